What follows belongs to an exercise in optimizing a design on an open flow for small area; a production flow would make more cautious choices.
In this exercise RTL edits were held to simulation tests only and were not proved equivalent to the original.
Order is by start time. A run may have started before the one above it ended, and the first run may already hold edits.
Some runs may be left out. An edit can pass the tests and still lose a function that they never use.
No activity file was given, so power comes from the tool's default toggle rates. The clock port is modelled as an ideal driver; clocking choices that lean on that would not hold on a real chip.

$ cat flow/design.v
`timescale 1ns / 1ps
module ALU(
input [31:0] A, B,
input Sel,
output [31:0] Data_out
    );
    wire [31:0] suma, iand;
    assign suma = A + B;
    assign iand = A & B;
    assign Data_out = Sel ? iand : suma;
endmodule
`timescale 1ns / 1ps
module Banco_de_Registros(
input write_enable, clk, rst,
input [4:0] Addrs1, Addrs2, Addrs3,
input [31:0] Data,
output [31:0] R1_out, R2_out
    );
    reg [31:0] R0, R1, R2, R3, R4, R5, R6, R7, R8, R9, R10, R11, R12,
    R13, R14, R15, R16, R17, R18, R19, R20, R21, R22, R23, R24, R25,
    R26, R27, R28, R29, R30, R31;
    always @ (posedge clk)
    begin
        if (rst)
            R0 <= 0;  
        else if ((Addrs3 == 5'd0) & write_enable)
            R0 <= Data;   
        else
            R0 <= R0;   
    end
    always @ (posedge clk)
    begin
        if (rst)
            R1 <= 0;
        else if ((Addrs3 == 5'd1) & write_enable)
            R1 <= Data;
        else
            R1 <= R1;
    end
    always @ (posedge clk)
    begin
        if (rst)
            R2 <= 0;
        else if ((Addrs3 == 5'd2) & write_enable)
            R2 <= Data;
        else
            R2 <= R2;
    end
    always @ (posedge clk)
    begin
        if (rst)
            R3 <= 0;
        else if ((Addrs3 == 5'd3) & write_enable)
            R3 <= Data;
        else
            R3 <= R3;
    end
    always @ (posedge clk)
    begin
        if (rst)
            R4 <= 0;
        else if ((Addrs3 == 5'd4) & write_enable)
            R4 <= Data;
        else
            R4 <= R4;
    end
    always @ (posedge clk)
    begin
        if (rst)
            R5 <= 0;
        else if ((Addrs3 == 5'd5) & write_enable)
            R5 <= Data;
        else
            R5 <= R5;
    end
    always @ (posedge clk)
    begin
        if (rst)
            R6 <= 0;
        else if ((Addrs3 == 5'd6) & write_enable)
            R6 <= Data;
        else
            R6 <= R6;
    end
    always @ (posedge clk)
    begin
        if (rst)
            R7 <= 0;
        else if ((Addrs3 == 5'd7) & write_enable)
            R7 <= Data;
        else
            R7 <= R7;
    end
    always @ (posedge clk)
    begin
        if (rst)
            R8 <= 0;
        else if ((Addrs3 == 5'd8) & write_enable)
            R8 <= Data;
        else
            R8 <= R8;
    end
    always @ (posedge clk)
    begin
        if (rst)
            R9 <= 0;
        else if ((Addrs3 == 5'd9) & write_enable)
            R9 <= Data;
        else
            R9 <= R9;
    end
    always @ (posedge clk)
    begin
        if (rst)
            R10 <= 0;
        else if ((Addrs3 == 5'd10) & write_enable)
            R10 <= Data;
        else
            R10 <= R10;
    end
    always @ (posedge clk)
    begin
        if (rst)
            R11 <= 0;
        else if ((Addrs3 == 5'd11) & write_enable)
            R11 <= Data;
        else
            R11 <= R11;
    end
    always @ (posedge clk)
    begin
        if (rst)
            R12 <= 0;
        else if ((Addrs3 == 5'd12) & write_enable)
            R12 <= Data;
        else
            R12 <= R12;
    end
    always @ (posedge clk)
    begin
        if (rst)
            R13 <= 0;
        else if ((Addrs3 == 5'd13) & write_enable)
            R13 <= Data;
        else
            R13 <= R13;
    end
    always @ (posedge clk)
    begin
        if (rst)
            R14 <= 14;
        else if ((Addrs3 == 5'd14) & write_enable)
            R14 <= Data;
        else
            R14 <= R14;
    end
    always @ (posedge clk)
    begin
        if (rst)
            R15 <= 0;
        else if ((Addrs3 == 5'd15) & write_enable)
            R15 <= Data;
        else
            R15 <= R15;
    end
    always @ (posedge clk)
    begin
        if (rst)
            R16 <= 0;
        else if ((Addrs3 == 5'd16) & write_enable)
            R16 <= Data;
        else
            R16 <= R16;
    end
    always @ (posedge clk)
    begin
        if (rst)
            R17 <= 0;
        else if ((Addrs3 == 5'd17) & write_enable)
            R17 <= Data;
        else
            R17 <= R17;
    end
    always @ (posedge clk)
    begin
        if (rst)
            R18 <= 0;
        else if ((Addrs3 == 5'd18) & write_enable)
            R18 <= Data;
        else
            R18 <= R18;
    end
    always @ (posedge clk)
    begin
        if (rst)
            R19 <= 0;
        else if ((Addrs3 == 5'd19) & write_enable)
            R19 <= Data;
        else
            R19 <= R19;
    end
    always @ (posedge clk)
    begin
        if (rst)
            R20 <= 0;
        else if ((Addrs3 == 5'd20) & write_enable)
            R20 <= Data;
        else
            R20 <= R20;
    end
    always @ (posedge clk)
    begin
        if (rst)
            R21 <= 0;
        else if ((Addrs3 == 5'd21) & write_enable)
            R21 <= Data;
        else
            R21 <= R21;
    end
    always @ (posedge clk)
    begin
        if (rst)
            R22 <= 0;
        else if ((Addrs3 == 5'd22) & write_enable)
            R22 <= Data;
        else
            R22 <= R22;
    end
    always @ (posedge clk)
    begin
        if (rst)
            R23 <= 0;
        else if ((Addrs3 == 5'd23) & write_enable)
            R23 <= Data;
        else
            R23 <= R23;
    end
    always @ (posedge clk)
    begin
        if (rst)
            R24 <= 0;
        else if ((Addrs3 == 5'd24) & write_enable)
            R24 <= Data;
        else
            R24 <= R24;
    end
    always @ (posedge clk)
    begin
        if (rst)
            R25 <= 0;
        else if ((Addrs3 == 5'd25) & write_enable)
            R25 <= Data;
        else
            R25 <= R25;
    end
    always @ (posedge clk)
    begin
        if (rst)
            R26 <= 0;
        else if ((Addrs3 == 5'd26) & write_enable)
            R26 <= Data;
        else
            R26 <= R26;
    end
    always @ (posedge clk)
    begin
        if (rst)
            R27 <= 0;
        else if ((Addrs3 == 5'd27) & write_enable)
            R27 <= Data;
        else
            R27 <= R27;
    end
    always @ (posedge clk)
    begin
        if (rst)
            R28 <= 0;
        else if ((Addrs3 == 5'd28) & write_enable)
            R28 <= Data;
        else
            R28 <= R28;
    end
    always @ (posedge clk)
    begin
        if (rst)
            R29 <= 0;
        else if ((Addrs3 == 5'd29) & write_enable)
            R29 <= Data;
        else
            R29 <= R29;
    end
    always @ (posedge clk)
    begin
        if (rst)
            R30 <= 0;
        else if ((Addrs3 == 5'd30) & write_enable)
            R30 <= Data;
        else
            R30 <= R30;
    end
    always @ (posedge clk)
    begin
        if (rst)
            R31 <= 0;
        else if ((Addrs3 == 5'd31) & write_enable)
            R31 <= Data;
        else
            R31 <= R31;
    end
    reg [31:0] mux1;
    always @* begin
        case(Addrs1)
            5'd0: mux1 = R0;
            5'd1: mux1 = R1;
            5'd2: mux1 = R2;
            5'd3: mux1 = R3;
            5'd4: mux1 = R4;
            5'd5: mux1 = R5;
            5'd6: mux1 = R6;
            5'd7: mux1 = R7;
            5'd8: mux1 = R8;
            5'd9: mux1 = R9;
            5'd10: mux1 = R10;
            5'd11: mux1 = R11;
            5'd12: mux1 = R12;
            5'd13: mux1 = R13;
            5'd14: mux1 = R14;
            5'd15: mux1 = R15;
            5'd16: mux1 = R16;
            5'd17: mux1 = R17;
            5'd18: mux1 = R18;
            5'd19: mux1 = R19;
            5'd20: mux1 = R20;
            5'd21: mux1 = R21;
            5'd22: mux1 = R22;
            5'd23: mux1 = R23;
            5'd24: mux1 = R24;
            5'd25: mux1 = R25;
            5'd26: mux1 = R26;
            5'd27: mux1 = R27;
            5'd28: mux1 = R28;
            5'd29: mux1 = R29;
            5'd30: mux1 = R30;
            5'd31: mux1 = R31;    
        endcase
    end
    reg [31:0] mux2;
    always @* begin
        case(Addrs2)
            5'd0: mux2 = R0;
            5'd1: mux2 = R1;
            5'd2: mux2 = R2;
            5'd3: mux2 = R3;
            5'd4: mux2 = R4;
            5'd5: mux2 = R5;
            5'd6: mux2 = R6;
            5'd7: mux2 = R7;
            5'd8: mux2 = R8;
            5'd9: mux2 = R9;
            5'd10: mux2 = R10;
            5'd11: mux2 = R11;
            5'd12: mux2 = R12;
            5'd13: mux2 = R13;
            5'd14: mux2 = R14;
            5'd15: mux2 = R15;
            5'd16: mux2 = R16;
            5'd17: mux2 = R17;
            5'd18: mux2 = R18;
            5'd19: mux2 = R19;
            5'd20: mux2 = R20;
            5'd21: mux2 = R21;
            5'd22: mux2 = R22;
            5'd23: mux2 = R23;
            5'd24: mux2 = R24;
            5'd25: mux2 = R25;
            5'd26: mux2 = R26;
            5'd27: mux2 = R27;
            5'd28: mux2 = R28;
            5'd29: mux2 = R29;
            5'd30: mux2 = R30;
            5'd31: mux2 = R31;    
        endcase
    end
    assign R1_out = mux1;
    assign R2_out = mux2;
endmodule
`timescale 1ns / 1ps
module Extensor_de_Signo(
input ImnSrc,
input [19:0] inmediato,
output [31:0] out
    );
    wire [31:0] twelve_bits, vingt_bits;
    assign twelve_bits = inmediato[19] ? {inmediato[19], 20'b11111111111111111111, inmediato[18:8]} : {inmediato[19], 20'b0, inmediato[18:8]};
    assign vingt_bits = {inmediato[19:0], 12'b0};
    assign out = ImnSrc ? vingt_bits : twelve_bits;
endmodule
`timescale 1ns / 1ps
module Memoria_Datos(
input clk, rst, write_enable, stype,
input [4:0] Addrs,
input [31:0] Data_in,
output [31:0] Data_out
    );
    reg [7:0] Mem [31:0];
    wire [31:0] Data;
    wire [4:0] AddrsP1, AddrsP2, AddrsP3;
    assign AddrsP1 = Addrs + 5'd1;
    assign AddrsP2 = Addrs + 5'd2;
    assign AddrsP3 = Addrs + 5'd3;
    assign Data = stype ? {Data_in[7:0], Mem[AddrsP1], Mem[AddrsP2], Mem[AddrsP3]} : Data_in; 
    integer i;
    always @(posedge clk)
    begin
    if (rst)
        for (i = 0; i < 32; i = i + 1)
            Mem[i] <= 0;
    else if (write_enable)
    begin
        Mem[Addrs] <= Data[31:24];
        Mem[AddrsP1] <= Data[23:16];
        Mem[AddrsP2] <= Data[15:8];
        Mem[AddrsP3] <= Data[7:0];
    end
    end
    assign Data_out = {Mem[Addrs], Mem[AddrsP1], Mem[AddrsP2], Mem[AddrsP3]};
endmodule
`timescale 1ns / 1ps
module UC_ES(
input [3:0] Q,
input [1:0] x,
output [3:0] State
    );
    assign State[0] = ~Q[3]&~Q[2]&~Q[1]&~Q[0] | ~Q[3]&~Q[2]&~Q[1]&(x[1] | x[0]) | Q[2]&Q[1]&Q[0]&~x[0];
    assign State[1] = ~Q[3]&~Q[2]&Q[0] | ~Q[2]&Q[1]&~Q[0];
    assign State[2] = ~Q[2]&Q[1] | ~Q[3]&Q[0]&(Q[1] | ~Q[2]&x[1]);
    assign State[3] = ~Q[3]&Q[2]&~Q[1]&Q[0];
endmodule
`timescale 1ns / 1ps
module Unidad_Control(
input clk, rst,
input [31:0] inst, 
output AluControl, InstW, MemW, RegW, PCW, AluSrcB, stype, ltype, ImnSrc, ImmType,
output [1:0] AluSrcA, ResultSrc
    );
    parameter Fetch = 4'd0;
    parameter Decode = 4'd1;
    parameter Immediate = 4'd2;
    parameter Utype = 4'd3;
    parameter Store = 4'd4;
    parameter Load = 4'd5;
    parameter AluWB = 4'd6;
    parameter MemAddrs = 4'd7;
    parameter MemWB = 4'd8;
    reg [3:0] State;
    wire [3:0] Next;
    reg [1:0] x;   
    wire [6:0] Opcode;
    assign Opcode = inst[6:0];
    always @*
        case(State)
        Decode: x <= {~Opcode[4], Opcode[2]};
        MemAddrs: x <= {1'b0, Opcode[5]}; 
        default: x <= 2'b0;
        endcase
    always @(posedge clk)
    begin
        if (rst)
            State <= 0;
        else
            State <= Next;
    end
    UC_ES LCES(State, x, Next);
    assign AluControl = (State == Immediate) & (&inst[14:12]);  
    assign PCW = State == Fetch;   
    assign InstW = State == Fetch;   
    assign RegW = (State == AluWB) | State[3];   
    assign MemW = State == Store;   
    assign AluSrcB = ~State[3]&~State[2]&~State[1];   
    assign AluSrcA[1] = State == Utype;   
    assign AluSrcA[0] = ~State[3]&~State[2]&~State[1];
    assign ResultSrc[0] = State == MemWB;   
    assign ResultSrc[1] = ~State[3]&~State[2]&~State[1];
    assign ltype = inst[14] & (State == Load);  
    assign stype = ~inst[13] & (State == Store);  
    assign  ImnSrc = State == Utype;
    assign ImmType = Opcode[5]&~Opcode[4];  
endmodule
`timescale 1ns / 1ps
module CPU_top(
input clk, rst,
input [31:0] imem_data,
output [31:0] imem_addr,
output [31:0] out
    );
    wire [31:0] WriteData, ReadData;
    reg [31:0] Result, inst_reg;
    wire AluControl, InstW, MemW, RegW, PCW, AluSrcB, stype, ltype, ImmSrc, ImmType;
    wire [1:0] AluSrcA, ResultSrc;
    Unidad_Control UC (clk, rst, inst_reg, AluControl, InstW, MemW, RegW, PCW, 
    AluSrcB, stype, ltype, ImmSrc, ImmType, AluSrcA, ResultSrc);
    reg [31:0] PC;
    always @(posedge clk)
    begin
    if (rst)
        PC <= 0;
    else if (PCW)
        PC <= Result;
    end
    wire [31:0] inst;
    assign imem_addr = PC;
    assign inst = imem_data;
    always @(posedge clk)
    begin
    if (rst)
        inst_reg <= 0;
    else if (InstW)
        inst_reg <= inst;
    end
    reg [31:0] Data_reg;
    wire [31:0] Data;
    assign Data = ltype ? {24'd0, ReadData[31:24]} : ReadData;
    always @(posedge clk)
    begin
    if (rst)
        Data_reg <= 0;
    else
        Data_reg <= Data;
    end
    Memoria_Datos Datos(clk, rst, MemW, stype, Result[4:0], WriteData, ReadData);
    wire [31:0] R1_out, R2_out;
    reg [31:0] R1_reg, R2_reg;
    assign WriteData = R2_reg;
    Banco_de_Registros Registers(RegW, clk, rst, inst_reg[19:15], inst_reg[24:20], inst_reg[11:7],
    Result, R1_out, R2_out);
    always @(posedge clk)
    begin
    if (rst)
        R1_reg <= 0;
    else
        R1_reg <= R1_out;
    end
    always @(posedge clk)
    begin
    if (rst)
        R2_reg <= 0;
    else
        R2_reg <= R2_out;
    end
    wire [19:0] Imm;
    wire [31:0] ExtImm;
    assign Imm = ImmType ? {inst_reg[31:25], inst_reg[11:7], 8'd0} : inst_reg[31:12];
    Extensor_de_Signo ExtSign(ImmSrc, Imm, ExtImm);
    reg [31:0] SrcA, AluOut;
    wire [31:0] SrcB, AluResult;
    assign SrcB = AluSrcB ? 31'd4 : ExtImm;
    always @*
    case(AluSrcA)
        2'b00: SrcA = R1_reg;
        2'b01: SrcA = PC;
        2'b10: SrcA = 2'b0;
        2'b11: SrcA = 2'b0;
    endcase
    ALU CPU_ALU(SrcA, SrcB, AluControl, AluResult);
    always @(posedge clk)
    begin
    if (rst)
        AluOut <= 0;
    else
        AluOut <= AluResult;
    end
    always @*
    case(ResultSrc)
        2'd0: Result = AluOut;
        2'd1: Result = Data_reg;
        2'd2: Result = AluResult;
        2'd3: Result = 0;
    endcase
    assign out = Result;
endmodule
$ cat flow/run.sh
#!/bin/bash
# synth_recipe.tcl (not shown) runs the flow's synth.tcl, then flattens the netlist and writes it again
# the make line also repeats each setting of config.mk as NAME=value (left out here)
make -C /OpenROAD-flow-scripts/flow DESIGN_CONFIG=/design/flow/config.mk WORK_HOME=/design/flow/orfs CLKGATE_MAP_FILE= SYNTH_SCRIPT=/design/flow/synth_recipe.tcl finish
$ cat flow/config.mk
export PLATFORM = sky130hd
export DESIGN_NAME = CPU_top
export DESIGN_NICKNAME = CPU_top
export VERILOG_FILES = /design/flow/design.v
export SDC_FILE = /design/flow/constraint.sdc
export NUM_CORES = 8
export LEC_CHECK = 0
export CAP_MARGIN = 20
export CORE_MARGIN = 2
export CORE_UTILIZATION = 30
export PLACE_DENSITY = 0.5
export SLEW_MARGIN = 20
$ cat flow/constraint.sdc
create_clock -name core_clock -period 10.5 [get_ports {clk}]
set_input_delay 2.1000 -clock core_clock [delete_from_list [all_inputs] [get_ports {clk}]]
set_output_delay 2.1000 -clock core_clock [all_outputs]
set_load 0.01 [all_outputs]
==> results.yml, run 1 <==
status:
  status: "complete, no violations"
clock_tree:
  htree_levels: 4
  tritoncts: "built"
  hold_buf_cts: 0
  clk_path_buf_depth: 3
  tritoncts_num_sinks: 1472
  clk_pin_slew_ps: 60
  cts_post_setup_buffers_inserted: 0
  cts_inserted_buffers: 171
  cts.repair.resized: 0
  clockRootBuffer: "sky130_fd_sc_hd__clkbuf_16"
  worstSkewPairLatency_ps: 910
detailed_routing:
  finalWirelength_microns: 504300
  vias: 87832
  post-route-drc-count: 0
  count_of_routing_violations_after_the_opening_detailed_route_iteration: 16963
  drt_first_pass_iters: 28
  final_antenna_net_count: 0
  avgViaCountPerCell: 7.014
  wl_per_cell_microns: 40.27
setup_path:
  cp.arrival_ps: 6590
  crit_type: "flip-flop to output port"
  critPathRequiredTime_ps: 8400
  worst-path-max-fanout: 6
  cp-end-kind: "output port"
  worstSetupStartpointType: "flip-flop"
timing:
  clock_skew_ps: 86.88
  final_number_of_setup_violating_endpoints: 0
  fmax_ghz: 0.1151
  fin_crit_ps: 8691
  max_slew.worst_pin.slew_ps: 1274
  report.final.hold_viol_count: 0
  layout_worst_path_cycle_share: 0.8277
  totalNegativeSetupSlack_ps: 0
  grt_setup_unrepaired: "no"
  final-max-slew-violation-count: 0
  max_slew_margin: 0.1483
logic_synthesis:
  netlist_instances: 9195
  share_of_flip_flops_with_an_asynchronous_set_or_reset_after_synthesis: 0
  synth_seq_cells: 1472
  synth_top_flop_cell: "sky130_fd_sc_hd__dfxtp_1"
  post_synth_num_cell_types: 107
  synth-edff-count: 256
  syn_avg_cell_area_sq_um: 8.688
  ys_warn_count: 4
  post_synthesis_sequential_area_ratio: 0.4010
  synthesis.area_sq_um: 79890
global_route:
  grt_max_degree: 200
  globalRoute.totalOverflow: 0
  globalRouteTotalUtil: 0.3551
  grt_pass1_vias: 77980
  initial_antenna_violation_count: 35
  wire_length_of_the_first_global_routing_pass_microns: 674400
floorplan:
  die_area_sq_um: 270400
  initial_core_util: 0.3014
  dieHeight_microns: 520.0
  die_width_microns: 520.0
  floorplan.io_pins: 98
  floorplan.rows: 189
  core_sq_um: 265100
power_and_ir_drop:
  totalPowerFinal_w: 0.02814
  vdd_drop_max_mv: 0.4822
  leakagePower_nw: 29.44
  power_per_cell_area_nw_per_um2: 308.4
finish:
  num-fill-cells: 27142
  finish.utilization: 0.3442
  layout.nets: 8888
  final_instance_count_excl_fillers: 12522
  largest-register: "Datos.Mem"
  area_growth_pct: 14.23
  layout_cell_share_with_drive_strength_beyond_1: 0.1123
  number_of_flip_flops_in_the_largest_register: 256
flow_run:
  max-cap-violations: 0
placement:
  place.detailed.instances: 12168
  globalplace.congestion: 1.051
  place.detailed.hpwl_microns: 310800
  input_output_buffers: 93
worst_hold_path:
  worst_hold_path_type: "flip-flop to flip-flop"
==> synthesized netlist by cell type, types with 16 or more instances <==
master	number	area, sq um
sky130_fd_sc_hd__nor2_1	1447	5431
sky130_fd_sc_hd__dfxtp_1	1216	24340
sky130_fd_sc_hd__a211oi_1	1003	7530
sky130_fd_sc_hd__clkbuf_1	823	3089
sky130_fd_sc_hd__nand2_1	631	2369
sky130_fd_sc_hd__a221oi_1	587	5141
sky130_fd_sc_hd__a22oi_1	389	2920
sky130_fd_sc_hd__a22o_1	343	3004
sky130_fd_sc_hd__a21oi_1	299	1496
sky130_fd_sc_hd__mux2i_1	293	2933
sky130_fd_sc_hd__nand3_1	280	1401
sky130_fd_sc_hd__nor3_1	263	1316
sky130_fd_sc_hd__edfxtp_1	256	7687
sky130_fd_sc_hd__o21ai_0	151	755.7
sky130_fd_sc_hd__nand4_1	134	838.3
sky130_fd_sc_hd__mux4_2	86	1937
sky130_fd_sc_hd__buf_2	80	400.4
sky130_fd_sc_hd__buf_1	62	232.7
sky130_fd_sc_hd__mux2_2	47	529.3
sky130_fd_sc_hd__o211ai_1	47	352.8
sky130_fd_sc_hd__inv_1	46	172.7
sky130_fd_sc_hd__nor4_1	43	269.0
sky130_fd_sc_hd__ha_1	41	513.0
sky130_fd_sc_hd__o22ai_1	31	193.9
sky130_fd_sc_hd__a21o_1	30	225.2
sky130_fd_sc_hd__or4_1	30	225.2
sky130_fd_sc_hd__o31ai_1	29	217.7
sky130_fd_sc_hd__and2_1	23	143.9
sky130_fd_sc_hd__xnor2_1	23	201.4
sky130_fd_sc_hd__and3_1	22	137.6
sky130_fd_sc_hd__nand2b_1	22	137.6
sky130_fd_sc_hd__buf_4	21	157.7
sky130_fd_sc_hd__o21ai_1	20	100.1
sky130_fd_sc_hd__a311oi_1	19	166.4
sky130_fd_sc_hd__a221oi_2	18	270.3
sky130_fd_sc_hd__a31oi_1	18	112.6
sky130_fd_sc_hd__or3_1	17	106.4
sky130_fd_sc_hd__nor2b_1	16	100.1
==> layout by cell type (no fill, tap or decap), types with 280 or more instances in the layout <==
cell type,instances
sky130_fd_sc_hd__a211oi_1,1002
sky130_fd_sc_hd__a21oi_1,292
sky130_fd_sc_hd__a221oi_1,575
sky130_fd_sc_hd__a22o_1,343
sky130_fd_sc_hd__a22oi_1,381
sky130_fd_sc_hd__buf_4,337
sky130_fd_sc_hd__dfxtp_1,1215
sky130_fd_sc_hd__mux2i_1,289
sky130_fd_sc_hd__nand2_1,627
sky130_fd_sc_hd__nand3_1,280
sky130_fd_sc_hd__nor2_1,1344
==> path summary, 6_finish.rpt <==
kind	startpoint	to	slack, ps	cells after the start
setup reg to reg	inst_reg[4]	Datos.Mem[5][0]	1920	19
hold reg to reg	Registers.R1[1]	Registers.R1[1]	480	2
setup / recovery	inst_reg[4]	out[28]	1810	17
hold / removal	Registers.R1[1]	Registers.R1[1]	480	2
==> report_power, final <==
part / total [W] / switching (W) / internal (W)
registers: 0.00658 / 0.000487 / 0.00609
logic: 0.0152 / 0.0114 / 0.00378
clock network: 0.00634 / 0.00279 / 0.00355
==> area by class of cell <==
type	instances	area [sq um]	share of cell area
Timing Repair Buffer	442	3721	0.04078
Antenna cell	38	95.09	0.001042
Sequential cell	1472	32030	0.3510
Multi-Input combinational cell	6674	44950	0.4925
Clock buffer	229	4768	0.05225
Tap cell	3533	4420	0.04844
Inverter	51	203.9	0.002235
Clock inverter	83	1066	0.01168
==> worst max-delay path: stages, from the launching register on <==
cell	delay, ps
sky130_fd_sc_hd__dfxtp_1	400
sky130_fd_sc_hd__nand2b_1	430
sky130_fd_sc_hd__mux2i_1	430
sky130_fd_sc_hd__nor2_1	100
sky130_fd_sc_hd__ha_1	280
sky130_fd_sc_hd__fa_1	480
sky130_fd_sc_hd__nand3_1	160
sky130_fd_sc_hd__a21boi_0	120
sky130_fd_sc_hd__buf_4	180
sky130_fd_sc_hd__o32ai_1	410
sky130_fd_sc_hd__o21ai_0	380
sky130_fd_sc_hd__a41oi_1	670
sky130_fd_sc_hd__o21ai_0	240
sky130_fd_sc_hd__a31o_2	290
sky130_fd_sc_hd__a21oi_1	170
sky130_fd_sc_hd__xor2_1	120
sky130_fd_sc_hd__o21ai_0	280
sky130_fd_sc_hd__clkdlybuf4s50_1	610
==> through the flow <==
stage | worst slack (ps) | instance area, sq um | hold slack (ps)
3_5_place_dp | 2351 | 85200 | 463.5
6_report | 1809 | 91250 | 475.0
4_1_cts | 1896 | 91040 | 477.1
5_1_grt | 1616 | 91160 | 497.4
2_1_floorplan | 2352 | 79890 | 436.7
3_3_place_gp | 2412 | 85150 | 463.0
==> kinds of logic (layout without fill, tap and decap cells) <==
kind of cell,after synthesis,in the layout,synth area share
buf+inv,1049,805,0.05269
fa+ha+maj,42,42,0.006672
simple gates,2996,2996,0.1635
other cells,0,38,0
xor+xnor,33,33,0.003618
mux,435,435,0.07017
compound gates,3168,3168,0.3024
flops,1472,1472,0.4010
==> layer usage <==
| layer | GRT usage | wire (microns) |
|---|---|---|
| met1 | 0.4744 | 196000 |
| met3 | 0.1526 | 80600 |
| met5 | 0 | 205 |
| met2 | 0.4682 | 191200 |
| met4 | 0.2059 | 36280 |
==> run 2: changes to the inputs <==
==> flow/design.v (replaced) <==
module ALU(
input [31:0] a, imm,
input [31:12] u,
input lui, andi,
output [31:0] y
    );
    assign y = lui ? {u, 12'd0} : andi ? (a & imm) : (a + imm);
endmodule
module Banco_de_Registros(
input clk, rst, clr, ph, we,
input [3:0] waddr, raddr,
input [31:0] wdata,
output [31:0] rdata
    );
    wire [31:0] a_w [0:15];
    genvar g;
    generate for (g = 0; g < 16; g = g + 1) begin : ring
        reg [31:0] ra, rb;
        wire sel = clr | (we & (waddr == g));
        wire [31:0] d;
        if (g == 7)   
            assign d = clr ? {28'd0, {3{~rst}}, 1'b0} : wdata;
        else
            assign d = clr ? 32'd0 : wdata;
        always @(posedge clk) begin
            ra <= rb;
            rb <= sel ? d : ra;
        end
        assign a_w[g] = ra;
    end endgenerate
    assign rdata = a_w[raddr];
endmodule
module Extensor_de_Signo(
input [31:7] ir,
input store,
output [31:0] imm
    );
    assign imm = {{20{ir[31]}}, ir[31:25], store ? ir[11:7] : ir[24:20]};
endmodule
module Memoria_Datos(
input clk, rst, we, sb, lbu,
input [4:0] addr,
input [31:0] wdata,
output [31:0] rdata
    );
    wire [2:0] w = addr[4:2];
    wire [1:0] off = addr[1:0];
    wire [7:0] db [0:3];
    assign db[0] = sb ? wdata[7:0] : wdata[31:24];
    assign db[1] = wdata[23:16];
    assign db[2] = wdata[15:8];
    assign db[3] = wdata[7:0];
    wire [7:0] bv [0:3];
    genvar k, j;
    generate for (k = 0; k < 4; k = k + 1) begin : bank
        wire [2:0] idx = w + (k < off);
        wire [1:0] q = k - off;
        wire [7:0] wb = rst ? 8'd0 : db[q];
        wire bwe = we & (~sb | (q == 2'd0));
        wire [7:0] cells [0:7];
        for (j = 0; j < 8; j = j + 1) begin : cb
            reg [7:0] m;
            always @(posedge clk)
                if (rst | (bwe & (idx == j))) m <= wb;
            assign cells[j] = m;
        end
        assign bv[k] = cells[idx];
    end endgenerate
    wire [7:0] b0 = bv[off];
    wire [7:0] b1 = bv[off + 2'd1];
    wire [7:0] b2 = bv[off + 2'd2];
    wire [7:0] b3 = bv[off + 2'd3];
    assign rdata = lbu ? {24'd0, b0} : {b0, b1, b2, b3};
endmodule
module UC_ES(
input [2:0] st,
input load,
output reg [2:0] nxt
    );
    always @*
        case (st)
            3'd0: nxt = 3'd1;
            3'd1: nxt = 3'd2;
            3'd2: nxt = 3'd3;
            3'd3: nxt = load ? 3'd4 : 3'd0;
            default: nxt = 3'd0;
        endcase
endmodule
module Unidad_Control(
input clk, rst,
input [1:0] cls,
output st_f, st_d, st_x, st_w, st_m,
output reg pf,       
output reg ph,       
output clr,          
output is_lui, is_opi, is_load, is_store
    );
    reg [2:0] st;
    reg rst_d;
    wire [2:0] nxt;
    UC_ES LCES (.st(st), .load(is_load), .nxt(nxt));
    always @(posedge clk) begin
        st    <= rst ? 3'd0 : nxt;
        pf    <= ~rst & (st_m | (st_w & ~is_load));
        ph    <= ~rst & ~ph;
        rst_d <= rst;
    end
    assign clr = rst | rst_d;
    assign st_f = st == 3'd0;
    assign st_d = st == 3'd1;
    assign st_x = st == 3'd2;
    assign st_w = st == 3'd3;
    assign st_m = st == 3'd4;
    assign is_lui   = cls == 2'b11;
    assign is_opi   = cls == 2'b01;
    assign is_load  = cls == 2'b00;
    assign is_store = cls == 2'b10;
endmodule
module CPU_top(
input clk, rst,
input [31:0] imem_data,
output [31:0] imem_addr,
output [31:0] out
    );
    wire st_f, st_d, st_x, st_w, st_m, pf, ph, clr;
    wire is_lui, is_opi, is_load, is_store;
    reg  [31:7] ir;
    reg  [1:0]  cls;    
    Unidad_Control UC (.clk(clk), .rst(rst), .cls(cls),
        .st_f(st_f), .st_d(st_d), .st_x(st_x), .st_w(st_w), .st_m(st_m),
        .pf(pf), .ph(ph), .clr(clr),
        .is_lui(is_lui), .is_opi(is_opi), .is_load(is_load), .is_store(is_store));
    reg  [31:2] pc;
    wire [31:2] pc_inc = pc + 30'd1;
    always @(posedge clk)
        if (rst) pc <= 30'd0;
        else if (st_f) pc <= pc_inc;
    assign imem_addr = {pc, 2'b00};
    always @(posedge clk)
        if (st_f) begin
            ir  <= imem_data[31:7];
            cls <= {imem_data[5], imem_data[4]};
        end
    wire andi = ir[14];           
    wire lbu  = ir[14];           
    wire sb   = ~ir[13];          
    wire [4:0]  raddr = (st_d | st_x) ? ir[19:15] : ir[24:20];
    wire [31:0] rv;
    reg  [31:0] T;
    wire wr_now = ((st_w & ~is_load & ~is_store) | st_m | (st_f & pf & ~is_store)) & (ir[7] == ph);
    Banco_de_Registros Registers (.clk(clk), .rst(rst), .clr(clr), .ph(ph),
        .we(wr_now), .waddr(ir[11:8]), .wdata(T), .raddr(raddr[4:1]), .rdata(rv));
    wire [31:0] imm;
    Extensor_de_Signo ExtSign (.ir(ir), .store(is_store), .imm(imm));
    wire [31:0] alu;
    ALU CPU_ALU (.a(rv), .imm(imm), .u(ir[31:12]), .lui(is_lui), .andi(is_opi & andi), .y(alu));
    wire [31:0] mval;
    wire mwe = ((st_w & is_store) | (st_f & pf & is_store)) & (ir[20] == ph);
    Memoria_Datos Datos (.clk(clk), .rst(rst), .we(mwe), .sb(sb), .addr(T[4:0]),
        .wdata(rv), .lbu(lbu), .rdata(mval));
    wire t_alu = (st_d | st_x) & (is_lui | (ir[15] == ph));
    wire t_ld  = st_w & is_load;
    always @(posedge clk)
        if (t_alu | t_ld) T <= t_ld ? mval : alu;
    assign out = (st_w | st_m) ? T : {pc_inc, 2'b00};
endmodule
==> run 2 against run 1 <==
Against the previous run: cell count shrank 41%; still clean on timing, DRC and antenna; non-clock buffer count shrank 233; largest cell class is now registers; combinational power shrank 89%; critical path type is now flip-flop to flip-flop.
==> results.yml, run 2 <==
status:
  status: "complete, no violations"
setup_path:
  worstSetupStartpointType: "flip-flop"
  critical_path.cell_chain: "xnor2_2 -> buf_4 -> or2_1 -> buf_4 -> mux2_2 -> buf_4 -> buf_4 -> a22oi_1 -> o311a_1 -> o2111ai_1 -> ha_1 -> fa_1 -> a211oi_1 -> o311ai_0 -> a221o_1 -> o21ai_0 -> and2_1 -> o211ai_1 -> o221ai_1 -> a21oi_1 -> mux2i_1 -> a221oi_1"
  cp.arrival_ps: 8120
  critical_path.endpoint: "T[28]"
  r2r_end: "T[28]"
  r2r.worst_path.cells: 22
  critPathMaxStageDelay_ps: 550
  critPathRequiredTime_ps: 11060
  standard_cell_with_the_maximum_stage_delay_on_the_critical_path: "sky130_fd_sc_hd__or2_1"
  worst-path-max-fanout: 30
  timing.critical_path.buf_inv: 4
  critPathMostFrequentCell: "sky130_fd_sc_hd__buf_4"
  critical-path-top-delay-family: "compound AO/OA/AOI/OAI gates"
  timing.reg2reg.setup_slack_ps: 2940
  crit_type: "flip-flop to flip-flop"
  cp-end-kind: "flip-flop"
  regToRegStartpoint: "UC.st[0]"
  startpoint: "UC.st[0]"
  cp.depth: 22
power_and_ir_drop:
  power.share.combinational: 0.130
  vdd_drop_max_mv: 0.1708
  switching_share: 0.2819
  switching_power_total_w: 0.003522
  p_int_w: 0.008971
  leakagePower_nw: 20.07
  share_seq_of_total_power: 0.458
  power_per_cell_area_nw_per_um2: 213.8
  totalPowerFinal_w: 0.01249
  clkPwrFrac: 0.411
clock_tree:
  cts_post_setup_buffers_inserted: 0
  clk_path_buf_depth: 3
  clockRootBuffer: "sky130_fd_sc_hd__clkbuf_16"
  cts.repair.resized: 0
  clk_pin_slew_ps: 60
  cts_inserted_buffers: 145
  worstSkewPairLatency_ps: 810
  tritoncts: "built"
  tritoncts_num_sinks: 1375
  hold_buf_cts: 0
  htree_levels: 4
logic_synthesis:
  synth_seq_cells: 1375
  largest_family_of_logic_cells_by_synthesized_area: "compound AO/OA/AOI/OAI gates"
  ys_warn_count: 5
  netlist_instances: 5064
  synth_top_flop_cell: "sky130_fd_sc_hd__dfxtp_1"
  mux_contribution_to_synthesized_area: 0.03980
  synth_adder_area_share: 0.01111
  synth_largest_type_area_fraction: 0.4224
  synth_simple_gate_area_frac: 0.1378
  cell_types_with_the_largest_area_share_after_synthesis: "sky130_fd_sc_hd__dfxtp_1 (42%), sky130_fd_sc_hd__edfxtp_1 (19%), sky130_fd_sc_hd__nand2_1 (9.1%), sky130_fd_sc_hd__a21oi_1 (6.7%), sky130_fd_sc_hd__clkbuf_1 (2.8%)"
  post_synthesis_sequential_area_ratio: 0.6107
  share_of_flip_flops_with_an_asynchronous_set_or_reset_after_synthesis: 0
  yosys-top-cells-count: "sky130_fd_sc_hd__nand2_1 (1221), sky130_fd_sc_hd__dfxtp_1 (1060), sky130_fd_sc_hd__a21oi_1 (671)"
  synth_compound_area_frac: 0.1517
  netlist.top_cell.by_area: "sky130_fd_sc_hd__dfxtp_1"
  synth_most_common_cell: "sky130_fd_sc_hd__nand2_1"
  syn_avg_cell_area_sq_um: 9.920
  xor_xnor_portion_of_the_synthesized_cell_area: 0.01517
  synthesis.area_sq_um: 50240
  post_synth_num_cell_types: 75
  synth-edff-count: 315
global_route:
  initial_antenna_violation_count: 6
  wire_length_of_the_first_global_routing_pass_microns: 268000
  grt_pass1_vias: 36828
  grt_max_degree: 207
  globalRouteTotalUtil: 0.2165
  globalRoute.totalOverflow: 0
floorplan:
  die_width_microns: 413.2
  initial_core_util: 0.3014
  dieHeight_microns: 413.2
  die_area_sq_um: 170700
  floorplan.rows: 150
  core_sq_um: 166700
  floorplan.io_pins: 98
finish:
  layout_top_registers: "Registers.ring.ra (512), Registers.ring.rb (512), Datos.bank.cb.m (256)"
  num-fill-cells: 16606
  layout_cell_share_with_drive_strength_beyond_1: 0.09225
  area_growth_pct: 16.34
  mostFrequentLayoutCell: "sky130_fd_sc_hd__nand2_1"
  layout.nets: 5100
  layout.cells.most_common_list: "sky130_fd_sc_hd__nand2_1 (1220), sky130_fd_sc_hd__dfxtp_1 (1060), sky130_fd_sc_hd__a21oi_1 (671), sky130_fd_sc_hd__edfxtp_1 (315), sky130_fd_sc_hd__nor2_1 (195)"
detailed_routing:
  count_of_routing_violations_after_the_opening_detailed_route_iteration: 4157
  finalWirelength_microns: 188600
  post-route-drc-count: 0
  vias: 38306
  final_antenna_net_count: 0
  met3_wire_length_microns: 13180
  highest-signal-layer: "met5"
  wl_per_cell_microns: 25.69
  wl_met1_microns: 82300
  avgViaCountPerCell: 5.217
  wl_met2_microns: 86700
  drt_first_pass_iters: 6
timing:
  final_number_of_setup_violating_endpoints: 0
  totalNegativeSetupSlack_ps: 0
  report.final.hold_viol_count: 0
  final-max-slew-violation-count: 0
  fmax_ghz: 0.1323
  clock_skew_ps: 65.47
  grt_setup_unrepaired: "no"
  max_slew.worst_pin.slew_ps: 1300
  max_slew_margin: 0.1333
  fin_crit_ps: 7558
  layout_worst_path_cycle_share: 0.7198
  final.hold.worst_slack_ps: 305.2
placement:
  place.detailed.hpwl_microns: 113100
  globalplace.congestion: 0.9463
  input_output_buffers: 90
flow_run:
  max-cap-violations: 0
worst_hold_path:
  min_from: "Registers.ring[15].rb[25]"
  worst_hold_path_type: "flip-flop to flip-flop"
## run 2: cell types whose count changed after synthesis, moves of 204 or more
| cell | delta |
|---|---|
| sky130_fd_sc_hd__a21oi_1 | +372 |
| sky130_fd_sc_hd__a22o_1 | -306 |
| sky130_fd_sc_hd__nor2_1 | -1237 |
| sky130_fd_sc_hd__nand3_1 | -204 |
| sky130_fd_sc_hd__clkbuf_1 | -448 |
| sky130_fd_sc_hd__nand2_1 | +590 |
| sky130_fd_sc_hd__a22oi_1 | -236 |
| sky130_fd_sc_hd__a221oi_1 | -548 |
| sky130_fd_sc_hd__a211oi_1 | -990 |
| sky130_fd_sc_hd__nor3_1 | -233 |
## run 2: how the worst min path moves through the flow
stage	depth (start not counted)	endpoint	slack, ps
after floorplan	0	Registers.ring[0].ra[0]	310
after global placement	0	Registers.ring[1].ra[8]	310
after detailed placement	0	Registers.ring[0].ra[14]	310
after CTS	0	Registers.ring[15].ra[25]	300
after global routing	0	Registers.ring[11].ra[23]	320
final	0	Registers.ring[15].ra[25]	310
## run 2: final cells by class
type,instances,area (sq um),share of cell area
sequential,1375,30680,0.5250
multi-input combinational,3244,18260,0.3125
clock buffer,214,4268,0.07303
tap,2204,2758,0.04719
timing repair buffer,209,1802,0.03083
clock inverter,49,495.5,0.008478
inverter,47,176.4,0.003019
antenna,1,2.502,0.00004282
## run 2: per-layer routing
| metal | up-vias | track usage |
|---|---|---|
| met5 | - | 0 |
| met3 | 320 | 0.03661 |
| met1 | 19025 | 0.2936 |
| li1 | 17540 | - |
| met4 | 8 | 0.07618 |
| met2 | 1413 | 0.3467 |
## run 2: logic make-up after synthesis
group,after synthesis
adder cells (fa/ha/maj),44
buffers and inverters,446
multiplexers,169
XOR/XNOR,87
flip-flops,1375
other,1
AO/OA/AOI/OAI,1248
AND/OR/NAND/NOR,1694
## run 2: per-stage QoR
step	cell area, sq um	instances	setup slack [ps]	utilization
after global routing	58440	7342	2685	0.3507
after CTS	58430	7342	3038	0.3506
after global placement	53670	7079	3010	0.3220
after floorplan	50240	5065	5509	-
after detailed placement	53670	7079	3019	0.3220
final	58440	7343	2942	0.3507
## run 2: power by group through the flow
stage | Sequential, W | Combinational [W] | Clock [W]
after floorplan | 0.00572 | 0.000997 | 0
after global placement | 0.00584 | 0.00161 | 0
after detailed placement | 0.00584 | 0.00161 | 0
after CTS | 0.00573 | 0.00162 | 0.00521
after global routing | 0.00574 | 0.00171 | 0.00542
final | 0.00573 | 0.00163 | 0.00514
==> run 3: changes to the inputs <==
==> flow/flow/run.sh (new file) <==
#!/bin/bash
set -euo pipefail
export CTS_ARGS="-sink_clustering_enable -repair_clock_nets -dont_use_dummy_load -sink_clustering_size 25 -sink_clustering_max_diameter 100"
export BUFFER_PORTS_ARGS="-buffer_cell sky130_fd_sc_hd__buf_1"
bash standard.sh > flow_make.log 2>&1
==> flow/standard.sh (new file) <==
#!/bin/bash
# synth_recipe.tcl (not shown) runs the flow's synth.tcl, then flattens the netlist and writes it again
# the make line also repeats each setting of config.mk as NAME=value (left out here)
make -C /OpenROAD-flow-scripts/flow DESIGN_CONFIG=/design/flow/config.mk WORK_HOME=/design/flow/orfs CLKGATE_MAP_FILE= SYNTH_SCRIPT=/design/flow/synth_recipe.tcl "${@:-finish}"
removed: flow/run.sh
==> run 3 against run 2 <==
Against the previous run: still clean on timing, DRC and antenna; clock power shrank 46%; critical path depth shrank 1; worst hold slack lost 36 ps.
==> results.yml, run 3 <==
power_and_ir_drop:
  vdd_drop_max_mv: 0.1013
  totalPowerFinal_w: 0.01014
  power_per_cell_area_nw_per_um2: 185.2
  leakagePower_nw: 18.31
logic_synthesis:
  synth_most_common_cell: "sky130_fd_sc_hd__nand2_1"
  share_of_flip_flops_with_an_asynchronous_set_or_reset_after_synthesis: 0
  netlist.top_cell.by_area: "sky130_fd_sc_hd__dfxtp_1"
  syn_avg_cell_area_sq_um: 9.920
  ys_warn_count: 5
  synthesis.area_sq_um: 50240
  synth_top_flop_cell: "sky130_fd_sc_hd__dfxtp_1"
  cell_types_with_the_largest_area_share_after_synthesis: "sky130_fd_sc_hd__dfxtp_1 (42%), sky130_fd_sc_hd__edfxtp_1 (19%), sky130_fd_sc_hd__nand2_1 (9.1%), sky130_fd_sc_hd__a21oi_1 (6.7%), sky130_fd_sc_hd__clkbuf_1 (2.8%)"
  synth-edff-count: 315
  yosys-top-cells-count: "sky130_fd_sc_hd__nand2_1 (1221), sky130_fd_sc_hd__dfxtp_1 (1060), sky130_fd_sc_hd__a21oi_1 (671)"
  post_synth_num_cell_types: 75
  post_synthesis_sequential_area_ratio: 0.6107
  synth_largest_type_area_fraction: 0.4224
  netlist_instances: 5064
  synth_seq_cells: 1375
finish:
  layout_cell_share_with_drive_strength_beyond_1: 0.06444
  area_growth_pct: 8.976
  layout.cells.most_common_list: "sky130_fd_sc_hd__nand2_1 (1220), sky130_fd_sc_hd__dfxtp_1 (1060), sky130_fd_sc_hd__a21oi_1 (671), sky130_fd_sc_hd__edfxtp_1 (315), sky130_fd_sc_hd__nor2_1 (195)"
  fin_area_sq_um: 54750
  mostFrequentLayoutCell: "sky130_fd_sc_hd__nand2_1"
  layout.nets: 5015
  layout_top_registers: "Registers.ring.ra (512), Registers.ring.rb (512), Datos.bank.cb.m (256)"
setup_path:
  cp.arrival_ps: 7480
  critical_path.cell_chain: "xnor2_2 -> buf_4 -> or2_1 -> buf_4 -> o31ai_4 -> buf_4 -> a22o_1 -> a221oi_1 -> o2111ai_1 -> ha_1 -> fa_1 -> a211oi_1 -> o311ai_0 -> a221o_1 -> o21ai_0 -> and2_1 -> o211ai_1 -> o221ai_1 -> nor4b_1 -> o21a_1 -> o21ai_0"
  critPathMaxStageDelay_ps: 560
  critical-path-top-delay-family: "compound AO/OA/AOI/OAI gates"
  cp-end-kind: "flip-flop"
  critPathRequiredTime_ps: 10920
  worstSetupStartpointType: "flip-flop"
  crit_type: "flip-flop to flip-flop"
  standard_cell_with_the_maximum_stage_delay_on_the_critical_path: "sky130_fd_sc_hd__o2111ai_1"
  critPathMostFrequentCell: "sky130_fd_sc_hd__buf_4"
  timing.critical_path.buf_inv: 3
  worst-path-max-fanout: 37
timing:
  final.hold.worst_slack_ps: 269.7
  report.final.hold_viol_count: 0
  final-max-slew-violation-count: 0
  max_slew_margin: 0.1918
  grt_setup_unrepaired: "no"
  fmax_ghz: 0.1417
  clock_skew_ps: 130.3
  fin_crit_ps: 7059
  layout_worst_path_cycle_share: 0.6723
  final_number_of_setup_violating_endpoints: 0
  max_slew.worst_pin.slew_ps: 1209
  totalNegativeSetupSlack_ps: 0
clock_tree:
  worstSkewPairLatency_ps: 740
  cts.repair.resized: 0
  clockRootBuffer: "sky130_fd_sc_hd__clkbuf_16"
  clk_path_buf_depth: 3
  htree_levels: 3
  clk_pin_slew_ps: 100
  cts_inserted_buffers: 66
  tritoncts: "built"
  hold_buf_cts: 0
  cts_post_setup_buffers_inserted: 0
  tritoncts_num_sinks: 1375
flow_run:
  max-cap-violations: 0
detailed_routing:
  avgViaCountPerCell: 5.290
  post-route-drc-count: 0
  final_antenna_net_count: 0
  finalWirelength_microns: 188200
  drt_first_pass_iters: 6
  wl_per_cell_microns: 26.36
  vias: 37774
  count_of_routing_violations_after_the_opening_detailed_route_iteration: 4232
status:
  status: "complete, no violations"
global_route:
  initial_antenna_violation_count: 8
  globalRouteTotalUtil: 0.2148
  grt_max_degree: 192
  grt_pass1_vias: 35256
  wire_length_of_the_first_global_routing_pass_microns: 264500
  globalRoute.totalOverflow: 0
placement:
  input_output_buffers: 90
  placedInstanceArea_sq_um: 53070
  globalplace.congestion: 0.9032
  place.detailed.hpwl_microns: 113500
floorplan:
  dieHeight_microns: 413.2
  floorplan.rows: 150
  core_sq_um: 166700
  initial_core_util: 0.3014
  die_width_microns: 413.2
  floorplan.io_pins: 98
  die_area_sq_um: 170700
worst_hold_path:
  worst_hold_path_type: "flip-flop to flip-flop"
[run 3: per-stage QoR]
stage | setup slack [ps] | utilization | cells
6_report | 3441 | 0.3285 | 7140
5_1_grt | 3218 | 0.3285 | 7140
4_1_cts | 3598 | 0.3283 | 7138
3_3_place_gp | 3563 | 0.3184 | 7072
3_5_place_dp | 3554 | 0.3184 | 7072
2_1_floorplan | 5509 | - | 5065
[run 3: area by class of cell]
| type | instances | area, sq um |
|---|---|---|
| Inverter | 47 | 176.4 |
| Sequential cell | 1375 | 30680 |
| Multi-Input combinational cell | 3244 | 18280 |
| Antenna cell | 1 | 2.502 |
| Fill cell | 16889 | 111900 |
| Tap cell | 2204 | 2758 |
| Timing Repair Buffer | 203 | 1200 |
| Clock buffer | 66 | 1652 |
[run 3: cells by family (layout without fill, tap and decap cells)]
family                   count (synthesis)  in the layout  synth area share
AND/OR/NAND/NOR                       1694           1694            0.1378
flip-flops                            1375           1375            0.6107
AO/OA/AOI/OAI                         1248           1248            0.1517
buffers and inverters                  446            316           0.03365
multiplexers                           169            169           0.03980
XOR/XNOR                                87             87           0.01517
adder cells (fa/ha/maj)                 44             44           0.01111
other                                    1              3        0.00007465
[run 3: power breakdown]
part / switching [W] / internal [W]
Sequential: 0.000149 / 0.00557
Combinational: 0.00116 / 0.000458
Clock: 0.00167 / 0.00113
[run 3: routing by layer]
layer | track usage | up-vias | part of all wire
met3 | 0.03052 | 251 | 0.070
li1 | - | 17231 | -
met5 | 0 | - | 0.00022
met2 | 0.3443 | 1430 | 0.46
met4 | 0.06652 | 6 | 0.031
met1 | 0.2983 | 18856 | 0.44
[run 3: worst paths after layout]
kind | startpoint | end | slack [ps] | cells past startpoint
max | UC.st[0] | T[26] | 3440 | 21
min reg2reg | Registers.ring[8].rb[7] | Registers.ring[8].ra[7] | 270 | 0
min | Registers.ring[8].rb[7] | Registers.ring[8].ra[7] | 270 | 0
max reg2reg | UC.st[0] | T[26] | 3440 | 21
==> run 4: changes to the inputs <==
==> flow/flow/run.sh (replaced) <==
#!/bin/bash
# Standard ORFS flow (standard.sh) with three changes:
#  - synthesis: the same script, but ABC maps with an area-oriented script
#    (flow/abc_area.script: &nf -a) instead of ORFS's delay-oriented one.
#    Registers are untouched (ABC only maps the combinational logic).
#  - clock tree: larger sink clusters (25 flip-flops per leaf buffer) and no
#    dummy loads;
#  - port buffers: the smallest buffer (buf_1).
set -euo pipefail
W=$(pwd)
F=$W/flow
# synthesis script: synth_recipe.tcl, sourcing a copy of ORFS synth.tcl whose
# ABC call uses flow/abc_area.script
sed "s#source \$::env(SCRIPTS_DIR)/synth_preamble.tcl#source \$::env(SCRIPTS_DIR)/synth_preamble.tcl\nset abc_args [lreplace \$abc_args 1 1 $F/abc_area.script]#" \
    "$FLOW_HOME/scripts/synth.tcl" > $W/own_synth_core.tcl
sed "s#source \$::env(SCRIPTS_DIR)/synth.tcl#source $W/own_synth_core.tcl#" $W/synth_recipe.tcl > $W/own_synth.tcl
grep -q "own_synth_core.tcl" $W/own_synth.tcl
grep -q "abc_area.script" $W/own_synth_core.tcl
sed "s#SYNTH_SCRIPT=[^ ]*#SYNTH_SCRIPT=$W/own_synth.tcl#" $W/standard.sh > $W/own_standard.sh
grep -q "SYNTH_SCRIPT=$W/own_synth.tcl" $W/own_standard.sh
export CTS_ARGS="-sink_clustering_enable -repair_clock_nets -dont_use_dummy_load -sink_clustering_size 25 -sink_clustering_max_diameter 100"
export BUFFER_PORTS_ARGS="-buffer_cell sky130_fd_sc_hd__buf_1"
bash $W/own_standard.sh > $W/flow_make.log 2>&1
==> flow/flow/abc_area.script (new file) <==
strash
&get -n
&st
&syn2
&dch
&nf -a
&put
topo
stime -c
buffer -c
upsize -c
dnsize -c
==> run 4 against run 3 <==
Against the previous run: global-route usage is 3.3 points lower; sequential power is 9.8% higher; final area is 6.1% lower; largest cell class unchanged; largest power group unchanged.
==> results.yml, run 4 <==
detailed_routing:
  finalWirelength_microns: 150100
  count_of_routing_violations_after_the_opening_detailed_route_iteration: 3009
  final_antenna_net_count: 0
  wl_per_cell_microns: 23.61
  drt_first_pass_iters: 6
  vias: 32453
  post-route-drc-count: 0
  avgViaCountPerCell: 5.104
timing:
  final_number_of_setup_violating_endpoints: 0
  max_slew_margin: 0.1089
  layout_worst_path_cycle_share: 0.6385
  totalNegativeSetupSlack_ps: 0
  report.final.hold_viol_count: 0
  clock_skew_ps: 98.75
  grt_setup_unrepaired: "no"
  final-max-slew-violation-count: 0
  max_slew.worst_pin.slew_ps: 1326
  fin_crit_ps: 6704
  fmax_ghz: 0.1492
setup_path:
  cp-end-kind: "flip-flop"
  worstSetupStartpointType: "flip-flop"
  regToRegStartpoint: "UC.st[0]"
  r2r.worst_path.cells: 20
  timing.reg2reg.setup_slack_ps: 3800
  critical-path-top-delay-family: "compound AO/OA/AOI/OAI gates"
  cp.arrival_ps: 7130
  critical_path.cell_chain: "nor2_2 -> nor3b_4 -> buf_4 -> mux2i_4 -> nor4_4 -> buf_4 -> buf_4 -> a22oi_1 -> nand4_1 -> o31ai_2 -> inv_1 -> ha_1 -> nand2_1 -> or3_1 -> o21ai_0 -> a21oi_1 -> o31ai_1 -> xnor2_1 -> o21ai_0 -> a22o_1"
  critPathMaxStageDelay_ps: 910
  critPathMostFrequentCell: "sky130_fd_sc_hd__buf_4"
  worst-path-max-fanout: 21
  r2r_end: "T[28]"
  crit_type: "flip-flop to flip-flop"
  timing.critical_path.buf_inv: 4
  standard_cell_with_the_maximum_stage_delay_on_the_critical_path: "sky130_fd_sc_hd__o31ai_2"
  critPathRequiredTime_ps: 10930
clock_tree:
  worstSkewPairLatency_ps: 740
  clk_pin_slew_ps: 110
  hold_buf_cts: 0
  cts.repair.resized: 0
  tritoncts_num_sinks: 1375
  htree_levels: 2
  tritoncts: "built"
  cts_inserted_buffers: 61
  clockRootBuffer: "sky130_fd_sc_hd__clkbuf_16"
  clk_path_buf_depth: 3
  cts_post_setup_buffers_inserted: 0
logic_synthesis:
  synth_seq_cells: 1375
  syn_avg_cell_area_sq_um: 10.83
  largest_family_of_logic_cells_by_synthesized_area: "compound AO/OA/AOI/OAI gates"
  synth_most_common_cell: "sky130_fd_sc_hd__dfxtp_1"
  synth_compound_area_frac: 0.1830
  post_synthesis_sequential_area_ratio: 0.6496
  ys_warn_count: 5
  synthesis.area_sq_um: 47230
  synth_top_flop_cell: "sky130_fd_sc_hd__dfxtp_1"
  synth-edff-count: 315
  cell_types_with_the_largest_area_share_after_synthesis: "sky130_fd_sc_hd__dfxtp_1 (45%), sky130_fd_sc_hd__edfxtp_1 (20%), sky130_fd_sc_hd__o21ai_0 (6.5%), sky130_fd_sc_hd__nand2_1 (5.4%), sky130_fd_sc_hd__a22oi_1 (3.9%)"
  synth_adder_area_share: 0.01182
  share_of_flip_flops_with_an_asynchronous_set_or_reset_after_synthesis: 0
  netlist.top_cell.by_area: "sky130_fd_sc_hd__dfxtp_1"
  yosys-top-cells-count: "sky130_fd_sc_hd__dfxtp_1 (1060), sky130_fd_sc_hd__nand2_1 (679), sky130_fd_sc_hd__o21ai_0 (613)"
  post_synth_num_cell_types: 78
  synth_largest_type_area_fraction: 0.4493
  synth_simple_gate_area_frac: 0.1042
  xor_xnor_portion_of_the_synthesized_cell_area: 0.01298
  mux_contribution_to_synthesized_area: 0.009431
  netlist_instances: 4359
finish:
  area_growth_pct: 8.790
  layout.nets: 4379
  mostFrequentLayoutCell: "sky130_fd_sc_hd__dfxtp_1"
  layout_top_registers: "Registers.ring.ra (512), Registers.ring.rb (512), Datos.bank.cb.m (256)"
  layout_cell_share_with_drive_strength_beyond_1: 0.05490
  fin_area_sq_um: 51380
  layout.cells.most_common_list: "sky130_fd_sc_hd__dfxtp_1 (1060), sky130_fd_sc_hd__nand2_1 (679), sky130_fd_sc_hd__o21ai_0 (612), sky130_fd_sc_hd__edfxtp_1 (315), sky130_fd_sc_hd__a22oi_1 (247)"
global_route:
  initial_antenna_violation_count: 7
  wire_length_of_the_first_global_routing_pass_microns: 219900
  grt.met3_usage: 0.01986
  grt_max_degree: 72
  top_usage_layer: "met2"
  globalRouteTotalUtil: 0.1822
  globalRoute.totalOverflow: 0
  grt_pass1_vias: 31102
  gr-usage-met2: 0.2908
  grt_util_met1: 0.2654
worst_hold_path:
  min_path_cells: 0
  min_from: "Registers.ring[10].rb[13]"
  hold_path_end: "Registers.ring[10].ra[13]"
  worst_hold_path_type: "flip-flop to flip-flop"
status:
  status: "complete, no violations"
floorplan:
  die_area_sq_um: 160600
  floorplan.io_pins: 98
  die_width_microns: 400.8
  initial_core_util: 0.3023
  dieHeight_microns: 400.8
  core_sq_um: 156200
  floorplan.rows: 145
flow_run:
  max-cap-violations: 0
placement:
  globalplace.congestion: 0.9037
  place.detailed.hpwl_microns: 96910
  placedInstanceArea_sq_um: 49840
  input_output_buffers: 90
power_and_ir_drop:
  vdd_drop_max_mv: 0.1555
  leakagePower_nw: 18.21
  power_per_cell_area_nw_per_um2: 215.3
==> run 4: area by class of cell <==
class | count | area (sq um)
sequential | 1375 | 30680
fill | 15829 | 104800
antenna | 1 | 2.502
tap | 2058 | 2575
multi-input combinational | 2652 | 15460
inverter | 38 | 142.6
clock buffer | 61 | 1526
timing repair buffer | 173 | 992.2
==> run 4: worst max-delay path by stage <==
stage	start	endpoint	slack, ps	depth (start not counted)
detailed placement	UC.st[0]	T[25]	3970	21
finish	UC.st[0]	T[28]	3800	20
global route	UC.st[0]	T[30]	3470	21
global placement	UC.st[0]	T[25]	3930	21
CTS	UC.st[0]	T[30]	3950	21
floorplan	UC.st[2]	T[30]	5790	21
==> run 4: power breakdown <==
part           switching (W)  internal (W)  total [W]
sequential          0.000261       0.00602    0.00628
combinational        0.00152      0.000621    0.00215
clock                0.00161       0.00104    0.00264
total                0.00339       0.00767     0.0111
==> run 4: logic make-up after synthesis <==
logic type | Yosys count
buffers and inverters | 333
flip-flops | 1375
AND/OR/NAND/NOR | 1101
XOR/XNOR | 70
other | 1
multiplexers | 37
adder cells (fa/ha/maj) | 44
AO/OA/AOI/OAI | 1398
==> run 4: layer usage <==
layer	up-vias	part of all wire
li1	15432	-
met3	150	0.047
met1	16113	0.48
met2	756	0.45
met5	-	0.000087
met4	2	0.020
==> run 4: metrics by stage <==
stage	utilization	setup slack, ps	hold slack, ps	power (W)	instances
2_1_floorplan	-	5787	309.6	0.007591	4360
3_3_place_gp	0.3188	3934	309.7	0.008501	6294
3_5_place_dp	0.3191	3967	312.1	0.008520	6296
4_1_cts	0.3288	3953	292.7	0.01113	6357
5_1_grt	0.3289	3472	314.3	0.01154	6357
6_report	0.3289	3796	304.7	0.01106	6358
==> run 5: changes to the inputs <==
--- a/flow/design.v
+++ b/flow/design.v
@@ -6,3 +6,27 @@
     );
-    assign y = lui ? {u, 12'd0} : andi ? (a & imm) : (a + imm);
+    function [6:0] rca6(input [5:0] x, input [5:0] z, input cin);
+        integer k;
+        reg c;
+        begin
+            c = cin;
+            for (k = 0; k < 6; k = k + 1) begin
+                rca6[k] = x[k] ^ z[k] ^ c;
+                c = (x[k] & z[k]) | (x[k] & c) | (z[k] & c);
+            end
+            rca6[6] = c;
+        end
+    endfunction
+    wire [6:0] l0 = rca6(a[5:0], imm[5:0], 1'b0);
+    wire [6:0] h0 = rca6(a[11:6], imm[11:6], 1'b0);
+    wire [6:0] h1 = rca6(a[11:6], imm[11:6], 1'b1);
+    wire [6:0] h = l0[6] ? h1 : h0;
+    wire s = imm[11];
+    wire [20:0] d;
+    assign d[0] = h[6] ^ s;
+    genvar k;
+    generate for (k = 0; k < 20; k = k + 1) begin : hc
+        assign d[k+1] = (a[12+k] ^ s) & d[k];
+    end endgenerate
+    wire [31:0] sum = {a[31:12] ^ d[19:0], h[5:0], l0[5:0]};
+    assign y = lui ? {u, 12'd0} : andi ? (a & imm) : sum;
 endmodule
@@ -40,4 +64,6 @@
 module Memoria_Datos(
-input clk, rst, we, sb, lbu,
-input [4:0] addr,
+input clk, rst, clr, ph,
+input we1,               
+input sb, lbu,
+input [31:0] t,          
 input [31:0] wdata,
@@ -45,2 +71,13 @@
     );
+    reg [4:0] a5;
+    reg we2, sb2;
+    always @(posedge clk) begin
+        a5  <= t[4:0];
+        we2 <= ~rst & we1;
+        sb2 <= sb;
+    end
+    wire wr = we1 | we2;
+    wire [4:0] addr = we2 ? a5 : t[4:0];
+    wire [31:0] dw = we2 ? t : wdata;
+    wire sbx = we2 ? sb2 : sb;
     wire [2:0] w = addr[4:2];
@@ -48,27 +85,32 @@
     wire [7:0] db [0:3];
-    assign db[0] = sb ? wdata[7:0] : wdata[31:24];
-    assign db[1] = wdata[23:16];
-    assign db[2] = wdata[15:8];
-    assign db[3] = wdata[7:0];
-    wire [7:0] bv [0:3];
-    genvar k, j;
+    assign db[0] = dw[31:24];
+    assign db[1] = dw[23:16];
+    assign db[2] = dw[15:8];
+    assign db[3] = dw[7:0];
+    wire [7:0] bv [0:3];      
+    wire [7:0] ri [0:3];      
+    wire [7:0] ro [0:3];      
+    wire [1:0] amt = wr ? ((sbx ? 2'd3 : 2'd0) - off) : (off + {1'b0, lbu});
+    genvar k, p;
     generate for (k = 0; k < 4; k = k + 1) begin : bank
         wire [2:0] idx = w + (k < off);
-        wire [1:0] q = k - off;
-        wire [7:0] wb = rst ? 8'd0 : db[q];
-        wire bwe = we & (~sb | (q == 2'd0));
-        wire [7:0] cells [0:7];
-        for (j = 0; j < 8; j = j + 1) begin : cb
-            reg [7:0] m;
-            always @(posedge clk)
-                if (rst | (bwe & (idx == j))) m <= wb;
-            assign cells[j] = m;
-        end
-        assign bv[k] = cells[idx];
+        wire bwe = wr & (~sbx | (off == k));
+        wire [7:0] wd = clr ? 8'd0 : ro[k];
+        wire [7:0] ca [0:3];
+        wire [7:0] cb [0:3];
+        for (p = 0; p < 4; p = p + 1) begin : pr
+            reg [7:0] ma, mb;
+            wire sel = clr | (bwe & (idx[2:1] == p) & (idx[0] == ph));
+            always @(posedge clk) begin
+                ma <= mb;
+                mb <= sel ? wd : ma;
+            end
+            assign ca[p] = ma;
+            assign cb[p] = mb;
+        end
+        assign bv[k] = (idx[0] == ph) ? ca[idx[2:1]] : cb[idx[2:1]];
+        assign ri[k] = wr ? db[k] : bv[k];
+        assign ro[k] = ri[(k + amt) & 2'd3];
     end endgenerate
-    wire [7:0] b0 = bv[off];
-    wire [7:0] b1 = bv[off + 2'd1];
-    wire [7:0] b2 = bv[off + 2'd2];
-    wire [7:0] b3 = bv[off + 2'd3];
-    assign rdata = lbu ? {24'd0, b0} : {b0, b1, b2, b3};
+    assign rdata = {ro[0] & {8{~lbu}}, ro[1] & {8{~lbu}}, ro[2] & {8{~lbu}}, ro[3]};
 endmodule
@@ -95,2 +137,3 @@
 output clr,          
+output reg rsel,     
 output is_lui, is_opi, is_load, is_store
@@ -106,2 +149,3 @@
         rst_d <= rst;
+        rsel  <= ~rst & (st_f | st_d);
     end
@@ -124,3 +168,3 @@
     );
-    wire st_f, st_d, st_x, st_w, st_m, pf, ph, clr;
+    wire st_f, st_d, st_x, st_w, st_m, pf, ph, clr, rsel;
     wire is_lui, is_opi, is_load, is_store;
@@ -130,3 +174,3 @@
         .st_f(st_f), .st_d(st_d), .st_x(st_x), .st_w(st_w), .st_m(st_m),
-        .pf(pf), .ph(ph), .clr(clr),
+        .pf(pf), .ph(ph), .clr(clr), .rsel(rsel),
         .is_lui(is_lui), .is_opi(is_opi), .is_load(is_load), .is_store(is_store));
@@ -146,3 +190,3 @@
     wire sb   = ~ir[13];          
-    wire [4:0]  raddr = (st_d | st_x) ? ir[19:15] : ir[24:20];
+    wire [4:0]  raddr = rsel ? ir[19:15] : ir[24:20];
     wire [31:0] rv;
@@ -155,7 +199,8 @@
     wire [31:0] alu;
-    ALU CPU_ALU (.a(rv), .imm(imm), .u(ir[31:12]), .lui(is_lui), .andi(is_opi & andi), .y(alu));
+    wire mwe;
+    ALU CPU_ALU (.a(rv), .imm(imm & {32{~mwe}}), .u(ir[31:12]), .lui(is_lui), .andi(is_opi & andi), .y(alu));
     wire [31:0] mval;
-    wire mwe = ((st_w & is_store) | (st_f & pf & is_store)) & (ir[20] == ph);
-    Memoria_Datos Datos (.clk(clk), .rst(rst), .we(mwe), .sb(sb), .addr(T[4:0]),
-        .wdata(rv), .lbu(lbu), .rdata(mval));
+    assign mwe = ((st_w & is_store) | (st_f & pf & is_store)) & (ir[20] == ph);
+    Memoria_Datos Datos (.clk(clk), .rst(rst), .clr(clr), .ph(ph), .we1(mwe), .sb(sb), .lbu(lbu),
+        .t(T), .wdata(rv), .rdata(mval));
     wire t_alu = (st_d | st_x) & (is_lui | (ir[15] == ph));
@@ -163,3 +208,3 @@
     always @(posedge clk)
-        if (t_alu | t_ld) T <= t_ld ? mval : alu;
+        if (t_alu | t_ld | mwe) T <= t_ld ? mval : alu;
     assign out = (st_w | st_m) ? T : {pc_inc, 2'b00};
--- a/flow/flow/run.sh
+++ b/flow/flow/run.sh
@@ -5,3 +5,3 @@
 #    Registers are untouched (ABC only maps the combinational logic).
-#  - clock tree: larger sink clusters (25 flip-flops per leaf buffer) and no
+#  - clock tree: larger sink clusters (28 flip-flops per leaf buffer) and no
 #    dummy loads;
@@ -20,3 +20,3 @@
 grep -q "SYNTH_SCRIPT=$W/own_synth.tcl" $W/own_standard.sh
-export CTS_ARGS="-sink_clustering_enable -repair_clock_nets -dont_use_dummy_load -sink_clustering_size 25 -sink_clustering_max_diameter 100"
+export CTS_ARGS="-sink_clustering_enable -repair_clock_nets -dont_use_dummy_load -sink_clustering_size 28 -sink_clustering_max_diameter 100"
 export BUFFER_PORTS_ARGS="-buffer_cell sky130_fd_sc_hd__buf_1"
--- a/flow/config.mk
+++ b/flow/config.mk
@@ -9,4 +9,4 @@
 export CORE_MARGIN = 2
-export CORE_UTILIZATION = 30
-export PLACE_DENSITY = 0.5
+export CORE_UTILIZATION = 50
+export PLACE_DENSITY = 0.65
 export SLEW_MARGIN = 20
==> run 5 against run 4 <==
Against the previous run: still clean; cell count is 13% lower; worst hold slack worse by 6.3 ps; global-route usage is 8.1 points higher; critical path depth is 6 higher; via count is 3.1% lower; clock power is 6% lower; wire length is 18% lower; critical path type unchanged; critical endpoint is now T[31].
==> results.yml, run 5 <==
worst_hold_path:
  min_from: "Registers.ring[3].rb[0]"
  worst_hold_path_type: "flip-flop to flip-flop"
  min_path_cells: 0
  hold_path_end: "Registers.ring[3].ra[0]"
detailed_routing:
  drt_first_pass_iters: 5
  met3_wire_length_microns: 8508
  wl_per_cell_microns: 22.31
  count_of_routing_violations_after_the_opening_detailed_route_iteration: 3182
  wl_met1_microns: 56240
  wl_met2_microns: 55090
  final_antenna_net_count: 0
  finalWirelength_microns: 123800
  vias: 31442
  avgViaCountPerCell: 5.666
  post-route-drc-count: 0
  highest-signal-layer: "met4"
clock_tree:
  tritoncts: "built"
  clk_path_buf_depth: 3
  htree_levels: 2
  cts_post_setup_buffers_inserted: 0
  cts_inserted_buffers: 55
  tritoncts_num_sinks: 1383
  clockRootBuffer: "sky130_fd_sc_hd__clkbuf_16"
  worstSkewPairLatency_ps: 680
  cts.repair.resized: 0
  hold_buf_cts: 0
  clk_pin_slew_ps: 120
floorplan:
  die_area_sq_um: 92710
  dieHeight_microns: 304.5
  initial_core_util: 0.5031
  core_sq_um: 89740
  floorplan.io_pins: 98
  die_width_microns: 304.5
  floorplan.rows: 110
finish:
  area_growth_pct: 6.497
  final_instance_count_excl_fillers: 5549
  seq_area_sq_um: 28280
  layout_cell_share_with_drive_strength_beyond_1: 0.06221
  layout_top_registers: "Registers.ring.ra (512), Registers.ring.rb (512)"
  layout.cells.most_common_list: "sky130_fd_sc_hd__dfxtp_1 (1324), sky130_fd_sc_hd__nand2_1 (885), sky130_fd_sc_hd__o21ai_0 (729), sky130_fd_sc_hd__nor2_1 (185), sky130_fd_sc_hd__a21oi_1 (145)"
  num-fill-cells: 8179
  multi_input_comb_area_sq_um: 16000
  layout.nets: 4454
  fin_area_sq_um: 48070
  mostFrequentLayoutCell: "sky130_fd_sc_hd__dfxtp_1"
setup_path:
  worst-path-max-fanout: 29
  regToRegStartpoint: "UC.rsel"
  worstSetupStartpointType: "flip-flop"
  cp.arrival_ps: 9100
  cp-end-kind: "flip-flop"
  r2r_end: "T[31]"
  critPathRequiredTime_ps: 10990
  timing.reg2reg.setup_slack_ps: 1890
  r2r.worst_path.cells: 26
  crit_type: "flip-flop to flip-flop"
global_route:
  grt_max_degree: 80
  grt_pass1_vias: 29984
  initial_antenna_violation_count: 2
  globalRoute.totalOverflow: 0
  wire_length_of_the_first_global_routing_pass_microns: 187300
  globalRouteTotalUtil: 0.2628
power_and_ir_drop:
  vdd_drop_max_mv: 0.1358
  power_per_cell_area_nw_per_um2: 207.3
  leakagePower_nw: 17.79
logic_synthesis:
  post_synthesis_sequential_area_ratio: 0.6264
  synth_most_common_cell: "sky130_fd_sc_hd__dfxtp_1"
  cell_types_with_the_largest_area_share_after_synthesis: "sky130_fd_sc_hd__dfxtp_1 (59%), sky130_fd_sc_hd__o21ai_0 (8.1%), sky130_fd_sc_hd__nand2_1 (7.4%), sky130_fd_sc_hd__edfxtp_1 (3.9%), sky130_fd_sc_hd__mux4_2 (2.4%)"
  synth_seq_cells: 1383
  share_of_flip_flops_with_an_asynchronous_set_or_reset_after_synthesis: 0
  synth-edff-count: 59
  ys_warn_count: 6
  yosys-top-cells-count: "sky130_fd_sc_hd__dfxtp_1 (1324), sky130_fd_sc_hd__nand2_1 (885), sky130_fd_sc_hd__o21ai_0 (729)"
  synth_top_flop_cell: "sky130_fd_sc_hd__dfxtp_1"
  post_synth_num_cell_types: 77
  synthesis.area_sq_um: 45140
  synth_largest_type_area_fraction: 0.5872
  netlist_instances: 4445
  syn_avg_cell_area_sq_um: 10.16
  netlist.top_cell.by_area: "sky130_fd_sc_hd__dfxtp_1"
timing:
  max_slew_margin: 0.2788
  fmax_ghz: 0.1162
  report.final.hold_viol_count: 0
  timing.final.ws_setup_ps: 1891
  grt_setup_unrepaired: "no"
  totalNegativeSetupSlack_ps: 0
  max_slew.worst_pin.slew_ps: 1078
  clock_skew_ps: 63.92
  layout_worst_path_cycle_share: 0.8199
  final_number_of_setup_violating_endpoints: 0
  final-max-slew-violation-count: 0
  final.hold.worst_slack_ps: 298.3
  fin_crit_ps: 8609
status:
  status: "complete, no violations"
placement:
  preCtsSetupSlack_ps: 2103
  globalplace.congestion: 0.9245
  placedInstanceArea_sq_um: 46690
  input_output_buffers: 90
  place.detailed.hpwl_microns: 78510
  place.detailed.instances: 5493
flow_run:
  max-cap-violations: 0
run 5: changes by cell type in the layout (fill, tap and decap cells not counted), sizes merged, moves of 48 or more:
cell,previous run,this run
a22oi,247,69
nand2,679,885
mux2i,26,84
o21ai,624,731
dfxtp,1060,1324
edfxtp,315,59
a21oi,222,148
mux4,0,48
run 5: worst max-delay path, stage by stage, from the launching register on:
cell and delay, ps:
sky130_fd_sc_hd__dfxtp_1 740, sky130_fd_sc_hd__mux2i_4 550, sky130_fd_sc_hd__buf_4 490, sky130_fd_sc_hd__a211oi_4 40
sky130_fd_sc_hd__buf_4 300, sky130_fd_sc_hd__a22o_1 260, sky130_fd_sc_hd__a221o_1 260, sky130_fd_sc_hd__nor2_1 110
sky130_fd_sc_hd__a21oi_1 150, sky130_fd_sc_hd__ha_1 240, sky130_fd_sc_hd__inv_1 80, sky130_fd_sc_hd__fa_1 170
sky130_fd_sc_hd__inv_1 50, sky130_fd_sc_hd__fa_1 460, sky130_fd_sc_hd__fa_1 480, sky130_fd_sc_hd__fa_1 470
sky130_fd_sc_hd__fa_1 580, sky130_fd_sc_hd__a211o_1 350, sky130_fd_sc_hd__a31o_1 260, sky130_fd_sc_hd__o21a_1 220
sky130_fd_sc_hd__nor4b_4 610, sky130_fd_sc_hd__nand4_4 230, sky130_fd_sc_hd__nor4_4 300, sky130_fd_sc_hd__nand4_2 200
sky130_fd_sc_hd__or4_1 520, sky130_fd_sc_hd__and3_1 200, sky130_fd_sc_hd__o22ai_2 110
run 5: final cells by class:
type                       instances  area share
clock buffer                      55     0.02863
multi-input combinational       2750      0.3329
sequential                      1383      0.5882
antenna                            1  0.00005205
tap                             1176     0.03061
inverter                          27    0.002108
timing repair buffer             157     0.01752
run 5: worst max path at each step:
stage	from	to	slack, ps	cells past startpoint
global route	UC.rsel	T[31]	1560	26
finish	UC.rsel	T[31]	1890	26
detailed placement	UC.rsel	T[31]	2100	27
CTS	UC.rsel	T[31]	2060	26
floorplan	UC.rsel	T[31]	3520	30
global placement	UC.rsel	T[31]	2140	27
run 5: where the power goes:
group          switching (W)  internal, W  leakage, nW
Clock                0.00154     0.000941        0.678
Sequential          0.000247      0.00575         11.4
Combinational        0.00101     0.000487         5.70
run 5: cell families after synthesis:
family                     after synthesis  synth area share
AOI/OAI and AO/OA                     1197            0.1561
xor gates and xnor gates                69           0.01339
adders and majority gates               46           0.01358
buffers and inverters                  313           0.02655
DFF                                   1383            0.6264
muxes                                  138           0.04432
other                                    1        0.00008307
and+or+nand+nor                       1298            0.1196
run 5: per-layer routing:
metal / up-vias / GRT usage
met5: - / 0
met4: 0 / 0.08151
met3: 216 / 0.03470
met2: 1017 / 0.4153
met1: 15025 / 0.3758
li1: 15184 / -
run 5: per-stage QoR:
stage,util,power (W)
floorplan,-,0.006976
global placement,0.5203,0.007541
detailed placement,0.5203,0.007578
CTS,0.5357,0.009984
global route,0.5357,0.01034
finish,0.5357,0.009965
==> run 6: changes to the inputs <==
--- a/flow/design.v
+++ b/flow/design.v
@@ -54,3 +54,11 @@
     end endgenerate
-    assign rdata = a_w[raddr];
+    wire [15:0] rsel = 16'd1 << raddr;
+    reg [31:0] r;
+    integer i;
+    always @* begin
+        r = 32'd0;
+        for (i = 0; i < 16; i = i + 1)
+            r = r | (a_w[i] & {32{rsel[i]}});
+    end
+    assign rdata = r;
 endmodule
@@ -93,2 +101,3 @@
     wire [1:0] amt = wr ? ((sbx ? 2'd3 : 2'd0) - off) : (off + {1'b0, lbu});
+    wire [3:0] aoh = 4'd1 << amt;
     genvar k, p;
@@ -110,5 +119,20 @@
         end
-        assign bv[k] = (idx[0] == ph) ? ca[idx[2:1]] : cb[idx[2:1]];
+        wire [3:0] poh = 4'd1 << idx[2:1];
+        wire ina = (idx[0] == ph);
+        reg [7:0] r;
+        integer i;
+        always @* begin
+            r = 8'd0;
+            for (i = 0; i < 4; i = i + 1)
+                r = r | (ca[i] & {8{poh[i] & ina}}) | (cb[i] & {8{poh[i] & ~ina}});
+        end
+        assign bv[k] = r;
         assign ri[k] = wr ? db[k] : bv[k];
-        assign ro[k] = ri[(k + amt) & 2'd3];
+        reg [7:0] o;
+        always @* begin
+            o = 8'd0;
+            for (i = 0; i < 4; i = i + 1)
+                o = o | (ri[i] & {8{aoh[(i - k) & 3]}});
+        end
+        assign ro[k] = o;
     end endgenerate
==> run 6 against run 5 <==
Against the previous run: sequential power down 0.7%; die area down 1.2%; sequential share of layout area up 0.75 points; register-to-register slack better by 900 ps; flip-flop and latch count unchanged; critical path type unchanged; critical endpoint unchanged; largest power group unchanged.
==> results.yml, run 6 <==
setup_path:
  crit_type: "flip-flop to flip-flop"
  critPathRequiredTime_ps: 10900
  worst-path-max-fanout: 28
  cp-end-kind: "flip-flop"
  worstSetupStartpointType: "flip-flop"
  cp.arrival_ps: 8110
power_and_ir_drop:
  totalPowerFinal_w: 0.009684
  leakagePower_nw: 17.25
  power_per_cell_area_nw_per_um2: 204.0
  vdd_drop_max_mv: 0.1931
logic_synthesis:
  yosys-top-cells-count: "sky130_fd_sc_hd__dfxtp_1 (1324), sky130_fd_sc_hd__nand2_1 (928), sky130_fd_sc_hd__o21ai_0 (671)"
  synthesis.area_sq_um: 44590
  synth_most_common_cell: "sky130_fd_sc_hd__dfxtp_1"
  netlist_instances: 4472
  post_synth_num_cell_types: 65
  synth_seq_cells: 1383
  post_synthesis_sequential_area_ratio: 0.6341
  cell_types_with_the_largest_area_share_after_synthesis: "sky130_fd_sc_hd__dfxtp_1 (59%), sky130_fd_sc_hd__nand2_1 (7.8%), sky130_fd_sc_hd__o21ai_0 (7.5%), sky130_fd_sc_hd__edfxtp_1 (4.0%), sky130_fd_sc_hd__a22oi_1 (2.3%)"
  share_of_flip_flops_with_an_asynchronous_set_or_reset_after_synthesis: 0
  netlist.top_cell.by_area: "sky130_fd_sc_hd__dfxtp_1"
  ys_warn_count: 6
  synth_top_flop_cell: "sky130_fd_sc_hd__dfxtp_1"
  synth_largest_type_area_fraction: 0.5944
  syn_avg_cell_area_sq_um: 9.971
  synth-edff-count: 59
detailed_routing:
  avgViaCountPerCell: 5.705
  finalWirelength_microns: 126100
  count_of_routing_violations_after_the_opening_detailed_route_iteration: 3189
  wl_per_cell_microns: 22.67
  post-route-drc-count: 0
  final_antenna_net_count: 0
  drt_first_pass_iters: 7
  vias: 31733
floorplan:
  dieHeight_microns: 302.6
  floorplan.rows: 109
  die_width_microns: 302.6
  die_area_sq_um: 91590
  initial_core_util: 0.5046
  core_sq_um: 88370
  floorplan.io_pins: 98
timing:
  report.final.hold_viol_count: 0
  clock_skew_ps: 67.94
  fin_crit_ps: 7707
  fmax_ghz: 0.1297
  max_slew_margin: 0.2398
  max_slew.worst_pin.slew_ps: 1136
  final_number_of_setup_violating_endpoints: 0
  final-max-slew-violation-count: 0
  totalNegativeSetupSlack_ps: 0
  layout_worst_path_cycle_share: 0.7340
  grt_setup_unrepaired: "no"
clock_tree:
  cts.repair.resized: 0
  cts_post_setup_buffers_inserted: 0
  tritoncts_num_sinks: 1383
  worstSkewPairLatency_ps: 690
  clk_pin_slew_ps: 120
  htree_levels: 2
  cts_inserted_buffers: 55
  clockRootBuffer: "sky130_fd_sc_hd__clkbuf_16"
  hold_buf_cts: 0
  clk_path_buf_depth: 3
  tritoncts: "built"
finish:
  num-fill-cells: 7992
  layout_cell_share_with_drive_strength_beyond_1: 0.04481
  layout.nets: 4478
  mostFrequentLayoutCell: "sky130_fd_sc_hd__dfxtp_1"
  layout.cells.most_common_list: "sky130_fd_sc_hd__dfxtp_1 (1323), sky130_fd_sc_hd__nand2_1 (928), sky130_fd_sc_hd__o21ai_0 (671), sky130_fd_sc_hd__a21oi_1 (178), sky130_fd_sc_hd__nor2_1 (151)"
  area_growth_pct: 6.451
  layout_top_registers: "Registers.ring.ra (512), Registers.ring.rb (512)"
global_route:
  initial_antenna_violation_count: 0
  globalRoute.totalOverflow: 0
  globalRouteTotalUtil: 0.2706
  grt_pass1_vias: 29620
  grt_max_degree: 75
  wire_length_of_the_first_global_routing_pass_microns: 187700
worst_hold_path:
  worst_hold_path_type: "flip-flop to flip-flop"
placement:
  globalplace.congestion: 0.9591
  place.detailed.hpwl_microns: 79360
  input_output_buffers: 90
status:
  status: "complete, no violations"
flow_run:
  max-cap-violations: 0
## run 6: cell types whose count changed after synthesis, sizes merged, moves of 10 or more
cell,change
clkbuf,+13
or2,-25
mux4,-48
nor2,-34
a21oi,+34
nand2,+43
o221ai,-32
o22a,-10
and4,+17
nand2b,+39
a221oi,+26
a222oi,+28
o21ai,-55
a22oi,+66
## run 6: cells by family after synthesis
| kind of cell | Yosys count | synth area share |
|---|---|---|
| other | 1 | 0.00008410 |
| AOI/OAI and AO/OA | 1242 | 0.1674 |
| DFF | 1383 | 0.6341 |
| adders and majority gates | 46 | 0.01375 |
| buffers and inverters | 310 | 0.02654 |
| muxes | 81 | 0.01827 |
| and+or+nand+nor | 1346 | 0.1274 |
| xor gates and xnor gates | 63 | 0.01237 |
## run 6: area by class of cell
| type | instances | area [sq um] | area share |
|---|---|---|---|
| inverters | 20 | 75.07 | 0.001582 |
| multi-input cells | 2780 | 15430 | 0.3250 |
| well taps | 1165 | 1458 | 0.03071 |
| clock buffers | 55 | 1376 | 0.02899 |
| repair buffers | 158 | 849.6 | 0.01790 |
| flip-flops and latches | 1383 | 28280 | 0.5957 |
| diodes | 1 | 2.502 | 0.00005272 |
## run 6: routing by layer
metal  wire, microns  part of all wire  GRT usage  vias up
met5               0                 0          0        -
met4            6030             0.048     0.1175        0
met3            9425             0.075    0.04339      254
met2           54870              0.44     0.4185     1076
met1           55790              0.44     0.3761    15107
li1                -                 -          -    15296
## run 6: where the power goes
group,internal (W),switching [W]
sequential,0.00572,0.000233
combinational,0.000359,0.000887
clock,0.000942,0.00155
total,0.00702,0.00267
## run 6: critical path, stage by stage (launching register included)
cell                       delay (ps)
sky130_fd_sc_hd__dfxtp_1          720
sky130_fd_sc_hd__and3b_1          270
sky130_fd_sc_hd__nor2_1           490
sky130_fd_sc_hd__a21oi_4           30
sky130_fd_sc_hd__buf_4            350
sky130_fd_sc_hd__a222oi_1         340
sky130_fd_sc_hd__and3_1           190
sky130_fd_sc_hd__nand4_1          240
sky130_fd_sc_hd__ha_1             300
sky130_fd_sc_hd__inv_1             80
sky130_fd_sc_hd__fa_1             170
sky130_fd_sc_hd__inv_1             60
sky130_fd_sc_hd__fa_1             460
sky130_fd_sc_hd__fa_1             460
sky130_fd_sc_hd__fa_1             460
sky130_fd_sc_hd__fa_1             570
sky130_fd_sc_hd__nor2b_1          190
sky130_fd_sc_hd__o21ai_1          100
sky130_fd_sc_hd__a31o_1           320
sky130_fd_sc_hd__a211oi_1         140
sky130_fd_sc_hd__and4bb_4         400
sky130_fd_sc_hd__nand4_4          160
sky130_fd_sc_hd__nor4_4           290
sky130_fd_sc_hd__nand4_1          180
sky130_fd_sc_hd__o211ai_1         200
sky130_fd_sc_hd__o311a_1          210
sky130_fd_sc_hd__o22ai_2           70
## run 6: final timing paths
path | from | to | slack, ps | depth (start not counted)
worst min-delay path | Registers.ring[13].rb[3] | Registers.ring[13].ra[3] | 320 | 0
worst max-delay path | UC.rsel | T[31] | 2790 | 26
worst max register to register | UC.rsel | T[31] | 2790 | 26
worst min register to register | Registers.ring[13].rb[3] | Registers.ring[13].ra[3] | 320 | 0
## run 6: per-stage QoR
step                instance area, sq um  hold WS [ps]  cells  utilization  setup WS (ps)
global placement                   46080         309.6   5505       0.5214           2940
floorplan                          44600         309.6   4473            -           4101
detailed placement                 46080         312.1   5505       0.5214           2918
global route                       47470         327.7   5561       0.5371           2438
CTS                                47460         320.9   5560       0.5370           2884
finish                             47470         316.1   5562       0.5371           2793
==> run 7: changes to the inputs <==
--- a/flow/flow/run.sh
+++ b/flow/flow/run.sh
@@ -3,3 +3,4 @@
 #  - synthesis: the same script, but ABC maps with an area-oriented script
-#    (flow/abc_area.script: &nf -a) instead of ORFS's delay-oriented one.
+#    (flow/abc_area.script: &nf with a relaxed delay target) instead of
+#    ORFS's delay-oriented one.
 #    Registers are untouched (ABC only maps the combinational logic).
==> flow/flow/abc_area.script (replaced) <==
strash
&get -n
&st
&dch -f
&nf -p -R 1000 -C 32 -F 8 -A 4 -a
&put
topo
stime -c
==> run 7 against run 6 <==
Against the previous run: clock-buffer cell count up 1; sequential power shrank 1%; setup slack worse by 1600 ps; global-route usage rose by 0.14 points; critical path type unchanged; highest routed layer is now met5.
==> results.yml, run 7 <==
setup_path:
  crit_type: "flip-flop to flip-flop"
  regToRegStartpoint: "UC.rsel"
  standard_cell_with_the_maximum_stage_delay_on_the_critical_path: "sky130_fd_sc_hd__mux2_1"
  cp.arrival_ps: 9630
  worstSetupStartpointType: "flip-flop"
  worst-path-max-fanout: 16
  critPathMaxStageDelay_ps: 670
  critPathRequiredTime_ps: 10850
  startpoint: "UC.rsel"
  cp-end-kind: "flip-flop"
logic_synthesis:
  yosys-top-cells-count: "sky130_fd_sc_hd__dfxtp_1 (1324), sky130_fd_sc_hd__nand2_1 (778), sky130_fd_sc_hd__o21ai_0 (699)"
  synth_most_common_cell: "sky130_fd_sc_hd__dfxtp_1"
  cell_types_with_the_largest_area_share_after_synthesis: "sky130_fd_sc_hd__dfxtp_1 (62%), sky130_fd_sc_hd__o21ai_0 (8.2%), sky130_fd_sc_hd__nand2_1 (6.8%), sky130_fd_sc_hd__edfxtp_1 (4.2%), sky130_fd_sc_hd__a222oi_1 (4.0%)"
  share_of_flip_flops_with_an_asynchronous_set_or_reset_after_synthesis: 0
  synth-edff-count: 59
  post_synthesis_sequential_area_ratio: 0.6624
  synthesis.area_sq_um: 42690
  synth_top_flop_cell: "sky130_fd_sc_hd__dfxtp_1"
  ys_warn_count: 6
  post_synth_num_cell_types: 52
  syn_avg_cell_area_sq_um: 10.61
  synth_seq_cells: 1383
  netlist_instances: 4023
  synth_largest_type_area_fraction: 0.6209
  netlist.top_cell.by_area: "sky130_fd_sc_hd__dfxtp_1"
power_and_ir_drop:
  power_per_cell_area_nw_per_um2: 203.2
  leakagePower_nw: 16.78
  vdd_drop_max_mv: 0.1392
  totalPowerFinal_w: 0.009476
detailed_routing:
  drt_first_pass_iters: 8
  wl_met2_microns: 54170
  wl_per_cell_microns: 22.55
  wl_met1_microns: 53460
  highest-signal-layer: "met5"
  post-route-drc-count: 0
  finalWirelength_microns: 121200
  final_antenna_net_count: 0
  vias: 30928
  count_of_routing_violations_after_the_opening_detailed_route_iteration: 3234
  met3_wire_length_microns: 9052
  avgViaCountPerCell: 5.752
placement:
  placedInstanceArea_sq_um: 45200
  place.detailed.hpwl_microns: 77350
  globalplace.congestion: 0.9301
  place.detailed.instances: 5320
  input_output_buffers: 90
timing:
  max_slew.worst_pin.slew_ps: 1129
  layout_worst_path_cycle_share: 0.8835
  fin_crit_ps: 9277
  max_slew_margin: 0.2416
  report.final.hold_viol_count: 0
  final-max-slew-violation-count: 0
  totalNegativeSetupSlack_ps: 0
  fmax_ghz: 0.1078
  clock_skew_ps: 64.04
  final_number_of_setup_violating_endpoints: 0
  grt_setup_unrepaired: "no"
flow_run:
  max-cap-violations: 0
global_route:
  initial_antenna_violation_count: 3
  wire_length_of_the_first_global_routing_pass_microns: 181800
  globalRouteTotalUtil: 0.2721
  grt_pass1_vias: 29033
  globalRoute.totalOverflow: 0
  grt_max_degree: 86
finish:
  finish.utilization: 0.5495
  layout_cell_share_with_drive_strength_beyond_1: 0.04041
  layout.cells.most_common_list: "sky130_fd_sc_hd__dfxtp_1 (1324), sky130_fd_sc_hd__nand2_1 (778), sky130_fd_sc_hd__o21ai_0 (699), sky130_fd_sc_hd__nor2_1 (187), sky130_fd_sc_hd__a222oi_1 (169)"
  fin_area_sq_um: 46640
  final_instance_count_excl_fillers: 5377
  area_growth_pct: 9.250
  num-fill-cells: 7598
  mostFrequentLayoutCell: "sky130_fd_sc_hd__dfxtp_1"
  layout_top_registers: "Registers.ring.ra (512), Registers.ring.rb (512)"
  layout.nets: 4314
clock_tree:
  tritoncts_num_sinks: 1383
  tritoncts: "built"
  clockRootBuffer: "sky130_fd_sc_hd__clkbuf_16"
  cts_post_setup_buffers_inserted: 0
  clk_path_buf_depth: 3
  cts.repair.resized: 0
  worstSkewPairLatency_ps: 690
  hold_buf_cts: 0
  htree_levels: 2
  cts_inserted_buffers: 56
  clk_pin_slew_ps: 100
floorplan:
  core_sq_um: 84880
  floorplan.rows: 107
  initial_core_util: 0.5029
  floorplan.io_pins: 98
  die_area_sq_um: 87730
  die_width_microns: 296.2
  dieHeight_microns: 296.2
status:
  status: "complete, no violations"
worst_hold_path:
  min_from: "Registers.ring[6].rb[8]"
  worst_hold_path_type: "flip-flop to flip-flop"
[run 7: logic make-up after synthesis]
group | synth area share
flops | 0.6624
compound gates | 0.1821
simple gates | 0.1167
xor+xnor | 0.01457
fa+ha+maj | 0.01436
buf+inv | 0.003957
mux | 0.005774
other cells | 0.00008785
[run 7: path summary, 6_finish.rpt]
check             depth (start not counted)                      end  slack [ps]
setup / recovery                         32                    T[31]        1220
hold / removal                            0  Registers.ring[6].ra[8]         290
setup reg to reg                         32                    T[31]        1220
hold reg to reg                           0  Registers.ring[6].ra[8]         290
[run 7: cell type report]
class	count	area, sq um	area share
well taps	1144	1431	0.03069
diodes	1	2.502	0.00005366
flip-flops and latches	1383	28280	0.6063
repair buffers	154	819.5	0.01757
inverters	41	153.9	0.003300
multi-input cells	2598	14550	0.3120
clock buffers	56	1401	0.03005
[run 7: power breakdown]
part / total (W) / internal (W) / switching, W
clock network: 0.00250 / 0.000957 / 0.00155
registers: 0.00589 / 0.00567 / 0.000217
logic: 0.00108 / 0.000297 / 0.000787
[run 7: worst max-delay path: cells and delay by family, from the launching register on]
family | cells | cell delay, ps
compound gates | 3 | 970
xor+xnor | 1 | 190
fa+ha+maj | 6 | 2390
buf+inv | 3 | 270
flops | 1 | 570
mux | 2 | 890
simple gates | 17 | 3700
[run 7: stage by stage]
step / worst slack, ps / hold WS (ps)
floorplan: 703.1 / 309.6
global placement: 1303 / 309.6
detailed placement: 1272 / 312.1
CTS: 1250 / 271.5
global route: 565.9 / 287.1
finish: 1223 / 290.6
[run 7: routing by layer]
metal  up-vias  track usage
li1      14930            -
met1     14671       0.3779
met2      1088       0.4314
met3       235      0.04107
met4         4      0.09855
met5         -            0
==> run 8: changes to the inputs <==
--- a/flow/design.v
+++ b/flow/design.v
@@ -201,3 +201,10 @@
     reg  [31:2] pc;
-    wire [31:2] pc_inc = pc + 30'd1;
+    wire [31:2] pc_inc;
+    wire [30:0] pc_c;
+    assign pc_c[0] = 1'b1;
+    genvar i;
+    generate for (i = 0; i < 30; i = i + 1) begin : inc
+        assign pc_inc[i+2] = pc[i+2] ^ pc_c[i];
+        assign pc_c[i+1] = pc[i+2] & pc_c[i];
+    end endgenerate
     always @(posedge clk)
==> flow/flow/run.sh (replaced) <==
#!/bin/bash
# Standard ORFS flow (standard.sh) with these changes:
#  - synthesis: the same script, but
#      * ABC maps with an area-oriented script (flow/abc_area.script: &nf
#        with a relaxed delay target) instead of ORFS's delay-oriented one;
#      * no full-adder extraction before ABC (ADDER_MAP_FILE empty), so ABC
#        maps the adders too.
#    Registers are untouched (ABC only maps the combinational logic).
#  - clock tree: clkbuf_8 leaf buffers driving up to 16 flip-flops each, no
#    dummy loads;
#  - port buffers: the smallest buffer (buf_1).
set -euo pipefail
W=$(pwd)
F=$W/flow
# synthesis script: synth_recipe.tcl, sourcing a copy of ORFS synth.tcl whose
# ABC call uses flow/abc_area.script
sed "s#source \$::env(SCRIPTS_DIR)/synth_preamble.tcl#source \$::env(SCRIPTS_DIR)/synth_preamble.tcl\nset abc_args [lreplace \$abc_args 1 1 $F/abc_area.script]#" \
    "$FLOW_HOME/scripts/synth.tcl" > $W/own_synth_core.tcl
sed "s#source \$::env(SCRIPTS_DIR)/synth.tcl#source $W/own_synth_core.tcl#" $W/synth_recipe.tcl > $W/own_synth.tcl
grep -q "own_synth_core.tcl" $W/own_synth.tcl
grep -q "abc_area.script" $W/own_synth_core.tcl
sed "s#SYNTH_SCRIPT=[^ ]*#SYNTH_SCRIPT=$W/own_synth.tcl ADDER_MAP_FILE=#" $W/standard.sh > $W/own_standard.sh
grep -q "SYNTH_SCRIPT=$W/own_synth.tcl ADDER_MAP_FILE=" $W/own_standard.sh
export CTS_ARGS="-sink_clustering_enable -repair_clock_nets -dont_use_dummy_load -buf_list sky130_fd_sc_hd__clkbuf_8 -sink_clustering_size 16 -sink_clustering_max_diameter 100"
export BUFFER_PORTS_ARGS="-buffer_cell sky130_fd_sc_hd__buf_1"
bash $W/own_standard.sh > $W/flow_make.log 2>&1
==> flow/flow/abc_area.script (replaced) <==
strash
&get -n
&st
&dch -f -C 2000
&nf -p -R 1000 -C 32 -F 10 -A 8 -a -E 50
&put
topo
stime -c
==> run 8 against run 7 <==
Against the previous run: setup slack improved by 490 ps; sequential share of layout area rose by 0.92 points; clock power fell by 4%; combinational power fell by 4%; sequential power barely moved; clock-buffer cell count rose by 40; wire length rose by 0.82%; worst hold slack got worse by 8.1 ps; clock skew rose by 14 ps; core utilization barely moved; critical path type unchanged; critical endpoint unchanged.
==> results.yml, run 8 <==
global_route:
  initial_antenna_violation_count: 3
  wire_length_of_the_first_global_routing_pass_microns: 182500
  grt_max_degree: 87
  grt_pass1_vias: 29213
  globalRoute.totalOverflow: 0
  globalRouteTotalUtil: 0.2779
detailed_routing:
  vias: 31061
  count_of_routing_violations_after_the_opening_detailed_route_iteration: 3412
  finalWirelength_microns: 122200
  drt_first_pass_iters: 9
  final_antenna_net_count: 0
  wl_per_cell_microns: 23.11
  post-route-drc-count: 0
  avgViaCountPerCell: 5.874
timing:
  final-max-slew-violation-count: 0
  fin_crit_ps: 8791
  totalNegativeSetupSlack_ps: 0
  layout_worst_path_cycle_share: 0.8373
  clock_skew_ps: 78.15
  max_slew.worst_pin.slew_ps: 1179
  max_slew_margin: 0.2131
  report.final.hold_viol_count: 0
  final_number_of_setup_violating_endpoints: 0
  grt_setup_unrepaired: "no"
  final.hold.worst_slack_ps: 282.4
  fmax_ghz: 0.1137
placement:
  place.detailed.instances: 5190
  input_output_buffers: 90
  place.detailed.hpwl_microns: 79200
  globalplace.congestion: 0.9479
floorplan:
  initial_core_util: 0.5049
  dieHeight_microns: 294.5
  die_area_sq_um: 86710
  die_width_microns: 294.5
  core_sq_um: 83560
  floorplan.rows: 106
  floorplan.io_pins: 98
power_and_ir_drop:
  power_per_cell_area_nw_per_um2: 203.0
  leakagePower_nw: 16.54
  vdd_drop_max_mv: 0.1362
setup_path:
  worstSetupStartpointType: "flip-flop"
  critPathRequiredTime_ps: 11000
  startpoint: "UC.rsel"
  regToRegStartpoint: "UC.rsel"
  critPathMaxStageDelay_ps: 740
  standard_cell_with_the_maximum_stage_delay_on_the_critical_path: "sky130_fd_sc_hd__a221oi_1"
  critPathMostFrequentCell: "sky130_fd_sc_hd__nand2_1"
  crit_type: "flip-flop to flip-flop"
  cp.arrival_ps: 9290
  worst-path-max-fanout: 16
  cp-end-kind: "flip-flop"
finish:
  finish.utilization: 0.5498
  area_growth_pct: 8.895
  final_instance_count_excl_fillers: 5288
  layout_top_registers: "Registers.ring.ra (512), Registers.ring.rb (512)"
  layout.cells.most_common_list: "sky130_fd_sc_hd__dfxtp_1 (1324), sky130_fd_sc_hd__nand2_1 (874), sky130_fd_sc_hd__o21ai_0 (678), sky130_fd_sc_hd__nor2_1 (158), sky130_fd_sc_hd__a222oi_1 (153)"
  layout_cell_share_with_drive_strength_beyond_1: 0.04874
  layout.nets: 4242
  mostFrequentLayoutCell: "sky130_fd_sc_hd__dfxtp_1"
clock_tree:
  clk_pin_slew_ps: 110
  cts_post_setup_buffers_inserted: 0
  tritoncts_num_sinks: 1383
  worstSkewPairLatency_ps: 780
  htree_levels: 3
  cts_inserted_buffers: 96
  clockRootBuffer: "sky130_fd_sc_hd__clkbuf_8"
  cts.repair.resized: 0
  tritoncts: "built"
  clk_path_buf_depth: 3
  hold_buf_cts: 0
logic_synthesis:
  ys_warn_count: 6
  synthesis.area_sq_um: 42190
  share_of_flip_flops_with_an_asynchronous_set_or_reset_after_synthesis: 0
  post_synth_num_cell_types: 53
  post_synthesis_sequential_area_ratio: 0.6703
  synth_top_flop_cell: "sky130_fd_sc_hd__dfxtp_1"
  synth_seq_cells: 1383
  synth_largest_type_area_fraction: 0.6283
  synth_most_common_cell: "sky130_fd_sc_hd__dfxtp_1"
  cell_types_with_the_largest_area_share_after_synthesis: "sky130_fd_sc_hd__dfxtp_1 (63%), sky130_fd_sc_hd__o21ai_0 (8.0%), sky130_fd_sc_hd__nand2_1 (7.8%), sky130_fd_sc_hd__edfxtp_1 (4.2%), sky130_fd_sc_hd__a222oi_1 (3.6%)"
  synth-edff-count: 59
  yosys-top-cells-count: "sky130_fd_sc_hd__dfxtp_1 (1324), sky130_fd_sc_hd__nand2_1 (874), sky130_fd_sc_hd__o21ai_0 (678)"
  netlist_instances: 3966
  syn_avg_cell_area_sq_um: 10.64
  netlist.top_cell.by_area: "sky130_fd_sc_hd__dfxtp_1"
status:
  status: "complete, no violations"
worst_hold_path:
  min_from: "Registers.ring[15].rb[20]"
  worst_hold_path_type: "flip-flop to flip-flop"
flow_run:
  max-cap-violations: 0
-- run 8: cell count changes after synthesis, sizes merged, moves of 35 or more --
cell and change:
o22ai -35, o221ai +38, nand2 +96, clkinv -38
ha -41
-- run 8: final timing paths --
path	end	slack [ps]	depth (start not counted)
min reg2reg	Registers.ring[15].ra[20]	280	0
max	T[31]	1710	33
min	Registers.ring[15].ra[20]	280	0
max reg2reg	T[31]	1710	33
-- run 8: through the flow --
step                setup WS [ps]  total power (W)  instance area [sq um]
floorplan                    2083         0.006535                  42200
global placement             1973         0.007003                  44560
detailed placement           1865         0.007030                  44570
CTS                          1668         0.009338                  45890
global route                916.0         0.009661                  45940
finish                       1709         0.009327                  45940
-- run 8: cells by family after synthesis --
kind of cell	share of synthesized area
flip-flops	0.6703
AND/OR/NAND/NOR	0.1214
AO/OA/AOI/OAI	0.1877
XOR/XNOR	0.01370
multiplexers	0.006199
buffers and inverters	0.0006227
other	0.00008889
-- run 8: power breakdown --
| part | switching (W) | internal (W) | leakage (nW) |
|---|---|---|---|
| clock | 0.00157 | 0.000820 | 0.690 |
| sequential | 0.000221 | 0.00568 | 11.4 |
| combinational | 0.000767 | 0.000272 | 4.45 |
| total | 0.00256 | 0.00677 | 16.5 |
-- run 8: cell type report --
cell class                 instances  area [sq um]
antenna                            2         5.005
clock buffer                      96          1321
fill                            7471         37620
inverter                           3         11.26
multi-input combinational       2579         14220
sequential                      1383         28280
tap                             1080          1351
timing repair buffer             145         755.7
-- run 8: layer usage --
layer	up-vias	wire length, microns	GRT usage
met5	-	13	0
li1	14852	-	-
met3	238	9673	0.04517
met2	1177	53200	0.4263
met1	14792	55390	0.3993
met4	2	3940	0.09233
-- run 8: critical path, delay by kind of cell (launching register included) --
kind,cells,cell delay [ps]
AO/OA/AOI/OAI,10,3070
flip-flops,1,590
multiplexers,2,1080
AND/OR/NAND/NOR,21,3760

port drivers added, routing unchanged:
How much do the figures lean on ideal ports? The routed layouts below were timed once more, with nothing changed but the port constraints.
Step 1: set_driving_cell puts a clkbuf_16 on clk and a buf_2 on each other input, an assumption about the parent block.
Step 2 times the ports against the registers' clock, not the clock port: input delays grow and output delays shrink by t, the midpoint of the rising clock arrivals with the driver on.
a / b / c = no drivers / after step 1 / after step 2; a / b = the first two.
| run | t, ns | setup WS [ns] | worst register clock-pin slew, ns |
|---|---|---|---|
| run 1 | 0.974 | 1.809 / 1.695 / 1.924 | 0.08 / 0.08 |
| run 2 | 0.846 | 2.942 / 2.942 / 2.942 | 0.07 / 0.07 |
| run 3 | 0.759 | 3.441 / 3.441 / 3.441 | 0.10 / 0.10 |
| run 4 | 0.764 | 3.796 / 3.796 / 3.796 | 0.11 / 0.11 |
| run 5 | 0.723 | 1.891 / 1.891 / 1.891 | 0.12 / 0.12 |
| run 6 | 0.726 | 2.793 / 2.793 / 2.793 | 0.12 / 0.12 |
| run 7 | 0.724 | 1.223 / 1.223 / 1.223 | 0.11 / 0.11 |
| run 8 | 0.800 | 1.709 / 1.709 / 1.709 | 0.11 / 0.11 |
After both steps setup and hold are still met in every run listed.
